What follows belongs to an exercise in optimizing a design on an open flow for small area; a production flow would make more cautious choices. In this exercise RTL edits were held to simulation tests only and were not proved equivalent to the original. The runs stand in the order in which they began. Some may have run side by side, so a run need not build on the results above it, and the first need not be the original design. Some runs may be left out. An edit can pass the tests and still lose a function that they never use. No driver is modelled on the clock port, so clocking that relies on it looks cheaper here than on a real chip. Power is estimated from default activity; no workload was simulated.

File: config.mk
export PLATFORM = sky130hd
export DESIGN_NAME = SCPU
export DESIGN_NICKNAME = SCPU
export VERILOG_FILES = /design/flow/design.v
export SDC_FILE = /design/flow/constraint.sdc
export NUM_CORES = 4
export LEC_CHECK = 0
export CAP_MARGIN = 20
export CORE_MARGIN = 2
export CORE_UTILIZATION = 40
export PLACE_DENSITY = 0.6
export SLEW_MARGIN = 20
File: constraint.sdc
create_clock -name core_clock -period 15.0 [get_ports {clk}]
set_input_delay 3.0000 -clock core_clock [delete_from_list [all_inputs] [get_ports {clk}]]
set_output_delay 3.0000 -clock core_clock [all_outputs]
set_load 0.01 [all_outputs]
File: design.v
`timescale 1ns / 1ps
module ALU(
    input [31:0] A,
    input [31:0] B,
    input [3:0] ALU_operation,
    output reg [31:0] res,
    output zero
    );
    assign zero = (res == 0);
    always @(*) begin
        case(ALU_operation)
            4'b0000: res = $signed(A) + $signed(B);
            4'b0001: res = $signed(A) - $signed(B);
            4'b0010: res = A << B[4:0];
            4'b0011: res = ($signed(A) < $signed(B));
            4'b0100: res = ($unsigned(A) < $unsigned(B));
            4'b0101: res = A ^ B;
            4'b0110: res = A >> B[4:0];
            4'b0111: res = $signed(A) >>> B[4:0];
            4'b1000: res = A | B;
            4'b1001: res = A & B;
            default: res = 32'b0;
        endcase
    end
endmodule
`timescale 1ns / 1ps
module Regs(
    input clk,
    input rst,
    input [4:0] Rs1_addr, 
    input [4:0] Rs2_addr, 
    input [4:0] Wt_addr, 
    input [31:0] Wt_data, 
    input RegWrite, 
    output [31:0] Rs1_data, 
    output [31:0] Rs2_data
    );
    reg [31:0] temp [31:0];
    assign Rs1_data = temp[Rs1_addr];
    assign Rs2_data = temp[Rs2_addr];
    always @(negedge clk or posedge rst) begin
        if (rst) begin
            temp [0] <= 32'b0;
            temp [1] <= 32'b0;
            temp [2] <= 32'b0;
            temp [3] <= 32'b0;
            temp [4] <= 32'b0;
            temp [5] <= 32'b0;
            temp [6] <= 32'b0;
            temp [7] <= 32'b0;
            temp [8] <= 32'b0;
            temp [9] <= 32'b0;
            temp [10] <= 32'b0;
            temp [11] <= 32'b0;
            temp [12] <= 32'b0;
            temp [13] <= 32'b0;
            temp [14] <= 32'b0;
            temp [15] <= 32'b0;
            temp [16] <= 32'b0;
            temp [17] <= 32'b0;
            temp [18] <= 32'b0;
            temp [19] <= 32'b0;
            temp [20] <= 32'b0;
            temp [21] <= 32'b0;
            temp [22] <= 32'b0;
            temp [23] <= 32'b0;
            temp [24] <= 32'b0;
            temp [25] <= 32'b0;
            temp [26] <= 32'b0;
            temp [27] <= 32'b0;
            temp [28] <= 32'b0;
            temp [29] <= 32'b0;
            temp [30] <= 32'b0;
            temp [31] <= 32'b0;
        end else begin 
            if (RegWrite) begin
                if (Wt_addr != 5'b00000) begin
                    temp[Wt_addr] <= Wt_data;
                end else begin
                    temp[0] = 32'b0;
                end
            end
        end
    end
endmodule
`timescale 1ns / 1ps
module ImmGen(
    input [31:0] inst_field,
    input [2:0] ImmSel,
    output reg [31:0] Imm_out
    );
    always @(*) begin
        case(ImmSel) 
            3'd0: Imm_out = {{20{inst_field[31]}}, inst_field[31:20]};
            3'd1: Imm_out = {{20{inst_field[31]}}, inst_field[31:25], inst_field[11:7]};
            3'd2: Imm_out = {{19{inst_field[31]}}, inst_field[31], inst_field[7], inst_field[30:25], inst_field[11:8], 1'b0};
            3'd3: Imm_out = {{11{inst_field[31]}}, inst_field[31], inst_field[19:12], inst_field[20], inst_field[30:21], 1'b0};
            3'd4: Imm_out = {inst_field[31:12], 12'b0};
            default: Imm_out = 32'b0;
        endcase
    end
endmodule
`timescale 1ns / 1ps
module ALU_ctrl(
    input [2:0]       Fun3,
    input             Fun7,
    input [1:0]       ALU_op,
    output reg [3:0]  ALU_Control
    );
always @(*) begin
    case(ALU_op) 
    2'b00: ALU_Control = 4'd0;  
    2'b01: begin
        case(Fun3) 
        3'd0: ALU_Control = 4'd5;  
        3'd1: ALU_Control = 4'd5;  
        3'd4: ALU_Control = 4'd3;  
        3'd5: ALU_Control = 4'd3;  
        3'd6: ALU_Control = 4'd4;  
        3'd7: ALU_Control = 4'd4;  
        default: ALU_Control = 4'd10;
        endcase
    end
    2'b10: begin
        case(Fun3)
        3'd0: ALU_Control = Fun7 ? 4'd1 : 4'd0;  
        3'd1: ALU_Control = 4'd2;  
        3'd2: ALU_Control = 4'd3;  
        3'd3: ALU_Control = 4'd4;  
        3'd4: ALU_Control = 4'd5;  
        3'd5: ALU_Control = Fun7 ? 4'd7 : 4'd6;  
        3'd6: ALU_Control = 4'd8;  
        3'd7: ALU_Control = 4'd9;  
        default: ALU_Control = 4'd10;
        endcase
    end
    2'b11: begin
        case(Fun3)
        3'd0: ALU_Control = 4'd0;  
        3'd1: ALU_Control = 4'd2;  
        3'd2: ALU_Control = 4'd3;  
        3'd3: ALU_Control = 4'd4;  
        3'd4: ALU_Control = 4'd5;  
        3'd5: ALU_Control = Fun7 ? 4'd7 : 4'd6;  
        3'd6: ALU_Control = 4'd8;  
        3'd7: ALU_Control =  4'd9;  
        default: ALU_Control = 4'd10;
    endcase
    end
    default: ALU_Control = 4'd10;
    endcase
end
endmodule
`timescale 1ns / 1ps
module main_ctrl(
    input [6:0]       OPcode,
    input [2:0]       Fun3,
    input             Fun7,
    output reg [2:0]  ImmSel,
    output reg        ALUSrc_A,   
    output reg        ALUSrc_B,
    output reg [2:0]  MemtoReg,
    output reg [1:0]  Jump,  
    output reg [2:0]  Branch, 
    output reg        sign,  
    output reg [1:0]  width,
    output reg        RegWrite,
    output reg        MemWrite,  
    output reg        MemRead,  
    output reg [1:0]  ALU_op,
    output reg        CPU_MIO
    );
always @(*) begin
    case(OPcode)
    7'b0110011: begin  
        ImmSel = 3'b000;
        ALUSrc_A = 0;
        ALUSrc_B = 0;
        MemtoReg = 3'b000;
        Jump = 2'b00;
        Branch = 3'b000;
        RegWrite = 1;
        MemWrite = 0;
        MemRead = 0;
        ALU_op = 2'b10;
        CPU_MIO = 0;
        if (Fun3 == 3'b011) begin
            sign = 1;
        end else begin 
            sign = 0;
        end
        width = 2'b00;
    end
    7'b0010011: begin  
        ImmSel = 3'b000;
        ALUSrc_A = 0;
        ALUSrc_B = 1;
        MemtoReg = 3'b000;
        Jump = 2'b00;
        Branch = 3'b000;
        RegWrite = 1;
        MemWrite = 0;
        MemRead = 0;
        ALU_op = 2'b11;
        CPU_MIO = 0;
        if (Fun3 == 3'b011) begin
            sign = 1;
        end else begin 
            sign = 0;
        end
        width = 2'b00;
    end
    7'b0000011: begin  
        ImmSel = 3'b000;
        ALUSrc_A = 0;
        ALUSrc_B = 1;
        MemtoReg = 3'b001;
        Jump = 2'b00;
        Branch = 3'b000;
        RegWrite = 1;
        MemWrite = 0;
        MemRead = 1;
        ALU_op = 2'b00;
        CPU_MIO = 1;
        sign = Fun3[2];
        width = Fun3[1:0];
    end
    7'b1100111: begin  
        ImmSel = 3'b000;
        ALUSrc_A = 0;
        ALUSrc_B = 1;
        MemtoReg = 3'b010;
        Jump = 2'b11;
        Branch = 3'b000;
        RegWrite = 1;
        MemWrite = 0;
        MemRead = 0;
        ALU_op = 2'b00;
        CPU_MIO = 0;
        sign = 0;
        width = 2'b00;
    end
    7'b0100011: begin  
        ImmSel = 3'b001;
        ALUSrc_A = 0;
        ALUSrc_B = 1;
        MemtoReg = 3'b000;
        Jump = 2'b00;
        Branch = 3'b000;
        RegWrite = 0;
        MemWrite = 1;
        MemRead = 0;
        ALU_op = 2'b00;
        CPU_MIO = 1;
        sign = 0;
        width = Fun3[1:0];
    end
    7'b1100011: begin  
        ImmSel = 3'b010;
        ALUSrc_A = 0;
        ALUSrc_B = 0;
        MemtoReg = 3'b000;
        Jump = 2'b00;
        case (Fun3)
        3'b000: begin
            Branch = 3'b100;  
            sign = 0;
        end
        3'b001: begin 
            Branch = 3'b101;  
            sign = 0;
        end
        3'b100: begin 
            Branch = 3'b110;  
            sign = 0;
        end
        3'b101: begin 
            Branch = 3'b111;  
            sign = 0;
        end
        3'b110: begin 
            Branch = 3'b110;  
            sign = 1;
        end
        3'b111: begin 
            Branch = 3'b111;  
            sign = 1;
        end
        default: begin 
            Branch = 3'b000;
            sign = 0;
        end
        endcase
        RegWrite = 0;
        MemWrite = 0;
        MemRead = 0;
        ALU_op = 2'b01;
        CPU_MIO = 0;
        width = 2'b00;
    end
    7'b1101111: begin  
        ImmSel = 3'b011;
        ALUSrc_A = 0;
        ALUSrc_B = 0;
        MemtoReg = 3'b010;
        Jump = 2'b10;
        Branch = 3'b000;
        RegWrite = 1;
        MemWrite = 0;
        MemRead = 0;
        ALU_op = 2'b00;
        CPU_MIO = 0;
        sign = 0;
        width = 2'b00;
    end
    7'b0110111: begin  
        ImmSel = 3'b100;
        ALUSrc_A = 0;
        ALUSrc_B = 1;
        MemtoReg = 3'b011;
        Jump = 2'b00;
        Branch = 3'b000;
        RegWrite = 1;
        MemWrite = 0;
        MemRead = 0;
        ALU_op = 2'b00;
        CPU_MIO = 0;
        sign = 0;
        width = 2'b00;
    end
    7'b0010111: begin  
        ImmSel = 3'b100;
        ALUSrc_A = 1;
        ALUSrc_B = 1;
        MemtoReg = 3'b100;
        Jump = 2'b00;
        Branch = 3'b000;
        RegWrite = 1;
        MemWrite = 0;
        MemRead = 0;
        ALU_op = 2'b00;
        CPU_MIO = 0;
        sign = 0;
        width = 2'b00;
    end
    default: begin
        ImmSel = 3'b000;
        ALUSrc_A = 0;
        ALUSrc_B = 0;
        MemtoReg = 3'b000;
        Jump = 2'b00;
        Branch = 3'b000;
        RegWrite = 0;
        MemWrite = 0;
        MemRead = 0;
        ALU_op = 2'b00;
        CPU_MIO = 0;
        sign = 0;
        width = 2'b00;
    end
    endcase
end
endmodule
`timescale 1ns / 1ps
module SCPU_ctrl(
  input [6:0]       OPcode, 
  input [2:0]       Fun3,
  input             Fun7,
  input             MIO_ready,
  output [2:0]  ImmSel,
  output        ALUSrc_A,
  output        ALUSrc_B,
  output  [2:0]  MemtoReg,
  output  [1:0]  Jump,
  output  [2:0]  Branch,
  output         RegWrite,
  output         MemWrite,
  output         MemRead,
  output  [3:0]  ALU_Control,
  output         CPU_MIO,
  output         sign,
  output  [1:0]  width
);
wire [1:0] ALU_op;
main_ctrl U1(.OPcode(OPcode), .Fun3(Fun3), .Fun7(Fun7), .ImmSel(ImmSel), .ALUSrc_A(ALUSrc_A), .ALUSrc_B(ALUSrc_B), .MemtoReg(MemtoReg), .Jump(Jump), .Branch(Branch), .sign(sign), .width(width), .RegWrite(RegWrite), .MemWrite(MemWrite), .MemRead(MemRead), .ALU_op(ALU_op), .CPU_MIO(CPU_MIO));
ALU_ctrl U2(.ALU_op(ALU_op), .Fun3(Fun3), .Fun7(Fun7), .ALU_Control(ALU_Control));
endmodule
`timescale 1ns / 1ps
module stall(
    input [4:0] IF_ID_rs1,
    input [4:0] IF_ID_rs2,
    input [4:0] ID_EX_rd,
    input       ID_EX_MemRead,
    input       BJ,
    input       ID_EX_RegWrite,
    output      bubble
    );
    assign bubble = (ID_EX_MemRead && ID_EX_rd != 0 && ((ID_EX_rd == IF_ID_rs1) || (ID_EX_rd == IF_ID_rs2))) || (BJ && ID_EX_RegWrite && ID_EX_rd!= 0 && ((ID_EX_rd == IF_ID_rs1) || (ID_EX_rd == IF_ID_rs2)));
endmodule
`timescale 1ns / 1ps
module forwarding(
    input [4:0] EX_MEM_rd,
    input [4:0] MEM_WB_rd,
    input [4:0] ID_EX_rs1,
    input [4:0] ID_EX_rs2,
    input [2:0] EX_MEM_MemtoReg,
    input [2:0] MEM_WB_MemtoReg,
    input       EX_MEM_RegWrite,
    input       MEM_WB_RegWrite,
    input       ID_EX_ALUSrc_A, 
    input       ID_EX_ALUSrc_B, 
    output reg [2:0] forwardA,  
    output reg [2:0] forwardB,  
    output reg [1:0] forwardC  
    );
    always @(*) begin
        if (ID_EX_ALUSrc_A) begin
            forwardA = 3'b011;
        end else begin
            if (EX_MEM_RegWrite == 1 && EX_MEM_rd != 0 && EX_MEM_rd == ID_EX_rs1) begin
                if (EX_MEM_MemtoReg == 3'd3) begin 
                    forwardA = 3'b110;
                end else if (EX_MEM_MemtoReg == 3'd2) begin 
                    forwardA = 3'b100;
                end else begin 
                    forwardA = 3'b001;
                end
            end else if (MEM_WB_RegWrite == 1 && MEM_WB_rd != 0 && MEM_WB_rd == ID_EX_rs1) begin
                if (MEM_WB_MemtoReg == 3'd3) begin 
                    forwardA = 3'b111;
                end else if (MEM_WB_MemtoReg == 3'd2) begin 
                    forwardA = 3'b101;
                end else begin 
                    forwardA = 3'b010;
                end
            end else begin
                forwardA = 3'b000;
            end
        end
        if (ID_EX_ALUSrc_B) begin
            forwardB = 3'b011;
        end else begin
            if (EX_MEM_RegWrite == 1 && EX_MEM_rd != 0 && EX_MEM_rd == ID_EX_rs2) begin
                if (EX_MEM_MemtoReg == 3'd3) begin 
                    forwardB = 3'b110;
                end else if (EX_MEM_MemtoReg == 3'd2) begin 
                    forwardB = 3'b100;
                end else begin 
                    forwardB = 3'b001;
                end
            end else if (MEM_WB_RegWrite == 1 && MEM_WB_rd != 0 && MEM_WB_rd == ID_EX_rs2) begin
                if (MEM_WB_MemtoReg == 3'd3) begin 
                    forwardB = 3'b111;
                end else if (MEM_WB_MemtoReg == 3'd2) begin 
                    forwardB = 3'b101;
                end else begin 
                    forwardB = 3'b010;
                end
            end else begin
                forwardB = 3'b000;
            end
        end
        if (EX_MEM_RegWrite ==1 && EX_MEM_rd != 0 && EX_MEM_rd == ID_EX_rs2) begin 
            forwardC = 2'b01;
        end else if (MEM_WB_RegWrite == 1 && MEM_WB_rd != 0 && MEM_WB_rd == ID_EX_rs2) begin
            forwardC = 2'b10;
        end else begin
            forwardC = 2'b00;
        end
    end
endmodule
`timescale 1ns / 1ps
module SCPU(
    input clk,
    input rst,
    input [31:0] inst_in,
    input [31:0] Data_in,
    output reg [3:0] RAM_mask,
    output reg [31:0] Data_out,
    output reg [31:0] Addr_out,
    output reg        MemWrite,
    output reg [31:0] PC_out
    );
reg [31:0] IF_ID_PC, IF_ID_inst_field;
reg [31:0] ID_EX_PC, ID_EX_rs1_data, ID_EX_rs2_data, ID_EX_imm_data;
reg [4:0]  ID_EX_rs1, ID_EX_rs2, ID_EX_rd;
reg [3:0]  ID_EX_ALU_Control;
reg [2:0]  ID_EX_Branch, ID_EX_MemtoReg;
reg [1:0]  ID_EX_Jump, ID_EX_width;
reg        ID_EX_ALUSrc_A, ID_EX_ALUSrc_B, ID_EX_RegWrite, ID_EX_MemWrite, ID_EX_MemRead, ID_EX_sign;
reg [31:0] EX_MEM_PC, EX_MEM_ALU_out, EX_MEM_rs2_data, EX_MEM_imm_data;
reg [4:0]  EX_MEM_rd;
reg [2:0]  EX_MEM_MemtoReg;
reg [1:0]  EX_MEM_Jump, EX_MEM_width;
reg        EX_MEM_RegWrite, EX_MEM_MemWrite, EX_MEM_sign, EX_MEM_ALU_zero;
reg [31:0] MEM_WB_PC, MEM_WB_ALU_out, MEM_WB_imm_data, MEM_WB_Data_in;
reg [4:0]  MEM_WB_rd;
reg [3:0]  MEM_WB_MemtoReg;
reg [1:0]  MEM_WB_width;
reg        MEM_WB_sign, MEM_WB_RegWrite;
reg [31:0] Wt_data;
wire [31:0] PC_next;
reg  [31:0] PC;
always @(*) begin
    PC_out = PC;
end
always @(posedge clk or posedge rst) begin
    if(rst) begin
        PC <= 32'b0;
        IF_ID_PC <= 32'b0;
        IF_ID_inst_field <= 32'b0;
        ID_EX_PC <= 32'b0;
        ID_EX_rs1 <= 5'b0;
        ID_EX_rs2 <= 5'b0;
        ID_EX_rs1_data <= 32'b0;
        ID_EX_rs2_data <= 32'b0;
        ID_EX_imm_data <= 32'b0;
        ID_EX_rd <= 5'b0;
        ID_EX_ALU_Control <= 4'b0;
        ID_EX_Branch <= 3'b0;
        ID_EX_MemtoReg <= 3'b0;
        ID_EX_Jump <= 2'b0;
        ID_EX_width <= 2'b0;
        ID_EX_ALUSrc_A <= 1'b0;
        ID_EX_ALUSrc_B <= 1'b0;
        ID_EX_RegWrite <= 1'b0;
        ID_EX_MemWrite <= 1'b0;
        ID_EX_MemRead <= 1'b0;
        ID_EX_sign <= 1'b0;
        EX_MEM_PC <= 32'b0;
        EX_MEM_ALU_out <= 32'b0;
        EX_MEM_imm_data <= 32'b0;
        EX_MEM_rd <= 5'b0;
        EX_MEM_rs2_data <= 4'b0;
        EX_MEM_MemtoReg <= 3'b0;
        EX_MEM_Jump <= 2'b0;
        EX_MEM_width <= 2'b0;
        EX_MEM_RegWrite <= 1'b0;
        EX_MEM_MemWrite <= 1'b0;
        EX_MEM_sign <= 1'b0;
        EX_MEM_ALU_zero <= 1'b0;
        MEM_WB_PC <= 32'b0;
        MEM_WB_ALU_out <= 32'b0;
        MEM_WB_imm_data <= 32'b0;
        MEM_WB_Data_in <= 32'b0;
        MEM_WB_rd <= 5'b0;
        MEM_WB_MemtoReg <= 3'b0;
        MEM_WB_width <= 2'b0;
        MEM_WB_sign <= 1'b0;
        MEM_WB_RegWrite <= 1'b0;
    end else begin
        if (bubble) begin 
            ID_EX_ALU_Control <= 4'b0;
            ID_EX_Branch <= 3'b0;
            ID_EX_MemtoReg <= 3'b0;
            ID_EX_Jump <= 2'b0;
            ID_EX_width <= 2'b0;
            ID_EX_ALUSrc_A <= 1'b0;
            ID_EX_ALUSrc_B <= 1'b0;
            ID_EX_RegWrite <= 1'b0;
            ID_EX_MemWrite <= 1'b0;
            ID_EX_MemRead <= 1'b0;
            ID_EX_sign <= 1'b0;
        end else if (BJ) begin
            PC <= PC_next;
            IF_ID_PC <= PC;
            IF_ID_inst_field <= 32'h00000013;
            ID_EX_PC <= IF_ID_PC;
            ID_EX_rs1 <= IF_ID_inst_field[19:15];
            ID_EX_rs2 <= IF_ID_inst_field[24:20];
            ID_EX_rs1_data <= rs1_data;
            ID_EX_rs2_data <= rs2_data;
            ID_EX_imm_data <= imm_data;
            ID_EX_rd <= IF_ID_inst_field[11:7];
            ID_EX_ALU_Control <= ALU_Control;
            ID_EX_Branch <= Branch;
            ID_EX_MemtoReg <= MemtoReg;
            ID_EX_Jump <= Jump;
            ID_EX_width <= width;
            ID_EX_ALUSrc_A <= ALUSrc_A;
            ID_EX_ALUSrc_B <= ALUSrc_B;
            ID_EX_RegWrite <= RegWrite;
            ID_EX_MemWrite <= MemWrite_temp;
            ID_EX_MemRead <= MemRead_temp;
            ID_EX_sign <= sign;
        end else begin 
            PC <= PC_next;
            IF_ID_PC <= PC;
            IF_ID_inst_field <= inst_in;
            ID_EX_PC <= IF_ID_PC;
            ID_EX_rs1 <= IF_ID_inst_field[19:15];
            ID_EX_rs2 <= IF_ID_inst_field[24:20];
            ID_EX_rs1_data <= rs1_data;
            ID_EX_rs2_data <= rs2_data;
            ID_EX_imm_data <= imm_data;
            ID_EX_rd <= IF_ID_inst_field[11:7];
            ID_EX_ALU_Control <= ALU_Control;
            ID_EX_Branch <= Branch;
            ID_EX_MemtoReg <= MemtoReg;
            ID_EX_Jump <= Jump;
            ID_EX_width <= width;
            ID_EX_ALUSrc_A <= ALUSrc_A;
            ID_EX_ALUSrc_B <= ALUSrc_B;
            ID_EX_RegWrite <= RegWrite;
            ID_EX_MemWrite <= MemWrite_temp;
            ID_EX_MemRead <= MemRead_temp;
            ID_EX_sign <= sign;
        end
        EX_MEM_PC <= ID_EX_PC;
        EX_MEM_ALU_out <= ALU_res;
        EX_MEM_rs2_data <= rs2_data_temp;
        EX_MEM_imm_data <= ID_EX_imm_data;
        EX_MEM_rd <= ID_EX_rd;
        EX_MEM_MemtoReg <= ID_EX_MemtoReg;
        EX_MEM_Jump <= ID_EX_Jump;
        EX_MEM_width <= ID_EX_width;
        EX_MEM_RegWrite <= ID_EX_RegWrite;
        EX_MEM_MemWrite <= ID_EX_MemWrite;
        EX_MEM_sign <= ID_EX_sign;
        EX_MEM_ALU_zero <= ALU_zero;
        MEM_WB_PC <= EX_MEM_PC;
        MEM_WB_ALU_out <= EX_MEM_ALU_out;
        MEM_WB_imm_data <= EX_MEM_imm_data;
        MEM_WB_Data_in <= Data_in_temp;
        MEM_WB_rd <= EX_MEM_rd;
        MEM_WB_MemtoReg <= EX_MEM_MemtoReg;
        MEM_WB_width <= EX_MEM_width;
        MEM_WB_sign <= EX_MEM_sign;
        MEM_WB_RegWrite <= EX_MEM_RegWrite;
    end
end
wire [31:0] rs1_data, rs2_data, imm_data;
wire [31:0] reg1_data, reg2_data;
wire [31:0] PC_temp;
wire [31:0] jal_addr, jalr_addr, ALU_res_temp;
wire [3:0]  ALU_Control;
wire [2:0]  Branch;
wire [2:0]  MemtoReg, ImmSel;
wire [1:0]  Jump;
wire [1:0]  width;
wire        ALUSrc_A, ALUSrc_B, RegWrite, MemWrite_temp, MemRead_temp, CPU_MIO_temp, sign, BJ, Branch_temp;
assign BJ = (Jump[1] | Branch[2]);
wire [31:0] EX_MEM_result = (EX_MEM_MemtoReg == 3'd1) ? Data_in_temp :
                            (EX_MEM_MemtoReg == 3'd3) ? EX_MEM_imm_data :
                            (EX_MEM_MemtoReg == 3'd2) ? EX_MEM_PC + 4 : EX_MEM_ALU_out;
assign reg1_data = (BJ && EX_MEM_RegWrite && EX_MEM_rd != 0 && (EX_MEM_rd == IF_ID_inst_field[19:15])) ? EX_MEM_result : rs1_data;
assign reg2_data = (BJ && EX_MEM_RegWrite && EX_MEM_rd != 0 && (EX_MEM_rd == IF_ID_inst_field[24:20])) ? EX_MEM_result : rs2_data;
assign jal_addr = IF_ID_PC + imm_data;
assign jalr_addr = reg1_data + imm_data;
assign ALU_res_temp = 
(ALU_Control == 4'd5) ? (reg1_data ^ reg2_data) :
(ALU_Control == 4'd4) ? (reg1_data < reg2_data) :
($signed(reg1_data) < $signed(reg2_data));
assign Branch_temp = Branch[2] && ( ((ALU_res_temp == 32'b0) && (Branch[1:0] == 2'b00)) || ((ALU_res_temp != 32'b0) && (Branch[1:0] == 2'b01)) || ((ALU_res_temp[0] == 1) && (Branch[1:0] == 2'b10)) || ((ALU_res_temp[0] == 0) && (Branch[1:0] == 2'b11)));
assign PC_temp = BJ ? PC : PC + 4;
assign PC_next = Jump[1] ? (Jump[0] ? jalr_addr : jal_addr) : (Branch_temp ? (IF_ID_PC + imm_data) : PC_temp);
Regs U1(
    .clk(clk),
    .rst(rst),
    .RegWrite(MEM_WB_RegWrite),
    .Rs1_addr(IF_ID_inst_field[19:15]),
    .Rs2_addr(IF_ID_inst_field[24:20]),
    .Wt_addr(MEM_WB_rd),
    .Wt_data(Wt_data),
    .Rs1_data(rs1_data),
    .Rs2_data(rs2_data)
);
SCPU_ctrl U2(
    .OPcode(IF_ID_inst_field[6:0]),
    .Fun3(IF_ID_inst_field[14:12]),
    .Fun7(IF_ID_inst_field[30]),
    .MIO_ready(1'b0),
    .ImmSel(ImmSel),
    .ALUSrc_A(ALUSrc_A),
    .ALUSrc_B(ALUSrc_B),
    .MemtoReg(MemtoReg),
    .Jump(Jump),
    .Branch(Branch),
    .RegWrite(RegWrite),
    .MemWrite(MemWrite_temp),
    .MemRead(MemRead_temp),
    .ALU_Control(ALU_Control),
    .CPU_MIO(CPU_MIO_temp),
    .sign(sign),
    .width(width)
);
ImmGen U3(
    .inst_field(IF_ID_inst_field),
    .ImmSel(ImmSel),
    .Imm_out(imm_data)
);
wire bubble;
stall U6(
    .IF_ID_rs1(IF_ID_inst_field[19:15]),
    .IF_ID_rs2(IF_ID_inst_field[24:20]),
    .ID_EX_rd(ID_EX_rd),
    .ID_EX_MemRead(ID_EX_MemRead),
    .BJ(BJ),
    .ID_EX_RegWrite(ID_EX_RegWrite),
    .bubble(bubble)
);
wire [31:0] ALU_A, ALU_B, ALU_res;
wire [31:0] rs2_data_temp;
wire        ALU_zero;
wire [2:0] forwardA, forwardB;
wire [1:0] forwardC;
forwarding U5(
    .EX_MEM_rd(EX_MEM_rd),
    .MEM_WB_rd(MEM_WB_rd),
    .ID_EX_rs1(ID_EX_rs1),
    .ID_EX_rs2(ID_EX_rs2),
    .EX_MEM_RegWrite(EX_MEM_RegWrite),
    .EX_MEM_MemtoReg(EX_MEM_MemtoReg),
    .MEM_WB_RegWrite(MEM_WB_RegWrite),
    .MEM_WB_MemtoReg(MEM_WB_MemtoReg),
    .ID_EX_ALUSrc_A(ID_EX_ALUSrc_A),
    .ID_EX_ALUSrc_B(ID_EX_ALUSrc_B),
    .forwardA(forwardA),
    .forwardB(forwardB),
    .forwardC(forwardC)
);
assign ALU_A = forwardA[2] ? (forwardA[1] ? (forwardA[0] ? MEM_WB_imm_data : EX_MEM_imm_data) : (forwardA[0] ? MEM_WB_PC + 4 : EX_MEM_PC + 4)) : (forwardA[1] ? (forwardA[0] ? ID_EX_PC : Wt_data) : (forwardA[0] ? EX_MEM_ALU_out : ID_EX_rs1_data));
assign ALU_B = forwardB[2] ? (forwardB[1] ? (forwardB[0] ? MEM_WB_imm_data : EX_MEM_imm_data) : (forwardB[0] ? MEM_WB_PC + 4 : EX_MEM_PC + 4)) : (forwardB[1] ? (forwardB[0] ? ID_EX_imm_data : Wt_data) : (forwardB[0] ? EX_MEM_ALU_out : ID_EX_rs2_data));
assign rs2_data_temp = forwardC[1] ? (forwardC[0] ? 32'b0 : Wt_data) : (forwardC[0] ? EX_MEM_result : ID_EX_rs2_data);
ALU U4(
    .A(ALU_A),
    .B(ALU_B),
    .ALU_operation(ID_EX_ALU_Control),
    .res(ALU_res),
    .zero(ALU_zero)
);
always @(*) begin
    Addr_out = EX_MEM_ALU_out;
    MemWrite = EX_MEM_MemWrite;
    Data_out = 32'b0;
    RAM_mask = 4'b0000;
    if({EX_MEM_sign, EX_MEM_width} == 3'd0) begin
        case(EX_MEM_ALU_out[1:0])
            2'd0: begin
                Data_out = {24'b0, EX_MEM_rs2_data[7:0]};
                RAM_mask = 4'b0001;
            end
            2'd1: begin
                Data_out = {16'b0, EX_MEM_rs2_data[7:0], 8'b0};
                RAM_mask = 4'b0010;
            end
            2'd2: begin
                Data_out = {8'b0, EX_MEM_rs2_data[7:0], 16'b0};
                RAM_mask = 4'b0100;
            end
            2'd3: begin
                Data_out = {EX_MEM_rs2_data[7:0], 24'b0};
                RAM_mask = 4'b1000;
            end
            default: begin
                Data_out = 32'b0;
                RAM_mask = 4'b0000;
            end
        endcase
    end else if ({EX_MEM_sign, EX_MEM_width} == 3'd1) begin
        case(EX_MEM_ALU_out[1:0])
            2'd0: begin
                Data_out = {16'b0, EX_MEM_rs2_data[15:0]};
                RAM_mask = 4'b0011;
            end
            2'd1: begin
                Data_out = {8'b0, EX_MEM_rs2_data[15:0], 8'b0};
                RAM_mask = 4'b0110;
            end
            2'd2: begin
                Data_out = {EX_MEM_rs2_data[15:0], 16'b0};
                RAM_mask = 4'b1100;
            end
            default: begin
                Data_out = 32'b0;
                RAM_mask = 4'b0000;
            end
        endcase
    end else if ({EX_MEM_sign, EX_MEM_width} == 3'd2) begin
        Data_out = EX_MEM_rs2_data;
        RAM_mask = 4'b1111;
    end
end
reg [31:0] Data_in_temp;
always @(*) begin 
    case({EX_MEM_sign, EX_MEM_width, EX_MEM_ALU_out[1:0]})
        {3'd0, 2'd0}: Data_in_temp = {{24{Data_in[7]}}, Data_in[7:0]};
        {3'd0, 2'd1}: Data_in_temp = {{24{Data_in[15]}}, Data_in[15:8]};
        {3'd0, 2'd2}: Data_in_temp = {{24{Data_in[23]}}, Data_in[23:16]};
        {3'd0, 2'd3}: Data_in_temp = {{24{Data_in[31]}}, Data_in[31:24]}; 
        {3'd1, 2'd0}: Data_in_temp = {{16{Data_in[15]}}, Data_in[15:0]};
        {3'd1, 2'd1}: Data_in_temp = {{16{Data_in[23]}}, Data_in[23:8]};
        {3'd1, 2'd2}: Data_in_temp = {{16{Data_in[31]}}, Data_in[31:16]};
        {3'd2, 2'd0}: Data_in_temp = Data_in;
        {3'd4, 2'd0}: Data_in_temp = {{24{1'b0}}, Data_in[7:0]};
        {3'd4, 2'd1}: Data_in_temp = {{24{1'b0}}, Data_in[15:8]};
        {3'd4, 2'd2}: Data_in_temp = {{24{1'b0}}, Data_in[23:16]};
        {3'd4, 2'd3}: Data_in_temp = {{24{1'b0}}, Data_in[31:24]};
        {3'd5, 2'd0}: Data_in_temp = {{16{1'b0}}, Data_in[15:0]};
        {3'd5, 2'd1}: Data_in_temp = {{16{1'b0}}, Data_in[23:8]};
        {3'd5, 2'd2}: Data_in_temp = {{16{1'b0}}, Data_in[31:16]};
        default: Data_in_temp = 32'b0;
    endcase
end
always @(*) begin
    case(MEM_WB_MemtoReg) 
        3'd0: Wt_data = MEM_WB_ALU_out;
        3'd1: Wt_data = MEM_WB_Data_in;
        3'd2: Wt_data = MEM_WB_PC + 4;
        3'd3: Wt_data = MEM_WB_imm_data;
        3'd4: Wt_data = MEM_WB_ALU_out;
        default: Wt_data = 32'b0;
    endcase
end
endmodule
File: run.sh
#!/bin/bash
# synth_recipe.tcl (not shown) runs the flow's synth.tcl, then flattens the netlist and writes it again
# the make line also repeats each setting of config.mk as NAME=value (left out here)
make -C /OpenROAD-flow-scripts/flow DESIGN_CONFIG=/design/flow/config.mk WORK_HOME=/design/flow/orfs CLKGATE_MAP_FILE= SYNTH_SCRIPT=/design/flow/synth_recipe.tcl finish
==> out/qor.yml, run 1 <==
detailed_routing:
  drc: 0
  via_count: 91700
  ant_nets: 0
  wl_per_cell_um: 37.5
  drt_wl_total_um: 488000
  via_per_inst: 7.06
  firstDrtPassIters: 10
  first_iter_violations: 16300
synthesis:
  ys_seq_area_share_pct: 43.9
  ys_top_cells_by_area: "dfrtn_1 (29%), dfrtp_1 (15%), a21oi_1 (5.8%)"
  ys_warn_count: 9
  syn_inst: 10100
  synth_ff_type: "dfrtn_1"
  synth_top_cell_area_share_pct: 28.9
  synth_cell_type_count: 119
  syn_area_um2: 88700
  ys_seq_elements: 1556
  yosys.area.top_type: "dfrtn_1"
  synthArstFlopShare_pct: 100
  synth_edf_count: 0
  syn_area_per_cell_um2: 8.81
clock_network:
  cts_inserted_buffers: 176
  post_cts_buffers: 0
  clockRootBuffer: "clkbuf_16"
  clkTransAtPathRegs_ps: 60
  cts_buffer_depth: 3
  cts_hold_buf: 0
  htree_levels: 4
  worstSkewPairLatency_ps: 900
  ctsResizeCount: 0
  cts_tree: "done"
  cts_sinks: 1556
finish:
  nets: 10100
  layout-drive-gt1-share_pct: 9.04
  final_cell_mix: "nand2_1 (1336), nor2_1 (1054), a21oi_1 (1031)"
  area_growth_pct: 13.1
  final_common_cell: "nand2_1"
  post-route-util_pct: 45.6
critical_path:
  endpoint_kind: "flop"
  critPathKind: "flop to flop"
  critical-path-max-stage-delay_ps: 710
  worstPathCellList: "a22o_1 > a221oi_1 > nand3_1 > o32a_1 > mux2i_1 > inv_1 > ha_1 > nand2_1 > nor4_1 > and2_1 > a211oi_1 > a21boi_0 > a211o_1 > a21oi_1 > o221a_2 > o221ai_1 > buf_4 > nand2_1 > o311ai_0 > a22o_1"
  crit_fanout: 21
  critPathLaunchType: "flop"
  required_ps: 15810
  r2r_cells: 20
  cpMaxStageDelayCell: "nor4_1"
  critPathArrivalTime_ps: 15030
global_routing:
  grt_pass1_vias: 84600
  grt_pass1_wl_um: 670000
  overflow: 0
  grt_antenna_before_repair: 34
  grt_start_max_net_pins: 162
  grt_usage_pct: 42.0
sta:
  fin_setup_tns_ps: 0
  tightest_slew_ps: 1390
  maxSlewHeadroom_pct: 7.31
  skew_ps: 130
  drv_slew: 0
  final-hold-violation-count: 0
  finalSetupViolations: 0
  rsz0062_at_grt: "false"
  hold_slack_ps: 350
floorplanning:
  rows: 172
  ios: 167
  core_um2: 220000
  fp.dieW_um: 475
  start_util_pct: 40.3
  die_h_um: 475
  dieArea_um2: 225000
power_and_ir_drop:
  seq_power_share_pct: 39.7
  p_leak_nw: 43.5
  internal-power_mw: 8.75
  p_sw_mw: 5.25
  vdd_ir_drop_max_v: 0.000139
  p_clk_share_pct: 33.7
  powerDensity_nw_per_um2: 140
  p_comb_share_pct: 26.6
  p_sw_share_pct: 37.5
min_path:
  hold_depth: 0
  min_path_type: "flop to flop"
placement:
  port_buffers: 166
  dp_hpwl_um: 311000
  gp_congestion: 1.04
job:
  cap_viol_max_count: 0
run_status:
  status: "complete, no violations"
==> Yosys cell counts (all sizes together), types with 149 or more instances <==
cell / number
o21ai: 613
a21oi: 1037
dfrtp: 532
a22oi: 378
inv: 149
a221oi: 360
nand2: 1353
nand3: 216
mux2i: 211
a22o: 342
ha: 206
clkbuf: 698
nor2: 1142
nand4: 175
dfrtn: 1024
==> state kept, by name (all words and copies together) (netlist names), 32 cells and up <==
signal,count
IF_ID_inst_field,32
MEM_WB_Data_in,32
U1.temp,1024
ID_EX_imm_data,32
PC,32
EX_MEM_PC,32
IF_ID_PC,32
MEM_WB_imm_data,32
ID_EX_PC,32
MEM_WB_ALU_out,32
ID_EX_rs2_data,32
EX_MEM_imm_data,32
MEM_WB_PC,32
EX_MEM_ALU_out,32
EX_MEM_rs2_data,32
ID_EX_rs1_data,32
==> worst max-delay path, delay by kind of cell (launching register included) <==
kind,cells,cell delay (ps)
simple gates,5,2030
flops,1,360
fa+ha+maj,1,420
compound gates,11,3090
mux,1,410
buf+inv,2,380
==> stage by stage <==
step	std cells	area [um^2]	power (mW)	worst slack (ps)
2_1_floorplan	10100	88700	7.48	-16510
3_3_place_gp	12600	93900	9.11	1070
3_5_place_dp	12600	93900	9.14	1160
4_1_cts	13000	100000	13.8	1210
5_1_grt	13000	100000	14.4	580
6_report	13000	100000	14.0	772
==> metal layers <==
layer / global-route usage [%] / up-vias / wire length, um
li1: - / 36600 / -
met1: 54.1 / 44500 / 179000
met4: 27.7 / 42 / 42100
met3: 18.3 / 2318 / 76800
met2: 56.7 / 8254 / 190000
met5: 0.606 / - / 478
==> power by group through the flow <==
stage / Clock, mW / Combinational (mW) / Sequential (mW)
after global placement: 0 / 3.53 / 5.57
after floorplan: 0 / 2.21 / 5.26
final: 4.71 / 3.73 / 5.56
after global routing: 4.86 / 3.91 / 5.60
after detailed placement: 0 / 3.56 / 5.58
after CTS: 4.69 / 3.57 / 5.52
==> kinds of logic (layout without fill, tap and decap cells) <==
group	after synthesis	count (layout)	synth area share (%)
AO/OA/AOI/OAI	3515	3515	26.9
AND/OR/NAND/NOR	3327	3327	16.4
flip-flops	1556	1556	43.9
buffers and inverters	990	923	4.43
multiplexers	300	300	3.66
adder cells (fa/ha/maj)	210	210	3.00
XOR/XNOR	167	167	1.65
other	0	36	0
==> path summary, 6_finish.rpt <==
kind                                                   from                             end  slack [ps]
worst min register to register     ID_EX_width[0]$_DFF_PP0_       EX_MEM_width[0]$_DFF_PP0_         350
worst max-delay path            U1.temp[11][31]$_DFFE_NP0P_              PC[13]$_DFFE_PP0P_         770
worst max register to register  U1.temp[11][31]$_DFFE_NP0P_              PC[13]$_DFFE_PP0P_         770
worst min-delay path               ID_EX_width[0]$_DFF_PP0_       EX_MEM_width[0]$_DFF_PP0_         350
max in group asynchronous                               rst     U1.temp[22][18]$_DFFE_NP0P_        3340
min in group asynchronous                               rst  ID_EX_rs2_data[26]$_DFFE_PP0P_        3360
==> cell type report <==
cell class              count  area (um^2)
flip-flops and latches   1556        38900
fillers                 21300       120000
inverters                 150          569
well taps                2958         3700
clock inverters            65          991
diodes                     36         90.1
repair buffers            453         3950
clock buffers             255         5210
multi-input cells        7519        46800
==> inputs of run 2 (changes only) <==
==> design.v (replaced) <==
module Regs(
    input        clk,
    input  [4:0] Rs1_addr,
    input  [4:0] Rs2_addr,
    input  [4:0] Wt_addr,
    input        RegWrite,
    input        Wt_bit,
    output       Rs1_bit,
    output       Rs2_bit
    );
    wire [31:0] q;
    assign q[0] = 1'b0;
    genvar i;
    generate
        for (i = 1; i < 32; i = i + 1) begin : r
            reg [31:0] x;
            always @(posedge clk)
                x <= {(RegWrite && Wt_addr == i) ? Wt_bit : x[0], x[31:1]};
            assign q[i] = x[0];
        end
    endgenerate
    assign Rs1_bit = q[Rs1_addr];
    assign Rs2_bit = q[Rs2_addr];
endmodule
`timescale 1ns / 1ps
module SCPU(
    input clk,
    input rst,
    input [31:0] inst_in,
    input [31:0] Data_in,
    output [3:0] RAM_mask,
    output [31:0] Data_out,
    output [31:0] Addr_out,
    output        MemWrite,
    output [31:0] PC_out
    );
reg  [4:0]  cnt;         
reg  [1:0]  ph;          
reg  [31:2] pc;
reg  [31:2] a;           
reg  [31:0] d;           
reg  [4:0]  t;           
reg         c;           
reg         ci;          
reg         f;           
wire init = ~ph[0] & ~ph[1];
wire p0   = ph[0];
wire p1   = ph[1];
wire c0   = (cnt == 5'd0);
wire c31  = (cnt == 5'd31);
wire [31:0] ins = inst_in;
wire [2:0]  f3  = ins[14:12];
wire o2 = ins[2], o3 = ins[3], o4 = ins[4], o5 = ins[5], o6 = ins[6];
wire isALU   = o4 & ~o2;             
wire isR     = isALU & o5;           
wire isU     = o4 & o2;              
wire isLUI   = isU & o5;
wire isAUIPC = isU & ~o5;
wire isJ     = ~o4 & o2;             
wire isJAL   = isJ & o3;
wire isBR    = o6 & ~o2;
wire isMEM   = ~o6 & ~o4;
wire isLOAD  = isMEM & ~o5;
wire isSTORE = isMEM & o5;
wire isShift = isALU & ~f3[1] & f3[0];
wire isSLL   = isShift & ~f3[2];
wire isSLT   = isALU & ~f3[2] & f3[1];
wire twoPh   = isBR | isMEM | isShift | isSLT;
wire rs1_bit, rs2_bit;
wire [31:0] pcf = {pc, 2'b00};
wire pc_bit = pcf[cnt];
reg imm_bit;
always @(*) begin
    if (isU)
        imm_bit = (cnt >= 5'd12) ? ins[cnt] : 1'b0;
    else if (isJAL) begin
        if (cnt == 5'd0)       imm_bit = 1'b0;
        else if (cnt <= 5'd10) imm_bit = ins[cnt + 5'd20];
        else if (cnt == 5'd11) imm_bit = ins[20];
        else if (cnt <= 5'd19) imm_bit = ins[cnt];
        else                   imm_bit = ins[31];
    end else begin
        if (cnt >= 5'd11)
            imm_bit = (isBR && cnt == 5'd11) ? ins[7] : ins[31];
        else if (cnt >= 5'd5)
            imm_bit = ins[cnt + 5'd20];
        else if (isBR | isSTORE)
            imm_bit = (isBR && cnt == 5'd0) ? 1'b0 : ins[cnt + 5'd7];
        else
            imm_bit = ins[cnt + 5'd20];
    end
end
wire sub   = p0 & ((isR & ins[30] & (f3 == 3'b000)) | isSLT | isBR | isSLL);
wire op_a  = (p1 | isAUIPC | isJAL) ? pc_bit : ((isLUI | isShift) ? 1'b0 : rs1_bit);
wire op_b  = (p0 & (isR | isBR)) ? rs2_bit : imm_bit;
wire bx    = op_b ^ sub;
wire cin   = c0 ? sub : c;
wire sum   = op_a ^ bx ^ cin;
wire cout  = (op_a & bx) | (op_a & cin) | (bx & cin);
reg alu_out;
always @(*) begin
    if (isALU)
        case (f3)
            3'b100:  alu_out = op_a ^ op_b;
            3'b110:  alu_out = op_a | op_b;
            3'b111:  alu_out = op_a & op_b;
            default: alu_out = sum;
        endcase
    else
        alu_out = sum;
end
wire ci_eff = (cnt == 5'd2) | ci;
wire inc_bit = pc_bit ^ ci_eff;
wire lt   = (op_a ^ op_b) ? op_a : sum;
wire ltu  = ~cout;
wire eq   = ~(f | sum);
wire cond = isBR ? ((f3[2] ? (f3[1] ? ltu : lt) : eq) ^ f3[0])
                 : (f3[0] ? ltu : lt);
wire [4:0] tap = isLOAD ? {t[1:0], 3'b000} : t;
wire [5:0] cs  = {1'b0, cnt} + {1'b0, t};
wire sh_fill   = isSLL ? ~(cs[5] | (t == 5'd0)) : cs[5];
wire ld_valid  = f3[1] | (f3[0] ? ~cnt[4] : (cnt[4:3] == 2'b00));
wire fill      = isLOAD ? ~ld_valid : sh_fill;
wire sgn       = isLOAD ? ~f3[2] : ins[30];
wire [1:0] off = t[1:0];
wire ld_first  = Data_in[{off, 3'b000}];
wire main_bit  = (isLOAD & c0) ? ld_first : d[tap];
wire p1_bit    = isSLT ? (c0 & f) : (fill ? (c & sgn) : main_bit);
wire rd_bit = p1 ? p1_bit : (isJ ? inc_bit : alu_out);
wire wr_p0  = (isALU & ~isShift & ~isSLT) | isU | isJ;
wire wr_p1  = isLOAD | isShift | isSLT;
wire we     = (p0 & wr_p0) | (p1 & wr_p1);
Regs U_regs (
    .clk(clk),
    .Rs1_addr(ins[19:15]),
    .Rs2_addr(ins[24:20]),
    .Wt_addr(ins[11:7]),
    .RegWrite(we),
    .Wt_bit(rd_bit),
    .Rs1_bit(rs1_bit),
    .Rs2_bit(rs2_bit)
);
wire commit = init | (p0 & ~twoPh) | p1;
wire a_in   = init ? 1'b0
            : p0 ? ((isJ | isMEM) ? sum : inc_bit)
            : ((isBR & f) ? sum : inc_bit);
wire [31:2] a_next = {a_in, a[31:3]};
always @(posedge clk) begin
    a  <= a_next;
    ci <= c31 ? 1'b0 : (pc_bit & ci_eff);
    if (commit & c31)
        pc <= a_next;
    if (p0 & (cnt < 5'd5))
        t <= {sum, t[4:1]};
    c <= (p1 & (isLOAD | isShift)) ? rd_bit : cout;
    if (p0)
        f <= c31 ? cond : ((~c0 & f) | sum);
end
wire st_bit = (f3[1:0] == 2'b00 && cnt >= 5'd8)  ? d[24]
            : (f3[1:0] == 2'b01 && cnt >= 5'd16) ? d[16]
            : rs2_bit;
wire d_in   = p1 ? d[0] : (isSTORE ? st_bit : rs1_bit);
wire cap    = p1 & isLOAD & c0;
always @(posedge clk) begin
    if (cap)
        d <= {Data_in[0], Data_in[31:1]};
    else
        d <= {d_in, d[31:1]};
end
always @(posedge clk or posedge rst) begin
    if (rst) begin
        cnt <= 5'd0;
        ph  <= 2'b00;
    end else begin
        cnt <= cnt + 5'd1;
        if (c31)
            ph <= (p0 & twoPh) ? 2'b10 : 2'b01;
    end
end
assign PC_out   = {pc, 2'b00};
assign Addr_out = {a, 2'b00};
assign Data_out = d;
assign MemWrite = p1 & isSTORE & c0;
assign RAM_mask = f3[1] ? 4'b1111
                : f3[0] ? (off[1] ? 4'b1100 : 4'b0011)
                : (4'b0001 << off);
endmodule
==> run 2 against run 1 <==
Effect of this change: largest power group unchanged; total power decreased by 59%; worst setup slack better by 6000 ps; register-to-register slack better by 8600 ps; non-clock buffer count fell by 286; routed wire length fell by 91%; sequential power is 46% lower; critical path type is now input pin to primary output; hold slack worse by 39 ps; cell count shrank 78%; sequential share of layout area rose by 30 points; clock-buffer cell count down 112.
==> out/qor.yml, run 2 <==
run_status:
  status: "complete, no violations"
critical_path:
  endpoint_kind: "primary output"
  required_ps: 12000  # -3810 ps
  critPathKind: "input pin to primary output"
  critPathLaunchType: "input pin"
  crit_fanout: 20  # -4.8%
  critPathArrivalTime_ps: 5190  # -9840 ps
synthesis:
  yosys.area.top_type: "dfxtp_1"
  ys_warn_count: 2  # -7
  synth_ff_type: "dfxtp_1"
  syn_inst: 1626  # -84%
  ys_seq_area_share_pct: 83.9  # +40 points
  syn_area_per_cell_um2: 16.4  # +86%
  synth_edf_count: 36  # +36
  synthArstFlopShare_pct: 0.637  # -99 points
  ys_top_cells_by_area: "dfxtp_1 (79%), edfxtp_1 (4.1%), mux4_2 (3.0%)"
  ys_seq_elements: 1099  # -29%
  yosysMostFrequentCell: "dfxtp_1"
  synth_cell_type_count: 72  # -39%
  yosys-top-cells-count: "dfxtp_1 (1056), nor2_1 (74), mux2_2 (48)"
  synth_top_cell_area_share_pct: 79.2  # +50 points
  syn_area_um2: 26700  # -70%
floorplanning:
  ios: 167  # unchanged
  die_h_um: 262  # -45%
  fp.dieW_um: 262  # -45%
  start_util_pct: 40.5  # +0.21 points
  dieArea_um2: 68800  # -69%
  rows: 94  # -45%
  core_um2: 65900  # -70%
detailed_routing:
  wl_per_cell_um: 16.3  # -57%
  drt_wl_total_um: 45500  # -91%
  first_iter_violations: 558  # -97%
  ant_nets: 0  # unchanged
  via_per_inst: 4.43  # -37%
  via_count: 12400  # -87%
  firstDrtPassIters: 5  # -5
  drc: 0  # unchanged
min_path:
  min_path_type: "flop to flop"
finish:
  post-route-util_pct: 49.6  # +4.0 points
  layout-drive-gt1-share_pct: 14.4  # +5.3 points
  area_growth_pct: 22.4
  largest_reg_flops: 992  # -3.1%
  n_fill_cell: 5475  # -74%
  nets: 1932  # -81%
  largestRegisters: "U_regs.r.x x992, d x32"
  final_common_cell: "dfxtp_1"
  top_register: "U_regs.r.x"
  multi_input_area_um2: 4010  # -91%
  final_cell_mix: "dfxtp_1 (1056), clkdlybuf4s50_1 (162), clkbuf_16 (100)"
  seq_area_um2: 22400  # -42%
global_routing:
  grt_usage_pct: 13.3  # -29 points
  overflow: 0  # unchanged
  grt_pass1_wl_um: 71600  # -89%
  grt_antenna_before_repair: 5  # -85%
  grt_pass1_vias: 12500  # -85%
  grt_start_max_net_pins: 34  # -79%
clock_network:
  htree_levels: 3  # -1
  post_cts_buffers: 0  # unchanged
  cts_hold_buf: 0  # unchanged
  cts_tree: "done"
  cts_sinks: 1099  # -29%
  cts_buffer_depth: 3  # unchanged
  cts_inserted_buffers: 96  # -45%
  worstSkewPairLatency_ps: 640  # -260 ps
  clkTransAtPathRegs_ps: 60  # about the same
  ctsResizeCount: 0  # unchanged
  clockRootBuffer: "clkbuf_16"
sta:
  hold_slack_ps: 311  # -39.0 ps
  rsz0062_at_grt: "false"
  drv_slew: 0  # unchanged
  fin_setup_tns_ps: 0  # unchanged
  finalSetupViolations: 0  # unchanged
  tightest_slew_ps: 947  # -440 ps
  final-hold-violation-count: 0  # unchanged
  fmax_ghz: 0.122
  min_period_ps: 8190
  postLayoutSetupSlackWorst_ps: 6810  # +6040 ps
  post-route-period-util_pct: 54.6
  skew_ps: 25.4  # -104 ps
  maxSlewHeadroom_pct: 36.6  # +29 points
job:
  cap_viol_max_count: 0  # unchanged
placement:
  place_ws_ps: 6700  # +5550 ps
  port_buffers: 162  # -2.4%
  gp_congestion: 0.842  # -19%
  dp_hpwl_um: 29200  # -91%
power_and_ir_drop:
  power_mw: 5.69  # -59%
  p_leak_nw: 12.9  # -70%
  powerDensity_nw_per_um2: 174  # +25%
  vdd_ir_drop_max_v: 0.000131  # -6.0%
## run 2: stage by stage
step,cells,instance area (um^2)
final,2797,32700
after global routing,2794,32700
after detailed placement,2614,29200
after CTS,2793,32700
after floorplan,1629,26700
after global placement,2614,29200
## run 2: worst paths after layout
check	start	endpoint	slack, ps	cells after the start
max in group asynchronous	rst	cnt[3]$_DFF_PP0_	12200	2
min	U_regs.r[9].x[1]$_DFF_P_	U_regs.r[9].x[0]$_DFF_P_	310	0
min reg2reg	U_regs.r[9].x[1]$_DFF_P_	U_regs.r[9].x[0]$_DFF_P_	310	0
min in group asynchronous	rst	ph[0]$_DFFE_PP0P_	2580	2
max	inst_in[4]	MemWrite	6810	5
max reg2reg	cnt[1]$_DFF_PP0_	U_regs.r[30].x[31]$_DFF_P_	9400	17
## run 2: report_power, final
part	total [mW]	internal [mW]	switching, mW
Clock	2.55	1.52	1.02
Sequential	3.00	2.98	0.0219
Combinational	0.144	0.0726	0.0709
Total	5.69	4.58	1.12
## run 2: cells by family after synthesis
logic type / synth area share, %
fa+ha+maj: 0.872
buf+inv: 1.12
compound gates: 3.67
flops: 83.9
xor+xnor: 0.258
simple gates: 3.03
other cells: 0.0141
mux: 7.13
## run 2: per-layer routing
layer	track usage [%]	vias to the layer above	share of wire (%)	wire, um
li1	-	5944	-	-
met1	17.8	6018	47	21100
met2	20.7	326	45	20500
met3	3.86	90	5.6	2550
met4	4.65	4	2.7	1210
met5	0	-	0.051	23
## run 2: layout make-up
cell class | count | area share (%)
flip-flops and latches | 1099 | 68.6
well taps | 864 | 3.31
inverters | 17 | 0.195
clock buffers | 143 | 9.11
clock inverters | 36 | 1.44
diodes | 4 | 0.0306
repair buffers | 167 | 5.08
multi-input cells | 467 | 12.3
## run 2: critical path, stage by stage
cell and delay [ps]:
clkdlybuf4s50_1 840, nor2_1 340, nand2_1 160, nor3_1 230, clkdlybuf4s50_1 610
==> inputs of run 3 (changes only) <==
==> flow/run.sh (new file) <==
#!/bin/bash
# Standard ORFS layout (bash standard.sh) with two changes:
#  - port buffers use the smallest buffer (buf_1) instead of clkdlybuf4s50_1;
#  - CTS uses clkbuf_8 leaf buffers with clusters of up to 18 registers and no dummy loads.
# Each tool's full output stays in orfs/logs; make's own output goes to make.log.
set -euo pipefail
export BUFFER_PORTS_ARGS="-buffer_cell sky130_fd_sc_hd__buf_1"
export CTS_ARGS="-sink_clustering_enable -repair_clock_nets -buf_list sky130_fd_sc_hd__clkbuf_8 -sink_clustering_size 18 -sink_clustering_max_diameter 60 -sink_buffer_max_cap_derate 1.0 -dont_use_dummy_load"
bash standard.sh > make.log 2>&1
==> standard.sh (new file) <==
#!/bin/bash
# synth_recipe.tcl (not shown) runs the flow's synth.tcl, then flattens the netlist and writes it again
# the make line also repeats each setting of config.mk as NAME=value (left out here)
make -C /OpenROAD-flow-scripts/flow DESIGN_CONFIG=/design/flow/config.mk WORK_HOME=/design/flow/orfs CLKGATE_MAP_FILE= SYNTH_SCRIPT=/design/flow/synth_recipe.tcl "${@:-finish}"
--- a/config.mk
+++ b/config.mk
@@ -7,6 +7,6 @@
 export LEC_CHECK = 0
 export CAP_MARGIN = 20
 export CORE_MARGIN = 2
-export CORE_UTILIZATION = 40
-export PLACE_DENSITY = 0.6
+export CORE_UTILIZATION = 60
+export PLACE_DENSITY = 0.8
 export SLEW_MARGIN = 20
removed: run.sh
==> run 3 against run 2 <==
Effect of this change: sequential share of layout area grew 9.0 points; highest routed layer is now met4; worst setup slack improved by 750 ps; still clean; hold slack worse by 24 ps.
==> out/qor.yml, run 3 <==
finish:
  multi_input_area_um2: 4010  # about the same
  largestRegisters: "U_regs.r.x x992, d x32"
  post-route-util_pct: 65.6  # +16 points
  final_cell_mix: "dfxtp_1 (1056), buf_1 (162), nor2_1 (74)"
  largest_reg_flops: 992  # unchanged
  stdcell_count: 2418  # -14%
  seq_area_um2: 22400  # unchanged
  top_register: "U_regs.r.x"
  nets: 1910  # -1.1%
  layout-drive-gt1-share_pct: 10.1  # -4.2 points
  n_fill_cell: 2982  # -46%
  area_growth_pct: 8.17
  fin_area_um2: 28900  # -12%
  final_common_cell: "dfxtp_1"
synthesis:
  yosys.area.top_type: "dfxtp_1"
  synth_edf_count: 36  # unchanged
  syn_area_um2: 26700  # unchanged
  synth_top_family_by_area: "multiplexers"
  ys_top_cells_by_area: "dfxtp_1 (79%), edfxtp_1 (4.1%), mux4_2 (3.0%)"
  synth_cell_type_count: 72  # unchanged
  yosys-top-cells-count: "dfxtp_1 (1056), nor2_1 (74), mux2_2 (48)"
  synthArstFlopShare_pct: 0.637  # unchanged
  ys_seq_elements: 1099  # unchanged
  synth_top_cell_area_share_pct: 79.2  # unchanged
  syn_inst: 1626  # unchanged
  ys_warn_count: 2  # unchanged
  syn_area_per_cell_um2: 16.4  # unchanged
  synthSimpleGateAreaFrac_pct: 3.03  # unchanged
  synth_ff_type: "dfxtp_1"
  synth_xor_area_share_pct: 0.258  # unchanged
  synth.area.mux_share_pct: 7.13  # unchanged
  yosysMostFrequentCell: "dfxtp_1"
  synthAdderAreaFrac_pct: 0.872  # unchanged
  ys_seq_area_share_pct: 83.9  # unchanged
  synth_compound_area_share_pct: 3.67  # unchanged
critical_path:
  crit_fanout: 15  # -25%
  r2r_cells: 17  # unchanged
  required_ps: 12000  # about the same
  cp.depth: 4  # -1
  cp_common_cell: "buf_1"
  critPathLaunchType: "input pin"
  endpoint_kind: "primary output"
  critPathArrivalTime_ps: 4430  # -760 ps
  critPathKind: "input pin to primary output"
  critical-path-max-stage-delay_ps: 620  # -220 ps
  worstPathCellList: "buf_1 > nand2_1 > nor3_1 > buf_1"
  path_buf_inv: 2  # unchanged
  cpMaxStageDelayCell: "buf_1"
  critPathTopFamily: "buffers and inverters"
sta:
  finalSetupViolations: 0  # unchanged
  final-hold-violation-count: 0  # unchanged
  post-route-period-util_pct: 49.6  # -5.0 points
  min_period_ps: 7430  # -753 ps
  drv_slew: 0  # unchanged
  maxSlewHeadroom_pct: 35.6  # -1.0 points
  skew_ps: 54.3  # +28.9 ps
  fin_setup_tns_ps: 0  # unchanged
  hold_slack_ps: 287  # -24.3 ps
  tightest_slew_ps: 966  # +18.6 ps
  rsz0062_at_grt: "false"
  fmax_ghz: 0.135  # +10%
power_and_ir_drop:
  powerDensity_nw_per_um2: 150  # -14%
  p_leak_nw: 11.2  # -12%
  vdd_ir_drop_max_v: 0.000117  # -11%
placement:
  port_buffers: 162  # unchanged
  place_inst: 2343  # -10%
  place_area_um2: 27900  # -4.6%
  dp_hpwl_um: 29800  # +2.3%
  gp_congestion: 0.865  # +2.8%
clock_network:
  clockRootBuffer: "clkbuf_8"
  cts_hold_buf: 0  # unchanged
  worstSkewPairLatency_ps: 660  # +20 ps
  cts_sinks: 1099  # unchanged
  ctsResizeCount: 0  # unchanged
  cts_inserted_buffers: 72  # -25%
  cts_buffer_depth: 3  # unchanged
  clkTransAtPathRegs_ps: 100  # +40 ps
  post_cts_buffers: 0  # unchanged
  htree_levels: 3  # unchanged
  cts_tree: "done"
job:
  cap_viol_max_count: 0  # unchanged
global_routing:
  overflow: 0  # unchanged
  grt_start_max_net_pins: 35  # +2.9%
  grt_antenna_before_repair: 7  # +2
  grt_pass1_vias: 12300  # -1.8%
  grt_usage_pct: 19.5  # +6.2 points
  grt_pass1_wl_um: 69000  # -3.7%
min_path:
  hold_depth: 0  # unchanged
  min_path_type: "flop to flop"
detailed_routing:
  drc: 0  # unchanged
  first_iter_violations: 713  # +28%
  ant_nets: 0  # unchanged
  firstDrtPassIters: 5  # unchanged
  wl_per_cell_um: 18.4  # +13%
  drt_wl_total_um: 44400  # -2.4%
  via_per_inst: 4.97  # +12%
  via_count: 12000  # -3.0%
floorplanning:
  die_h_um: 215  # -18%
  fp.dieW_um: 215  # -18%
  dieArea_um2: 46200  # -33%
  ios: 167  # unchanged
  core_um2: 44000  # -33%
  rows: 77  # -18%
  start_util_pct: 60.6  # +20 points
run_status:
  status: "complete, no violations"
## run 3: cell counts after synthesis
Identical to the previous run, type by type.
## run 3: final cells by class
cell class | instances | area share (%)
Clock buffer | 72 | 3.43
Inverter | 17 | 0.221
Tap cell | 592 | 2.57
Timing Repair Buffer | 169 | 2.30
Sequential cell | 1099 | 77.6
Multi-Input combinational cell | 467 | 13.9
Antenna cell | 2 | 0.0173
## run 3: kinds of logic after synthesis
group | count (synthesis)
DFF | 1099
and+or+nand+nor | 170
muxes | 134
xor gates and xnor gates | 7
buffers and inverters | 63
other | 1
adders and majority gates | 18
AOI/OAI and AO/OA | 134
## run 3: final timing paths
path | startpoint | endpoint | slack [ps]
min reg2reg | U_regs.r[4].x[29]$_DFF_P_ | U_regs.r[4].x[28]$_DFF_P_ | 290
min | U_regs.r[4].x[29]$_DFF_P_ | U_regs.r[4].x[28]$_DFF_P_ | 290
max | inst_in[5] | MemWrite | 7570
min in group asynchronous | rst | cnt[2]$_DFF_PP0_ | 2230
max in group asynchronous | rst | cnt[3]$_DFF_PP0_ | 12520
max reg2reg | cnt[0]$_DFF_PP0_ | U_regs.r[29].x[31]$_DFF_P_ | 9010
## run 3: per-layer routing
metal | track usage, % | share of wire [%]
met1 | 25.8 | 44
met2 | 31.6 | 47
met3 | 4.30 | 5.6
met4 | 7.55 | 3.1
met5 | 0 | 0
## run 3: worst reg2reg max path, delay by kind of cell (launching register included)
| kind | cells | cell delay (ps) |
|---|---|---|
| and+or+nand+nor | 2 | 320 |
| DFF | 1 | 340 |
| AOI/OAI and AO/OA | 4 | 1210 |
| xor gates and xnor gates | 1 | 200 |
| muxes | 5 | 1440 |
| buffers and inverters | 3 | 1040 |
| adders and majority gates | 2 | 1340 |
## run 3: report_power, final
group | switching (mW) | total, mW | internal, mW
Sequential | 0.0236 | 3.00 | 2.98
Combinational | 0.0694 | 0.111 | 0.0418
Clock | 0.789 | 1.22 | 0.434
Total | 0.882 | 4.34 | 3.46
## run 3: per-stage QoR
stage               setup slack, ps  total power [mW]
floorplan                      8110              3.13
global placement               7150              3.18
detailed placement             7020              3.18
CTS                            7600              4.38
global route                   7380              4.49
finish                         7570              4.34
==> inputs of run 4 (changes only) <==
--- a/design.v
+++ b/design.v
@@ -69,26 +69,24 @@
 wire rs1_bit, rs2_bit;
 wire [31:0] pcf = {pc, 2'b00};
 wire pc_bit = pcf[cnt];
+wire [31:0] ins_hi = {ins[31:12], 12'b0};
+wire hi_bit = ins_hi[cnt];                      
+wire [15:0] ins_lo = {5'b0, ins[30:20]};
+wire lo_bit = ins_lo[cnt[3:0]];                 
+wire [7:0] ins_sb = {3'b0, ins[11:7]};
+wire sb_bit = ins_sb[cnt[2:0]];                 
 reg imm_bit;
 always @(*) begin
-    if (isU)
-        imm_bit = (cnt >= 5'd12) ? ins[cnt] : 1'b0;
-    else if (isJAL) begin
-        if (cnt == 5'd0)       imm_bit = 1'b0;
-        else if (cnt <= 5'd10) imm_bit = ins[cnt + 5'd20];
-        else if (cnt == 5'd11) imm_bit = ins[20];
-        else if (cnt <= 5'd19) imm_bit = ins[cnt];
-        else                   imm_bit = ins[31];
-    end else begin
-        if (cnt >= 5'd11)
-            imm_bit = (isBR && cnt == 5'd11) ? ins[7] : ins[31];
-        else if (cnt >= 5'd5)
-            imm_bit = ins[cnt + 5'd20];
-        else if (isBR | isSTORE)
-            imm_bit = (isBR && cnt == 5'd0) ? 1'b0 : ins[cnt + 5'd7];
-        else
-            imm_bit = ins[cnt + 5'd20];
-    end
+    if (cnt >= 5'd12)
+        imm_bit = (isU | (isJAL & ~cnt[4]) | (isJAL & (cnt[4:2] == 3'b100))) ? hi_bit : ins[31];
+    else if (cnt == 5'd11)
+        imm_bit = isU ? 1'b0 : isJAL ? ins[20] : isBR ? ins[7] : ins[31];
+    else if (isU)
+        imm_bit = 1'b0;
+    else if ((cnt[4:2] == 3'b000 || cnt == 5'd4) && (isBR | isSTORE))
+        imm_bit = (isBR && cnt == 5'd0) ? 1'b0 : sb_bit;
+    else
+        imm_bit = (isJAL && cnt == 5'd0) ? 1'b0 : lo_bit;
 end
 wire sub   = p0 & ((isR & ins[30] & (f3 == 3'b000)) | isSLT | isBR | isSLL);
 wire op_a  = (p1 | isAUIPC | isJAL) ? pc_bit : ((isLUI | isShift) ? 1'b0 : rs1_bit);
--- a/config.mk
+++ b/config.mk
@@ -10,3 +10,4 @@
 export CORE_UTILIZATION = 60
 export PLACE_DENSITY = 0.8
 export SLEW_MARGIN = 20
+export SYNTH_HIERARCHICAL = 1
==> run 4 against run 3 <==
Effect of this change: total power barely moved; still clean on timing, DRC and antenna; worst setup slack improved by 290 ps; first-iteration DRC count up 5.0%; cell count down 2.6%; routed wire length fell by 4.5%; register-to-register slack improved by 1200 ps; clock power barely moved; flip-flop and latch count is the same; hold slack better by 3.1 ps; non-clock buffer count shrank 5; area after synthesis fell by 2.3%.
==> out/qor.yml, run 4 <==
global_routing:
  grt_use_met1_pct: 25.0  # -0.84 points
  grtUsageMet3_pct: 4.68  # +0.38 points
  grt_start_max_net_pins: 32  # -8.6%
  met2_usage_pct: 30.9  # -0.71 points
  top_usage_layer: "met2"
  grt_pass1_vias: 11600  # -5.6%
  overflow: 0  # unchanged
  grt_pass1_wl_um: 64500  # -6.5%
  grt_usage_pct: 19.0  # -0.45 points
  grt_antenna_before_repair: 3  # -4
floorplanning:
  fp.dieW_um: 212  # -1.1%
  start_util_pct: 60.7  # about the same
  die_h_um: 212  # -1.1%
  dieArea_um2: 45100  # -2.3%
  rows: 76  # -1.3%
  core_um2: 43000  # -2.4%
  ios: 167  # unchanged
finish:
  final_common_cell: "dfxtp_1"
  largest_reg_flops: 992  # unchanged
  nets: 1849  # -3.2%
  layout-drive-gt1-share_pct: 10.2  # +0.033 points
  top_register: "U_regs.r.x"
  largestRegisters: "U_regs.r.x x992, d x32"
  area_growth_pct: 8.35
  final_cell_mix: "dfxtp_1 (1056), buf_1 (160), clkbuf_8 (74)"
critical_path:
  worstPathCellList: "buf_1 > nor2_1 > nand2_1 > nor3_1 > buf_1"
  cp_common_cell: "buf_1"
  critPathKind: "input pin to primary output"
  crit_fanout: 13  # -2
  critical-path-max-stage-delay_ps: 300  # -320 ps
  required_ps: 12000  # about the same
  cpMaxStageDelayCell: "buf_1"
  critPathArrivalTime_ps: 4150  # -280 ps
  critPathLaunchType: "input pin"
  endpoint_kind: "primary output"
synthesis:
  synthAdderAreaFrac_pct: 0.605  # -0.27 points
  synth_edf_count: 36  # unchanged
  synth_cell_type_count: 74  # +2.8%
  syn_area_um2: 26100  # -2.3%
  synthArstFlopShare_pct: 0.637  # unchanged
  yosys.area.top_type: "dfxtp_1"
  ys_seq_elements: 1099  # unchanged
  synthSimpleGateAreaFrac_pct: 3.41  # +0.38 points
  synth_ff_type: "dfxtp_1"
  yosys-top-cells-count: "dfxtp_1 (1056), mux2_2 (70), nand2_1 (45)"
  synth_top_family_by_area: "multiplexers"
  synth_top_cell_area_share_pct: 81.1  # +1.9 points
  synth_compound_area_share_pct: 2.94  # -0.73 points
  yosysMostFrequentCell: "dfxtp_1"
  ys_seq_area_share_pct: 85.9  # +2.0 points
  synth_xor_area_share_pct: 0.134  # -0.12 points
  syn_area_per_cell_um2: 16.6  # +1.1%
  ys_top_cells_by_area: "dfxtp_1 (81%), edfxtp_1 (4.1%), mux2_2 (3.0%)"
  synth.area.mux_share_pct: 5.85  # -1.3 points
  syn_inst: 1571  # -3.4%
  ys_warn_count: 8  # +6
clock_network:
  htree_levels: 3  # unchanged
  worstSkewPairLatency_ps: 660  # about the same
  clkTransAtPathRegs_ps: 100  # about the same
  post_cts_buffers: 0  # unchanged
  cts_buffer_depth: 3  # unchanged
  cts_sinks: 1099  # unchanged
  clockRootBuffer: "clkbuf_8"
  cts_inserted_buffers: 74  # +2.8%
  cts_hold_buf: 0  # unchanged
  ctsResizeCount: 0  # unchanged
  cts_tree: "done"
placement:
  dp_hpwl_um: 27500  # -7.7%
  gp_congestion: 0.822  # -5.0%
  port_buffers: 160  # -1.2%
sta:
  tightest_slew_ps: 988  # +22.4 ps
  finalSetupViolations: 0  # unchanged
  post-route-period-util_pct: 47.7  # -1.9 points
  maxSlewHeadroom_pct: 34.1  # -1.5 points
  min_period_ps: 7150  # -285 ps
  drv_slew: 0  # unchanged
  skew_ps: 84.7  # +30.4 ps
  fmax_ghz: 0.140  # +4.0%
  fin_setup_tns_ps: 0  # unchanged
  rsz0062_at_grt: "false"
  final-hold-violation-count: 0  # unchanged
power_and_ir_drop:
  power_mw: 4.34  # about the same
  powerDensity_nw_per_um2: 154  # +2.2%
  p_leak_nw: 11.1  # -1.6%
  vdd_ir_drop_max_v: 0.000112  # -3.6%
detailed_routing:
  first_iter_violations: 749  # +5.0%
  firstDrtPassIters: 5  # unchanged
  via_per_inst: 4.90  # -1.5%
  ant_nets: 0  # unchanged
  drc: 0  # unchanged
  drt_wl_total_um: 42400  # -4.5%
  via_count: 11500  # -4.0%
  wl_per_cell_um: 18.0  # -2.0%
min_path:
  min_path_type: "flop to flop"
run_status:
  status: "complete, no violations"
job:
  cap_viol_max_count: 0  # unchanged
-- run 4: layout make-up --
| cell class | count | area, um^2 |
|---|---|---|
| Timing Repair Buffer | 164 | 631 |
| Tap cell | 585 | 732 |
| Multi-Input combinational cell | 412 | 3390 |
| Inverter | 20 | 75.1 |
| Fill cell | 2921 | 14700 |
| Antenna cell | 2 | 5.00 |
| Clock buffer | 74 | 1020 |
| Sequential cell | 1099 | 22400 |
-- run 4: path summary, 6_finish.rpt --
kind | from | end | slack [ps] | cells after the start
setup / recovery | inst_in[4] | MemWrite | 7850 | 5
hold / removal | U_regs.r[2].x[8]$_DFF_P_ | U_regs.r[2].x[7]$_DFF_P_ | 290 | 0
setup reg to reg | cnt[1]$_DFF_PP0_ | U_regs.r[20].x[31]$_DFF_P_ | 10180 | 15
hold reg to reg | U_regs.r[2].x[8]$_DFF_P_ | U_regs.r[2].x[7]$_DFF_P_ | 290 | 0
max in group asynchronous | rst | cnt[4]$_DFF_PP0_ | 12420 | 2
min in group asynchronous | rst | cnt[3]$_DFF_PP0_ | 2280 | 2
-- run 4: power by group --
part	total, mW	internal, mW	switching, mW
Sequential	3.00	2.98	0.0235
Combinational	0.0974	0.0353	0.0621
Clock	1.24	0.445	0.797
Total	4.34	3.46	0.883
-- run 4: modules after synthesis (local to each module, per instance) --
module	times used	cells
Regs	1	1121
SCPU	1	450
-- run 4: per-layer routing --
metal  part of all wire [%]  up-vias
li1                       -     5552
met3                    6.0      108
met5                  0.031        -
met2                     46      352
met1                     45     5520
met4                    3.1        2
-- run 4: through the flow --
step	hold WS (ps)	std cells	cell area [um^2]	util (%)	setup WS [ps]
final	290	2356	28200	65.7	7850
after global routing	291	2354	28200	65.7	7680
after CTS	292	2354	28200	65.7	7850
after detailed placement	312	2280	27200	63.3	7400
after global placement	310	2280	27200	63.3	7430
after floorplan	310	1574	26100	-	8280
-- run 4: cells by family after synthesis --
| logic type | after synthesis |
|---|---|
| AOI/OAI and AO/OA | 110 |
| xor gates and xnor gates | 4 |
| adders and majority gates | 12 |
| buffers and inverters | 63 |
| DFF | 1099 |
| muxes | 111 |
| other | 1 |
| and+or+nand+nor | 171 |
-- run 4: worst max-delay path, delay by kind of cell --
kind / cells / cell delay [ps]
and+or+nand+nor: 3 / 660
buffers and inverters: 2 / 490
==> inputs of run 5 (changes only) <==
--- a/config.mk
+++ b/config.mk
@@ -10,4 +10,3 @@
 export CORE_UTILIZATION = 60
 export PLACE_DENSITY = 0.8
 export SLEW_MARGIN = 20
-export SYNTH_HIERARCHICAL = 1
==> run 5 against run 4 <==
Effect of this change: design area about the same; via count up 1.6%; still clean on timing, DRC and antenna; highest routed layer unchanged; worst setup slack got worse by 180 ps.
==> out/qor.yml, run 5 <==
job:
  cap_viol_max_count: 0  # unchanged
power_and_ir_drop:
  internal-power_mw: 3.43  # -0.86%
  p_sw_share_pct: 19.8  # -0.50 points
  seq_power_share_pct: 69.7  # +0.6 points
  p_comb_share_pct: 1.8  # -0.4 points
  p_leak_nw: 11.0  # -0.91%
  powerDensity_nw_per_um2: 151  # -1.4%
  vdd_ir_drop_max_v: 0.000130  # +16%
  p_sw_uw: 848  # -3.9%
  p_clk_share_pct: 28.5  # about the same
  power_mw: 4.27  # -1.5%
finish:
  multi_input_area_um2: 3410  # +0.48%
  post-route-util_pct: 65.7  # about the same
  layout-drive-gt1-share_pct: 8.47  # -1.7 points
  area_growth_pct: 8.06
  top_register: "U_regs.r.x"
  largest_reg_flops: 992  # unchanged
  nets: 1839  # -0.54%
  largestRegisters: "U_regs.r.x x992, d x32"
  seq_area_um2: 22400  # about the same
  final_common_cell: "dfxtp_1"
  final_cell_mix: "dfxtp_1 (1056), buf_1 (160), clkbuf_8 (72)"
  n_fill_cell: 2914  # -0.24%
sta:
  min_period_ps: 7330  # +180 ps
  fmax_ghz: 0.136  # -2.5%
  maxSlewHeadroom_pct: 35.5  # +1.4 points
  skew_ps: 42.6  # -42.1 ps
  tightest_slew_ps: 968  # -20.5 ps
  post-route-period-util_pct: 48.9  # +1.2 points
  drv_slew: 0  # unchanged
  fin_setup_tns_ps: 0  # unchanged
  rsz0062_at_grt: "false"
  final-hold-violation-count: 0  # unchanged
  finalSetupViolations: 0  # unchanged
floorplanning:
  rows: 76  # unchanged
  fp.dieW_um: 213  # +0.10%
  dieArea_um2: 45200  # +0.20%
  die_h_um: 213  # +0.10%
  start_util_pct: 60.8  # +0.13 points
  core_um2: 43000  # unchanged
  ios: 167  # unchanged
global_routing:
  grt_pass1_wl_um: 63300  # -1.9%
  overflow: 0  # unchanged
  grt_start_max_net_pins: 32  # unchanged
  grt_antenna_before_repair: 8  # +5
  grt_pass1_vias: 11900  # +2.8%
  grt_usage_pct: 18.3  # -0.70 points
synthesis:
  synth_cell_type_count: 72  # -2.7%
  syn_area_per_cell_um2: 16.7  # +0.59%
  ys_seq_elements: 1099  # unchanged
  ys_seq_area_share_pct: 85.7  # -0.18 points
  yosys.area.top_type: "dfxtp_1"
  ys_top_cells_by_area: "dfxtp_1 (81%), edfxtp_1 (4.1%), mux4_2 (2.2%)"
  syn_inst: 1565  # -0.38%
  synth_ff_type: "dfxtp_1"
  synthArstFlopShare_pct: 0.637  # unchanged
  ys_warn_count: 2  # -6
  synth_top_cell_area_share_pct: 80.9  # -0.17 points
  syn_area_um2: 26100  # +0.21%
  yosys-top-cells-count: "dfxtp_1 (1056), o21ai_0 (42), nand2_1 (38)"
  yosysMostFrequentCell: "dfxtp_1"
  synth_edf_count: 36  # unchanged
detailed_routing:
  via_count: 11700  # +1.6%
  firstDrtPassIters: 5  # unchanged
  wl_per_cell_um: 17.4  # -3.3%
  drc: 0  # unchanged
  drt_wl_total_um: 40800  # -3.8%
  ant_nets: 0  # unchanged
  first_iter_violations: 836  # +12%
  via_per_inst: 5.00  # +2.0%
placement:
  dp_hpwl_um: 26800  # -2.8%
  gp_congestion: 0.825  # +0.43%
  port_buffers: 160  # unchanged
clock_network:
  cts_hold_buf: 0  # unchanged
  clkTransAtPathRegs_ps: 100  # about the same
  worstSkewPairLatency_ps: 650  # about the same
  cts_buffer_depth: 3  # unchanged
  clockRootBuffer: "clkbuf_8"
  ctsResizeCount: 0  # unchanged
  cts_tree: "done"
  cts_inserted_buffers: 72  # -2.7%
  htree_levels: 3  # unchanged
  cts_sinks: 1099  # unchanged
  post_cts_buffers: 0  # unchanged
critical_path:
  endpoint_kind: "primary output"
  critPathKind: "input pin to primary output"
  required_ps: 12000  # about the same
  critPathLaunchType: "input pin"
  critPathArrivalTime_ps: 4330  # +180 ps
  crit_fanout: 17  # +4
run_status:
  status: "complete, no violations"
min_path:
  min_path_type: "flop to flop"
run 5: per-stage QoR:
stage | setup WS [ps] | hold slack [ps] | cells | area, um^2
final | 7670 | 303 | 2346 | 28200
after global routing | 7570 | 301 | 2345 | 28200
after CTS | 7680 | 291 | 2345 | 28200
after detailed placement | 7680 | 312 | 2273 | 27200
after global placement | 7630 | 310 | 2273 | 27200
after floorplan | 8160 | 310 | 1568 | 26100
run 5: final cells by class:
cell class	instances	share of cell area [%]
antenna	1	0.00886
tap	585	2.59
inverter	15	0.199
clock buffer	72	3.51
timing repair buffer	166	2.29
multi-input combinational	408	12.1
sequential	1099	79.3
run 5: kinds of logic after synthesis:
kind of cell / share of synthesized area (%)
DFF: 85.7
AOI/OAI and AO/OA: 4.33
and+or+nand+nor: 2.78
muxes: 5.19
buffers and inverters: 1.29
adders and majority gates: 0.556
xor gates and xnor gates: 0.101
other: 0.0144
run 5: final timing paths:
path	startpoint	endpoint	slack, ps	cells past startpoint
max in group asynchronous	rst	cnt[4]$_DFF_PP0_	12520	2
max	inst_in[4]	MemWrite	7670	4
min	U_regs.r[13].x[26]$_DFF_P_	U_regs.r[13].x[25]$_DFF_P_	300	0
max reg2reg	cnt[2]$_DFF_PP0_	U_regs.r[6].x[31]$_DFF_P_	10310	14
min reg2reg	U_regs.r[13].x[26]$_DFF_P_	U_regs.r[13].x[25]$_DFF_P_	300	0
min in group asynchronous	rst	ph[1]$_DFFE_PP0P_	2270	2
run 5: power groups by stage:
stage | sequential (mW) | combinational (mW) | clock, mW
2_1_floorplan | 3.05 | 0.0432 | 0
3_3_place_gp | 3.05 | 0.0750 | 0
3_5_place_dp | 3.05 | 0.0755 | 0
4_1_cts | 2.98 | 0.0760 | 1.26
5_1_grt | 2.99 | 0.0835 | 1.36
6_report | 2.98 | 0.0764 | 1.22
run 5: critical path, stage by stage:
cell and delay (ps):
buf_1 330, or3b_2 660, nor2_1 150, buf_1 180
run 5: layer usage:
| layer | vias up | track usage, % | wire length, um |
|---|---|---|---|
| li1 | 5620 | - | - |
| met1 | 5661 | 24.5 | 18800 |
| met2 | 330 | 29.2 | 18600 |
| met3 | 103 | 4.32 | 2070 |
| met4 | 6 | 7.21 | 1240 |
| met5 | - | 0 | 40 |
==> inputs of run 6 (changes only) <==
==> flow/run.sh (replaced) <==
#!/bin/bash
# Standard ORFS layout (bash standard.sh) with three changes:
#  - port buffers use the smallest buffer (buf_1) instead of clkdlybuf4s50_1;
#  - CTS uses clkbuf_8 leaf buffers with clusters of up to 18 registers and no dummy loads;
#  - after CTS, flow/post_cts.tcl downsizes lightly loaded clock buffers to clkbuf_4.
# Each tool's full output stays in orfs/logs; make's own output goes to make.log.
set -euo pipefail
export BUFFER_PORTS_ARGS="-buffer_cell sky130_fd_sc_hd__buf_1"
export CTS_ARGS="-sink_clustering_enable -repair_clock_nets -buf_list sky130_fd_sc_hd__clkbuf_8 -sink_clustering_size 18 -sink_clustering_max_diameter 60 -sink_buffer_max_cap_derate 1.0 -dont_use_dummy_load"
export POST_CTS_TCL="$PWD/flow/post_cts.tcl"
bash standard.sh > make.log 2>&1
==> flow/post_cts.tcl (new file) <==
# Runs at the end of ORFS's CTS step (POST_CTS_TCL hook).
# Downsizes lightly loaded clock buffers to clkbuf_4: the upper tree levels,
# which drive only other clock buffers, and leaf buffers that drive at most
# 12 registers. The register clock-pin slew is reported before legalizing.
estimate_parasitics -placement
set n 0
foreach buf [get_cells clkbuf_*] {
  set out [get_pins -of_objects $buf -filter "direction==output"]
  set net [get_nets -of_objects $out]
  set nff 0
  set nbuf 0
  foreach p [get_pins -of_objects $net -filter "direction==input"] {
    if {[get_property $p name] eq "CLK"} {incr nff} else {incr nbuf}
  }
  if {$nff == 0 || ($nbuf == 0 && $nff <= 12)} {
    replace_cell $buf sky130_fd_sc_hd__clkbuf_4
    incr n
  }
}
puts "post_cts: downsized $n clock buffers to clkbuf_4"
estimate_parasitics -placement
set mx 0
foreach p [get_pins -hierarchical */CLK] {
  set s [get_property $p slew_max]
  if {$s > $mx} {set mx $s}
}
puts "post_cts: worst register clock-pin slew (placement estimate): $mx"
detailed_placement
check_placement -verbose
==> run 6 against run 5 <==
Effect of this change: still clean; synthesized cell count unchanged; hold slack got worse by 15 ps; die area did not move; fmax barely moved; worst setup slack worse by 2.1 ps; global-route usage is essentially flat; sequential share of layout area increased by 0.19 points; clock power down 3%; largest cell class unchanged.
==> out/qor.yml, run 6 <==
clock_network:
  cts_sinks: 1099  # unchanged
  worstSkewPairLatency_ps: 790  # +140 ps
  clkTransAtPathRegs_ps: 100  # about the same
  cts_tree: "done"
finish:
  largestRegisters: "U_regs.r.x x992, d x32"
  top_register: "U_regs.r.x"
  final_common_cell: "dfxtp_1"
  final_cell_mix: "dfxtp_1 (1056), buf_1 (160), clkbuf_8 (60)"
  nets: 1839  # unchanged
  largest_reg_flops: 992  # unchanged
  area_growth_pct: 7.80
  stdcell_count: 2349  # +0.13%
  layout-drive-gt1-share_pct: 8.47  # unchanged
detailed_routing:
  drt_wl_total_um: 41200  # +1.1%
  ant_nets: 0  # unchanged
  via_count: 11800  # +0.26%
  via_per_inst: 5.00  # +0.14%
  first_iter_violations: 820  # -1.9%
  firstDrtPassIters: 5  # unchanged
  wl_per_cell_um: 17.5  # +0.95%
  drc: 0  # unchanged
placement:
  gp_congestion: 0.825  # unchanged
  dp_hpwl_um: 26800  # unchanged
  place_inst: 2273  # unchanged
  port_buffers: 160  # unchanged
job:
  cap_viol_max_count: 0  # unchanged
sta:
  skew_ps: 53.0  # +10.4 ps
  final-hold-violation-count: 0  # unchanged
  min_period_ps: 7330  # +2.13 ps
  tightest_slew_ps: 947  # -20.5 ps
  drv_slew: 0  # unchanged
  fin_setup_tns_ps: 0  # unchanged
  finalSetupViolations: 0  # unchanged
  fmax_ghz: 0.136  # about the same
  post-route-period-util_pct: 48.9  # about the same
  maxSlewHeadroom_pct: 36.8  # +1.4 points
  rsz0062_at_grt: "false"
critical_path:
  worstPathCellList: "buf_1 > or3b_2 > nor2_1 > buf_1"
  endpoint_kind: "primary output"
  cp_common_cell: "buf_1"
  critical-path-max-stage-delay_ps: 660  # about the same
  r2r-start: "cnt[2]$_DFF_PP0_"
  critPathKind: "input pin to primary output"
  timing.rr.end: "U_regs.r[6].x[31]$_DFF_P_"
  required_ps: 12000  # about the same
  cpMaxStageDelayCell: "or3b_2"
  r2r_cells: 14  # unchanged
  reg2reg_slack_ps: 10250  # -60 ps
  critPathLaunchType: "input pin"
  crit_fanout: 17  # unchanged
  critPathArrivalTime_ps: 4330  # about the same
global_routing:
  grt_pass1_wl_um: 63300  # about the same
  grt_usage_pct: 18.3  # about the same
  grt_pass1_vias: 11900  # -0.18%
  grt_start_max_net_pins: 32  # unchanged
  overflow: 0  # unchanged
  grt_antenna_before_repair: 10  # +2
synthesis:
  ys_seq_elements: 1099  # unchanged
  yosys.area.top_type: "dfxtp_1"
  syn_inst: 1565  # unchanged
  ys_seq_area_share_pct: 85.7  # unchanged
  syn_area_um2: 26100  # unchanged
  synth_edf_count: 36  # unchanged
  synth_cell_type_count: 72  # unchanged
  synth_top_cell_area_share_pct: 80.9  # unchanged
  synth_ff_type: "dfxtp_1"
  syn_area_per_cell_um2: 16.7  # unchanged
  yosys-top-cells-count: "dfxtp_1 (1056), o21ai_0 (42), nand2_1 (38)"
  ys_warn_count: 2  # unchanged
  synthArstFlopShare_pct: 0.637  # unchanged
  ys_top_cells_by_area: "dfxtp_1 (81%), edfxtp_1 (4.1%), mux4_2 (2.2%)"
  yosysMostFrequentCell: "dfxtp_1"
power_and_ir_drop:
  seq_power_share_pct: 70.4  # +0.7 points
  p_sw_share_pct: 20.0  # +0.16 points
  vdd_ir_drop_max_v: 0.000128  # -1.6%
  internal-power_mw: 3.39  # -1.2%
  p_sw_uw: 847  # -0.15%
  p_clk_share_pct: 27.8  # -0.7 points
  p_leak_nw: 10.9  # -0.28%
  p_comb_share_pct: 1.8  # about the same
  powerDensity_nw_per_um2: 150  # -0.72%
min_path:
  min_to: "U_regs.r[17].x[30]$_DFF_P_"
  min_path_type: "flop to flop"
  hold_start: "U_regs.r[17].x[31]$_DFF_P_"
  hold_depth: 0  # unchanged
floorplanning:
  rows: 76  # unchanged
  start_util_pct: 60.8  # unchanged
  die_h_um: 213  # unchanged
  ios: 167  # unchanged
  fp.dieW_um: 213  # unchanged
  core_um2: 43000  # unchanged
  dieArea_um2: 45200  # unchanged
run_status:
  status: "complete, no violations"
-- run 6: routing by layer --
| metal | share of wire (%) | GRT usage, % | vias up |
|---|---|---|---|
| li1 | - | - | 5618 |
| met1 | 45 | 24.5 | 5666 |
| met2 | 46 | 29.3 | 349 |
| met3 | 5.1 | 4.28 | 112 |
| met4 | 3.3 | 7.11 | 6 |
| met5 | 0.18 | 0 | - |
-- run 6: critical path, delay by kind of cell --
family / cells / cell delay [ps]
buffers and inverters: 2 / 510
and+or+nand+nor: 2 / 820
-- run 6: area by class of cell --
type,count,area (um^2)
antenna,4,10.0
clock buffer,72,916
fill,2934,14800
inverter,15,56.3
multi-input combinational,408,3410
sequential,1099,22400
tap,585,732
timing repair buffer,166,646
-- run 6: logic make-up (layout without fill, tap and decap cells) --
| kind of cell | after synthesis | after routing | share of synthesized area, % |
|---|---|---|---|
| compound gates | 162 | 162 | 4.33 |
| xor+xnor | 3 | 3 | 0.101 |
| fa+ha+maj | 11 | 11 | 0.556 |
| buf+inv | 61 | 253 | 1.29 |
| flops | 1099 | 1099 | 85.7 |
| mux | 92 | 92 | 5.19 |
| other cells | 1 | 8 | 0.0144 |
| simple gates | 136 | 136 | 2.78 |
-- run 6: how the worst max path moves through the flow --
stage / slack (ps) / start / depth (start not counted) / end
6_report: 7670 / inst_in[4] / 4 / MemWrite
5_1_grt: 7570 / inst_in[4] / 4 / MemWrite
3_5_place_dp: 7680 / inst_in[4] / 4 / MemWrite
3_3_place_gp: 7630 / inst_in[2] / 15 / U_regs.r[31].x[31]$_DFF_P_
2_1_floorplan: 8160 / inst_in[6] / 3 / MemWrite
-- run 6: power by group through the flow --
stage	clock, mW	combinational (mW)	sequential, mW
final	1.18	0.0764	2.98
after global routing	1.31	0.0834	2.99
after detailed placement	0	0.0755	3.05
after global placement	0	0.0750	3.05
after floorplan	0	0.0432	3.05
-- run 6: stage by stage --
step           hold slack (ps)  power [mW]  cell area (um^2)  util [%]  setup slack (ps)
6_report                   287        4.23             28200      65.5              7670
5_1_grt                    280        4.38             28200      65.5              7570
3_5_place_dp               312        3.12             27200      63.4              7680
3_3_place_gp               310        3.12             27200      63.4              7630
2_1_floorplan              310        3.09             26100         -              8160

[what the ideal ports hide]
The results above use ideal ports. As a check the final layouts listed here were re-extracted and re-timed, cells and wires unchanged.
Step 1: set_driving_cell puts a clkbuf_16 on clk and a buf_2 on each other input, an assumption about the parent block.
Step 2 adds t to the input delays and takes it off the output delays; t is the mean of the earliest and latest rising clock arrival at the registers after step 1. Input paths then give back, and output paths get back, about the clock's delay inside the block.
Three values: ideal, step 1, step 2; two values: the first two.
| run | t, ns | setup WS [ns] | hold WS [ns] | latest minus earliest clock arrival (ns) | slew at the worst register clock pin (ns) |
|---|---|---|---|---|---|
| run 2 | 0.688 | 6.813 / 6.784 / 6.669 | 0.311 / 0.311 / 0.311 | 0.029 / 0.029 | 0.07 / 0.07 |
| run 3 | 0.682 | 7.566 / 7.537 / 7.002 | 0.287 / 0.287 / 0.287 | 0.058 / 0.059 | 0.11 / 0.11 |
| run 4 | 0.672 | 7.851 / 7.822 / 7.336 | 0.290 / 0.290 / 0.290 | 0.100 / 0.100 | 0.11 / 0.11 |
| run 5 | 0.665 | 7.671 / 7.647 / 7.596 | 0.303 / 0.303 / 0.303 | 0.064 / 0.063 | 0.11 / 0.11 |
| run 6 | 0.828 | 7.669 / 7.645 / 7.561 | 0.287 / 0.287 / 0.287 | 0.071 / 0.071 | 0.11 / 0.11 |
After both steps every run listed still meets setup and hold. The setup slack of run 3, which loses most, moves by -0.029 ns with the drivers and by -0.564 ns with both steps.
